What follows belongs to an exercise in optimizing a design on an open flow for small area; a production flow would make more cautious choices.
At most, simulation tests tie the RTL to the original design; equivalence was not proved.
Order is by start time. A run may have started before the one above it ended, and the first run may already hold edits.
Not every run is shown, and edits may drop behaviour that the tests do not exercise.
Function not checked in run 1: the RTL went through the layout flow alone.
In runs 5 to 11 the design's own scripts or RTL, not TritonCTS, make the clock network.
No driver is modelled on the clock port, so clock power and skew are understated where the tree is cut down; a real chip needs a root buffer or a tree.
No activity file was given, so power comes from the tool's default toggle rates.

<file path="flow/config.mk">
export PLATFORM = sky130hd
export DESIGN_NAME = main
export DESIGN_NICKNAME = main
export VERILOG_FILES = /design/flow/design.v
export SDC_FILE = /design/flow/constraint.sdc
export NUM_CORES = 4
export LEC_CHECK = 0
export CAP_MARGIN = 20
export CORE_MARGIN = 2
export CORE_UTILIZATION = 40
export PLACE_DENSITY = 0.6
export SLEW_MARGIN = 20
</file>
<file path="flow/constraint.sdc">
create_clock -name core_clock -period 10.0 [get_ports {CLOCK}]
set_input_delay 2.0000 -clock core_clock [delete_from_list [all_inputs] [get_ports {CLOCK}]]
set_output_delay 2.0000 -clock core_clock [all_outputs]
set_load 0.01 [all_outputs]
</file>
<file path="flow/design.v">
`timescale 1ns / 1ps
module btn_clk_divider(
    input clock,
    input rst,
    output reg slowclk,
    output tick
    );
    reg [3:0] count;
    assign tick = (count == 0) && !slowclk;
    always @ (posedge clock) begin
        if (rst) begin
            count <= 0;
            slowclk <= 0;
        end else begin
            count <= count + 1;
            slowclk <= (count == 0) ? ~slowclk : slowclk;
        end
    end
endmodule
`timescale 1ns / 1ps
module fastclock(
    input CLOCK,
    input rst,
    output reg FASTCLK,
    output tick
    );
    reg [1:0] COUNT;
    assign tick = (COUNT == 0) && !FASTCLK;
    always @ (posedge CLOCK) begin
        if (rst) begin
            COUNT <= 0;
            FASTCLK <= 0;
        end else begin
            COUNT <= COUNT + 1;
            FASTCLK <= (COUNT == 0) ? ~FASTCLK : FASTCLK;
        end
    end
endmodule
`timescale 1ns / 1ps
module medclock(
    input CLOCK,
    input rst,
    output reg MEDCLK,
    output tick
    );
    reg [7:0] COUNT;
    assign tick = (COUNT == 0) && !MEDCLK;
    always @ (posedge CLOCK) begin
        if (rst) begin
            COUNT <= 0;
            MEDCLK <= 0;
        end else begin
            COUNT <= COUNT + 1;
            MEDCLK <= (COUNT == 0) ? ~MEDCLK : MEDCLK;
        end
    end
endmodule
`timescale 1ns / 1ps
module slowclock(
    input CLOCK,
    input rst,
    output reg SLOWCLK,
    output tick
    );
    reg [10:0] COUNT;
    assign tick = (COUNT == 0) && !SLOWCLK;
    always @ (posedge CLOCK) begin
        if (rst) begin
            COUNT <= 0;
            SLOWCLK <= 0;
        end else begin
            COUNT <= COUNT + 1;
            SLOWCLK <= (COUNT == 0) ? ~SLOWCLK : SLOWCLK;
        end
    end
endmodule
`timescale 1ns / 1ps
module slowerclock(
    input CLOCK,
    input rst,
    output reg SLOWCLK,
    output tick
    );
    reg [11:0] COUNT;
    assign tick = (COUNT == 0) && !SLOWCLK;
    always @ (posedge CLOCK) begin
        if (rst) begin
            COUNT <= 0;
            SLOWCLK <= 0;
        end else begin
            COUNT <= COUNT + 1;
            SLOWCLK <= (COUNT == 0) ? ~SLOWCLK : SLOWCLK;
        end
    end
endmodule
`timescale 1ns / 1ps
module dff(
    input dff_clock,
    input rst,
    input en,
    input D,
    output reg Q
    );
    always @ (posedge dff_clock) begin
        if (rst) Q <= 0;
        else if (en) Q <= D;
    end
endmodule
`timescale 1ns / 1ps
module single_pulse(
    input clock,
    input rst,
    input en,
    input btn,
    output pulse
    );
    wire Q0, Q1;
    dff d0(clock, rst, en, btn, Q0);
    dff d1(clock, rst, en, Q0, Q1);
    assign pulse = Q0 & ~Q1;
endmodule
`timescale 1ns / 1ps
module single_pulse_debounce(
    input clock,
    input rst,
    input btn,
    output slowtick, pulse
    );
    wire slowclk;
    btn_clk_divider c0(clock, rst, slowclk, slowtick);
    single_pulse s0(clock, rst, slowtick, btn, pulse);
endmodule
`timescale 1ns / 1ps
module a_activation(
    input CLOCK,
    input rst,
    input E,
    output [3:0] an,
    output [6:0] seg,
    output [15:0] led,
    output done
    );
    reg seen;
    wire on = E | seen;
    always @ (posedge CLOCK) begin
        if (rst) seen <= 0;
        else if (E) seen <= 1;
    end
    assign an = on ? 4'b0 : ~4'b0;
    assign seg = on ? 7'b1110110 : ~7'b0;
    assign led = on ? 16'h7fff : 16'h0;
    assign done = on;
endmodule
`timescale 1ns / 1ps
module c_countdown(
    input a_done, CLOCK, rst,
    output reg [15:0] led,
    output reg LOA
    );
    reg [3:0] count;
    wire SLOWCLK, SLOWTICK;
    slowclock c0(CLOCK, rst, SLOWCLK, SLOWTICK);  
    always @ (posedge CLOCK) begin
        if (rst) begin
            count <= 0;
            led <= 0;
            LOA <= 0;
        end else if (SLOWTICK && a_done) begin
            count <= (count == 4'd15) ? count : count + 1;
            case (count)
            4'd0: led <= 16'h7fff;  
            4'd1: led[14] <= 0;
            4'd2: led[13] <= 0;
            4'd3: led[12] <= 0;
            4'd4: led[11] <= 0;
            4'd5: led[10] <= 0;
            4'd6: led[9] <= 0;
            4'd7: led[8] <= 0;
            4'd8: led[7] <= 0;
            4'd9: led[6] <= 0;
            4'd10: led[5] <= 0;
            4'd11: led[4] <= 0;
            4'd12: led[3] <= 0;
            4'd13: led[2] <= 0;
            4'd14: led[1] <= 0;
            4'd15:
                begin
                    led[0] <= 0;
                    LOA <= 1;
                end
            default: led <= 0;
            endcase
        end
    end
endmodule
`timescale 1ns / 1ps
module c_countdown_ant(
    input QUAR, CLOCK, rst, resetFLAG,
    output reg [15:0] led,
    output reg LOA, resetQUAR
    );
    reg [3:0] count;
    wire SLOWCLK, SLOWTICK;
    slowclock c0(CLOCK, rst, SLOWCLK, SLOWTICK);  
    always @ (posedge CLOCK) begin
        if (rst) begin
            count <= 0;
            led <= 0;
            LOA <= 0;
            resetQUAR <= 0;
        end else if (SLOWTICK) begin
            resetQUAR <= resetFLAG ? 0 : resetQUAR;
            if (QUAR) begin
                LOA <= 1;
                count <= (count == 4'd15) ? 0 : count + 1;
                case (count)
                4'd0: led <= 16'h7fff;  
                4'd1: led[14] <= 0;
                4'd2: led[13] <= 0;
                4'd3: led[12] <= 0;
                4'd4: led[11] <= 0;
                4'd5: led[10] <= 0;
                4'd6: led[9] <= 0;
                4'd7: led[8] <= 0;
                4'd8: led[7] <= 0;
                4'd9: led[6] <= 0;
                4'd10: led[5] <= 0;
                4'd11: led[4] <= 0;
                4'd12: led[3] <= 0;
                4'd13: led[2] <= 0;
                4'd14: led[1] <= 0;
                4'd15:
                    begin
                        led[0] <= 0;
                        LOA <= 0;
                        resetQUAR <= 1;
                    end
                default: led <= 0;
                endcase
            end
        end
    end
endmodule
`timescale 1ns / 1ps
module d_loa(
    input CLOCK, rst, LOA,
    output reg [3:0] an,
    output reg [6:0] seg
    );
    wire slowclk, fastclk, slowtick, fasttick, CURRTICK;
    reg [1:0] count;
    reg [2:0] start;
    slowerclock s0(CLOCK, rst, slowclk, slowtick);  
    fastclock s1(CLOCK, rst, fastclk, fasttick);  
    assign CURRTICK = start ? slowtick : fasttick;
    always @ (posedge CLOCK) begin
        if (rst) begin
            an <= 4'b0;
            seg <= 7'b1110110;
            count <= 0;
            start <= 1;
        end else if (CURRTICK && LOA) begin
            count <= (count == 2'd2) ? 0 : count + 1;
            if (start) begin
                start <= (start == 3'd4) ? 0 : start + 1;
            end
            case (count)
            2'd0:  
                begin
                    an <= 4'b1011; seg <= 7'b1000111;
                end
            2'd1:  
                begin
                    an <= 4'b1101; seg <= 7'b1000000;
                end
            2'd2:  
                begin
                    an <= 4'b1110; seg <= 7'b0001000;
                end
            default:
                begin
                    an <= 4'b1111; seg <= ~7'b0;
                end
            endcase
        end
    end
endmodule
`timescale 1ns / 1ps
module set_quartz(
    input CLOCK, rst, en, PULC, pass, resetQUAR,
    output reg QUARTZ, resetFLAG
    );
    always @ (posedge CLOCK) begin
        if (rst) begin
            QUARTZ <= 0;
            resetFLAG <= 0;
        end else if (en) begin
            if (resetQUAR) begin
                QUARTZ <= 0;
                resetFLAG <= 1;
            end else begin
                QUARTZ <= QUARTZ ? QUARTZ : (pass && PULC);
                resetFLAG <= 0;
            end
        end
    end
endmodule
`timescale 1ns / 1ps
module show_char(
    input CLOCK, rst, SLOWTICK, MEDTICK, PULU, PULD, ptr, resetQUAR,
    output reg [6:0] seg
    );
    reg [6:0] segtog;  
    reg [3:0] char;  
    always @ (posedge CLOCK) begin
        if (rst) segtog <= 7'b0;
        else if (MEDTICK) segtog <= ptr ? ~segtog : 7'b0;
    end
    always @ (posedge CLOCK) begin
        if (rst) begin
            char <= 4'd10;
            seg <= 7'b0110110;
        end else if (SLOWTICK) begin
            if (resetQUAR) begin
                char <= 4'd10;
            end else if (ptr) begin
                char <= PULU ? char + 1 : (PULD ? ((char == 0) ? 4'd10 : char - 1)  : char);
                case (char)
                4'd10: seg <= segtog | 7'b0110110;
                4'd0: seg <= segtog | 7'b1000000;
                4'd1: seg <= segtog | 7'b1111001;
                4'd2: seg <= segtog | 7'b0100100;
                4'd3: seg <= segtog | 7'b0110000;
                4'd4: seg <= segtog | 7'b0011001;
                4'd5: seg <= segtog | 7'b0010010;
                4'd6: seg <= segtog | 7'b0000010;
                4'd7: seg <= segtog | 7'b1111000;
                4'd8: seg <= segtog | 7'b0;
                4'd9: seg <= segtog | 7'b0010000;
                4'd11: char <= 4'd0;
                default: seg <= segtog | 7'b0110110;
                endcase
            end else begin
                case (char)
                4'd10: seg <= 7'b0110110;
                4'd0: seg <= 7'b1000000;
                4'd1: seg <= 7'b1111001;
                4'd2: seg <= 7'b0100100;
                4'd3: seg <= 7'b0110000;
                4'd4: seg <= 7'b0011001;
                4'd5: seg <= 7'b0010010;
                4'd6: seg <= 7'b0000010;
                4'd7: seg <= 7'b1111000;
                4'd8: seg <= 7'b0;
                4'd9: seg <= 7'b0010000;
                4'd11: char <= 4'd0;
                default: seg <= 7'b0110110;
                endcase
            end
        end
    end
endmodule
`timescale 1ns / 1ps
module name(
    input CLOCK, rst, SLOWTICK, PULC,
    input [6:0] segq0, segq1, segq2, segq3,
    output reg [6:0] seg0, seg1, seg2, seg3,
    output reg ALLDONE
    );
    wire pass, QUARTZ, garb;
    assign pass = (segq3 == 7'b0010000) && (segq2 == 7'b0100100) && (segq1 == 7'b0) && (segq0 == 7'b0000010);
    set_quartz q0(CLOCK, rst, SLOWTICK, PULC, pass, 1'b0, QUARTZ, garb);
    always @ (posedge CLOCK) begin
        if (rst) begin
            seg0 <= 7'b0110110;
            seg1 <= 7'b0110110;
            seg2 <= 7'b0110110;
            seg3 <= 7'b0110110;
            ALLDONE <= 0;
        end else if (SLOWTICK) begin
            if (QUARTZ) begin
                seg3 <= 7'b1010101;  
                seg2 <= 7'b1001111;  
                seg1 <= 7'b0101111;  
                seg0 <= 7'b0001000;  
                ALLDONE <= 1;
            end else begin
                seg3 <= segq3;
                seg2 <= segq2;
                seg1 <= segq1;
                seg0 <= segq0;
            end
        end
    end
endmodule
`timescale 1ns / 1ps
module e_quar(
    input CLOCK, rst, LOA,
    input btnC, btnU,btnD,btnR,btnL,
    output reg [3:0] an,
    output reg [6:0] seg,
    output [15:0] led,
    output ANTINE, ALLDONE
    );
    reg [3:0] ptr;  
    reg [1:0] count;  
    wire PULC, PULU, PULD, PULR, PULL;  
    wire clkC,clkU,clkD,clkR,clkL;  
    wire FASTCLK, MEDCLK, FASTTICK, MEDTICK;  
    wire QUAR, resetQUAR, resetFLAG;  
    wire [6:0] seg0, seg1, seg2, seg3;  
    wire [6:0] segq0, segq1, segq2, segq3;  
    single_pulse_debounce s0(CLOCK, rst, btnC, clkC, PULC);
    single_pulse_debounce s1(CLOCK, rst, btnU, clkU, PULU);
    single_pulse_debounce s2(CLOCK, rst, btnD, clkD, PULD);
    single_pulse_debounce s3(CLOCK, rst, btnR, clkR, PULR);
    single_pulse_debounce s4(CLOCK, rst, btnL, clkL, PULL);
    fastclock c0(CLOCK, rst, FASTCLK, FASTTICK);  
    medclock c1(CLOCK, rst, MEDCLK, MEDTICK);  
    set_quartz q0(CLOCK, rst, clkC, PULC, LOA, resetQUAR, QUAR, resetFLAG);
    c_countdown_ant cd0(QUAR, CLOCK, rst, resetFLAG, led, ANTINE, resetQUAR);
    show_char p0(CLOCK, rst, clkU, MEDTICK, PULU, PULD, ptr[0], resetQUAR, segq0);
    show_char p1(CLOCK, rst, clkU, MEDTICK, PULU, PULD, ptr[1], resetQUAR, segq1);
    show_char p2(CLOCK, rst, clkU, MEDTICK, PULU, PULD, ptr[2], resetQUAR, segq2);
    show_char p3(CLOCK, rst, clkU, MEDTICK, PULU, PULD, ptr[3], resetQUAR, segq3);
    name n0(CLOCK, rst, clkC, PULC, segq0, segq1, segq2, segq3,
            seg0, seg1, seg2, seg3, ALLDONE);
    always @ (posedge CLOCK) begin
        if (rst) begin
            ptr <= 4'b0001;  
        end else if (clkR) begin
            if (resetQUAR) begin
                ptr <= 4'b0001;  
            end else begin
                ptr <= (PULR && !ptr[0]) ? ptr >> 1 :
                       (PULL && !ptr[3]) ? ptr << 1 : ptr;
            end
        end
    end
    always @ (posedge CLOCK) begin
        if (rst) begin
            count <= 0;
            an <= 0;
            seg <= 7'b0110110;
        end else if (FASTTICK) begin
            count <= count+1;
            case (count)
            2'd0:
                begin
                    an <= 4'b1110;
                    seg <= seg0;
                end
            2'd1:
                begin
                    an <= 4'b1101;
                    seg <= seg1;
                end
            2'd2:
                begin
                    an <= 4'b1011;
                    seg <= seg2;
                end
            2'd3:
                begin
                    an <= 4'b0111;
                    seg <= seg3;
                end
            endcase
        end
    end
endmodule
`timescale 1ns / 1ps
module multiplexer(
    input [2:0] flag,
    input [3:0] an_a, an_d, an_e,
    input [6:0] seg_a, seg_d, seg_e,
    input [15:0] led_b, led_c, led_e,
    output  reg [3:0] an,
    output  reg [6:0] seg,
    output reg [15:0] led
    );
    always @ (*) begin
        case (flag)
        3'd0:  
            begin
                an = an_a;
                seg = seg_a;
                led = led_b;
            end
        3'd1:  
            begin
                an = an_a;
                seg = seg_a;
                led = led_c;
            end
        3'd2:  
            begin
                an = an_d;
                seg = seg_d;
                led = 0;
            end
        3'd3:  
            begin
                an = an_e;
                seg = seg_e;
                led = led_e;
            end
        3'd4:  
            begin
                an = an_e;
                seg = seg_e;
                led = 0;
            end
        default:
            begin
                an = 0;
                seg = 0;
                led = 0;
            end
        endcase
    end
endmodule
`timescale 1ns / 1ps
module main(
    input CLOCK,
    input rst,
    input [15:0] sw,
    input btnC, btnU, btnD, btnR, btnL,
    output [3:0] an,
    output [6:0] seg,
    output dp,
    output [15:0] led
    );
    wire a_done, LOA, E, ANTINE, ALLDONE;
    wire [2:0] flag;  
    wire [3:0] an_a, an_d, an_e;
    wire [6:0] seg_a, seg_d, seg_e;
    wire [15:0] led_b, led_c, led_e;
    assign dp = 1;  
    assign E = (sw == 16'h001f);  
    a_activation a0(CLOCK, rst, E, an_a, seg_a, led_b, a_done);
    c_countdown c0(a_done, CLOCK, rst, led_c, LOA);
    d_loa d0 (CLOCK, rst, LOA, an_d, seg_d);
    e_quar e0 (CLOCK, rst, LOA, btnC, btnU, btnD, btnR, btnL, an_e, seg_e, led_e, ANTINE,ALLDONE);
    assign flag = ALLDONE ? 3'd4 : (a_done ? (LOA ? (ANTINE ? 3'd3 : 3'd2) : 3'd1) : 0);
    multiplexer mul0 (flag, an_a, an_d, an_e, seg_a, seg_d, seg_e,
                      led_b, led_c, led_e, an, seg,led);
endmodule
</file>
<file path="flow/run.sh">
#!/bin/bash
# synth_recipe.tcl (not shown) runs the flow's synth.tcl, then flattens the netlist and writes it again
# the make line also repeats each setting of config.mk as NAME=value (left out here)
make -C /OpenROAD-flow-scripts/flow DESIGN_CONFIG=/design/flow/config.mk WORK_HOME=/design/flow/orfs CLKGATE_MAP_FILE= SYNTH_SCRIPT=/design/flow/synth_recipe.tcl finish
</file>
==> flow_summary.json, run 1 <==
{
  "crit_slowest_cell": "clkdlybuf4s50_1",
  "report.power.total_mw": 2.60,
  "syn-cell-area_um2": 12500,
  "yosysTopAreaCellShare_pct": 42.4,
  "rsz0062_at_grt": "no",
  "drtIter0Drc": 713,
  "fin_crit_ps": 6240,
  "syn_inst": 1485,
  "hold_viol": 0,
  "wirelength_mm": 29.1,
  "grt_pass1_wl_mm": 48.8,
  "setup_violations": 0,
  "grt_usage_pct": 17.5,
  "hold_path_class": "reg -> reg",
  "fmaxAchievable_ghz": 0.160,
  "grt_max_degree": 92,
  "firstDrtPassIters": 5,
  "syn_avg_cell_area_um2": 8.39,
  "cp_data_arrival_time_ps": 4240,
  "post_cts_buffers": 0,
  "cts_root_buffer": "clkbuf_16",
  "r2r-start": "e0.cd0.c0.COUNT[0]$_SDFF_PP0_",
  "setup.worst_path.start": "sw[7]",
  "ys_warn_count": 15,
  "antenna_found_initial": 0,
  "dieArea_um2": 32600,
  "synth_fp_nets": 1565,
  "clk_pin_slew_ps": 60,
  "cp-start-kind": "input port",
  "drc_errors": 0,
  "p_leak_nw": 5.40,
  "clkSinkCount": 264,
  "required_ps": 8000,
  "fin_crit_sh_pct": 62.4,
  "cts_made_buffers": 29,
  "worstPathMaxFanout": 17,
  "hold_start": "d0.s1.COUNT[0]$_SDFF_PP0_",
  "final_max_slew_viol_count": 0,
  "gr-total-overflow": 0,
  "power.net_switching_mw": 0.668,
  "antenna_cells": 0,
  "synth_edf_count": 0,
  "cts_htree_levels": 1,
  "grt_pass1_vias": 9535,
  "pin_count": 51,
  "switching_share_pct": 25.6,
  "hpwl_mm": 19.5,
  "place.gp.congestion": 0.843,
  "worst_pin_slew_ps": 1030,
  "filler_cell_count": 3048,
  "yosysTopAreaCell": "dfxtp_1",
  "peakVddDrop_uv": 145,
  "synthTopCellsByArea": "dfxtp_1, nor2_1, ha_1, a21oi_1, nand2_1",
  "final_util_pct": 46.4,
  "drt.antenna.violating_nets": 0,
  "vias": 10300,
  "hold_buffers": 0,
  "tns_ps": 0,
  "fp.coreArea_um2": 30600,
  "worstSkewPairLatency_ps": 550,
  "die_h_um": 180,
  "syn_to_final_growth_pct": 13.9,
  "initial_core_util_pct": 40.7,
  "cp-end-kind": "output port",
  "power_density_nw_per_um2": 184,
  "nets": 1567,
  "clockBufferDepth": 3,
  "wl_per_cell_um": 15.3,
  "via_per_inst": 5.41,
  "maxCapViolCount": 0,
  "port_buffers": 48,
  "cts_tree": "yes",
  "cts.repair.resized": 0,
  "power_frac_seq_pct": 45.2,
  "synth_most_common_cell": "dfxtp_1",
  "yosys-top-cells-count": "dfxtp_1, nor2_1, a21oi_1",
  "async_flop_share_pct": 0,
  "ys.flop_type": "dfxtp_1",
  "fin_skew_ps": 18.8,
  "criticalPathCategory": "in -> out",
  "clockPowerShare_pct": 43.5,
  "path_cells": "clkdlybuf4s50_1 > nor4b_1 > a41oi_1 > buf_4 > nor3_1 > buf_4 > a22o_1 > clkdlybuf4s50_1",
  "fp-row-count": 64,
  "max_stage_delay_ps": 540,
  "layout-drive-gt1-share_pct": 5.43,
  "die_w_um": 180,
  "status": "timing/DRC/antenna clean",
  "slew_headroom_pct": 30.4,
  "synth_seq_cells": 264,
  "p_int_mw": 1.94,
  "p_comb_share_pct": 11.3,
  "seq_area_frac_synth_pct": 42.4,
  "ys_types": 71
}
[state kept, by name, summed over array words and instances (netlist names), 7 cells and up]
signal,count
c0.c0.COUNT,11
c0.led,15
d0.s0.COUNT,12
e0.c1.COUNT,8
e0.cd0.c0.COUNT,11
e0.cd0.led,15
e0.n0.seg0,7
e0.n0.seg1,7
e0.n0.seg2,7
e0.n0.seg3,7
e0.p0.seg,7
e0.p0.segtog,7
e0.p1.seg,7
e0.p1.segtog,7
e0.p2.seg,7
e0.p2.segtog,7
e0.p3.seg,7
e0.p3.segtog,7
e0.seg,7
[cell usage in the layout (no fill, tap or decap), drive strengths merged, types with 7 or more instances in the layout]
cell type        n
clkbuf          43
and2             9
o21a            21
clkdlybuf4s50   47
o21ai           54
and3            19
a222oi           7
a31oi           28
nand2b          12
nand3           53
ha              57
nor4b           13
a221oi           9
xnor2           26
nor3            54
nand4b           7
nor3b            9
o311ai           9
inv             68
nand2          100
buf             13
a22o            15
nor2           226
a211oi          31
nor2b           19
dfxtp          264
mux2i           17
o211ai          20
xor2            33
nor4            18
a21oi          110
[per-stage QoR]
| step | area [µm²] | hold slack (ps) | std cells | worst slack [ps] |
|---|---|---|---|---|
| finish | 14200 | 410 | 1905 | 3760 |
| global route | 14200 | 436 | 1905 | 3550 |
| CTS | 14200 | 415 | 1905 | 3740 |
| detailed placement | 13100 | 406 | 1852 | 3740 |
| global placement | 13100 | 403 | 1852 | 3790 |
| floorplan | 12500 | 393 | 1485 | 4470 |
[kinds of logic (layout without fill, tap and decap cells)]
group / Yosys count / after routing / synth area share, %
other cells: 2 / 2 / 0.0603
flops: 264 / 264 / 42.4
compound gates: 357 / 357 / 18.7
xor+xnor: 59 / 59 / 4.15
mux: 22 / 22 / 1.82
buf+inv: 158 / 182 / 5.12
fa+ha+maj: 57 / 57 / 5.73
simple gates: 566 / 566 / 22.0
[power groups by stage]
stage | sequential, mW | clock [mW] | combinational, mW
2_1_floorplan | 1.18 | 0 | 0.232
3_3_place_gp | 1.20 | 0 | 0.291
3_5_place_dp | 1.20 | 0 | 0.294
4_1_cts | 1.18 | 1.17 | 0.296
5_1_grt | 1.18 | 1.20 | 0.335
6_report | 1.18 | 1.13 | 0.295
[worst max-delay path, delay by kind of cell]
kind                   cells  cell delay, ps
and+or+nand+nor            2             450
buffers and inverters      4            1410
AOI/OAI and AO/OA          2             360
[layout make-up]
| cell class | instances | area [µm²] | area share [%] |
|---|---|---|---|
| Timing Repair Buffer | 60 | 572 | 4.03 |
| Multi-Input combinational cell | 1063 | 6540 | 46.1 |
| Clock buffer | 43 | 868 | 6.12 |
| Sequential cell | 264 | 5290 | 37.3 |
| Tap cell | 396 | 495 | 3.49 |
| Inverter | 69 | 259 | 1.83 |
| Clock inverter | 10 | 164 | 1.16 |
[routing by layer]
metal	GRT usage [%]	part of all wire [%]	wire length [µm]
met1	25.1	50	14500
met3	2.57	4.2	1210
met5	0	0	0
met2	27.7	44	12900
met4	4.23	1.8	515
[worst paths after layout]
check | slack (ps) | endpoint | cells past startpoint
worst max-delay path | 3760 | led[3] | 8
worst min-delay path | 410 | d0.s1.COUNT[0]$_SDFF_PP0_ | 1
worst max register to register | 7370 | e0.cd0.count[0]$_SDFFE_PP0P_ | 7
worst min register to register | 410 | d0.s1.COUNT[0]$_SDFF_PP0_ | 1
==> run 2: changes to the inputs <==
==> flow/design.v (replaced) <==
`timescale 1ns / 1ps
module main(
    input CLOCK,
    input rst,
    input [15:0] sw,
    input btnC, btnU, btnD, btnR, btnL,
    output [3:0] an,
    output [6:0] seg,
    output dp,
    output [15:0] led
    );
    assign dp = 1;
    reg [12:0] v;
    wire [12:0] vn = v + 1'b1;
    wire ft = &v[2:0];    
    wire bt = &v[4:0];    
    wire mt = &v[8:0];    
    wire st = &v[11:0];   
    wire xt = &v[12:0];   
    always @(posedge CLOCK)
        v <= rst ? 13'h1fff : vn;
    reg [4:0] q0, q1;
    always @(posedge CLOCK) begin
        if (rst) q0 <= 5'b0;
        else if (bt) q0 <= {btnL, btnR, btnD, btnU, btnC};
        if (bt) q1 <= q0;
    end
    wire [4:0] pul = q0 & ~q1;
    wire pC = pul[0], pU = pul[1], pD = pul[2], pR = pul[3], pL = pul[4];
    wire E = (sw == 16'h001f);
    reg seen;
    always @(posedge CLOCK)
        seen <= rst ? 1'b0 : (seen | E);
    wire a_done = E | seen;
    reg p;
    reg [1:0] l;
    wire LOA = ~(p & (l == 2'd0));
    reg [3:0] cnt;
    reg quar, rq;
    wire inc = st & (LOA ? quar : a_done);
    wire c15 = (cnt == 4'd15);
    wire dtick = LOA & (p ? ft : xt);
    always @(posedge CLOCK) begin
        if (rst) begin
            p <= 1'b1;
            l <= 2'd0;
        end else if (inc & c15 & ~LOA) begin
            p <= 1'b0;
        end else if (dtick) begin
            p <= p | (l == 2'd3);
            l <= (l == 2'd3) ? 2'd1 : l + 1'b1;
        end
    end
    always @(posedge CLOCK) begin
        if (rst) cnt <= 4'd0;
        else if (inc) cnt <= cnt + 1'b1;
        if (rst) quar <= 1'b0;
        else if (bt) quar <= ~rq & (quar | (LOA & pC));
        if (rst) rq <= 1'b0;
        else if (st) rq <= quar & (c15 | rq);
    end
    reg [1:0] ptr, j;
    reg t;
    always @(posedge CLOCK) begin
        if (rst) ptr <= 2'd0;
        else if (bt) begin
            if (rq) ptr <= 2'd0;
            else if (pR && ptr != 2'd0) ptr <= ptr - 1'b1;
            else if (pL && ptr != 2'd3) ptr <= ptr + 1'b1;
        end
        if (rst) t <= 1'b0;
        else if (mt) t <= ~(t & (ptr == j));
        if (mt) j <= ptr;
    end
    wire m = t & (ptr == j);
    reg [15:0] ch, sq, sn;
    genvar i;
    generate for (i = 0; i < 4; i = i + 1) begin : dg
        wire [3:0] c = ch[4*i +: 4];
        wire sel = (ptr == i);
        always @(posedge CLOCK) begin
            if (rst) ch[4*i +: 4] <= 4'd10;
            else if (bt) begin
                if (rq) ch[4*i +: 4] <= 4'd10;
                else if (c == 4'd11) ch[4*i +: 4] <= 4'd0;
                else if (sel & pU) ch[4*i +: 4] <= c + 1'b1;
                else if (sel & pD) ch[4*i +: 4] <= (c == 4'd0) ? 4'd10 : c - 1'b1;
            end
            if (bt & ~rq & (c != 4'd11))
                sq[4*i +: 4] <= (sel & m) ? 4'd11 : c;
            if (bt) sn[4*i +: 4] <= sq[4*i +: 4];
        end
    end endgenerate
    wire pass = (sq[15:12] == 4'd9) & (sq[11:8] == 4'd2) &
                (sq[7:4] == 4'd8) & (sq[3:0] == 4'd6);
    reg quartz, alldone;
    always @(posedge CLOCK) begin
        if (rst) begin
            quartz <= 1'b0;
            alldone <= 1'b0;
        end else if (bt) begin
            quartz <= quartz | (pass & pC);
            alldone <= alldone | quartz;
        end
    end
    reg [3:0] disp;
    wire [1:0] k = vn[4:3];
    always @(posedge CLOCK)
        if (ft) disp <= alldone ? {2'b11, k} : sn[4*k +: 4];
    reg [6:0] seg_e;
    always @(*) begin
        case (disp)
        4'd0:  seg_e = 7'b1000000;
        4'd1:  seg_e = 7'b1111001;
        4'd2:  seg_e = 7'b0100100;
        4'd3:  seg_e = 7'b0110000;
        4'd4:  seg_e = 7'b0011001;
        4'd5:  seg_e = 7'b0010010;
        4'd6:  seg_e = 7'b0000010;
        4'd7:  seg_e = 7'b1111000;
        4'd8:  seg_e = 7'b0000000;
        4'd9:  seg_e = 7'b0010000;
        4'd10: seg_e = 7'b0110110;
        4'd11: seg_e = 7'b1111111;
        4'd12: seg_e = 7'b0001000;
        4'd13: seg_e = 7'b0101111;
        4'd14: seg_e = 7'b1001111;
        default: seg_e = 7'b1010101;
        endcase
    end
    wire [3:0] an_e = ~(4'b0001 << v[4:3]);
    reg [3:0] an_d;
    reg [6:0] seg_d;
    always @(*) begin
        case (l)
        2'd0: begin an_d = 4'b0000; seg_d = 7'b1110110; end
        2'd1: begin an_d = 4'b1011; seg_d = 7'b1000111; end
        2'd2: begin an_d = 4'b1101; seg_d = 7'b1000000; end
        default: begin an_d = 4'b1110; seg_d = 7'b0001000; end
        endcase
    end
    wire showE = alldone | (LOA & (cnt != 4'd0));
    assign an = showE ? an_e : (a_done ? an_d : 4'hf);
    assign seg = showE ? seg_e : (a_done ? seg_d : 7'h7f);
    genvar b;
    generate for (b = 0; b < 16; b = b + 1) begin : lg
        assign led[b] = ~alldone & (cnt != 4'd0) & ({1'b0, cnt} <= 5'd15 - b);
    end endgenerate
endmodule
==> run 2 against run 1 <==
Highest routed layer unchanged. Non-clock buffer count shrank 10. Wire length down 65%. Cell count shrank 61%. Register-to-register slack better by 440 ps. Global-route usage shrank 1.9 points. Clock skew decreased by 9.6 ps. Via count down 63%. Largest power group unchanged. First-iteration DRC count down 73%. Still clean. Largest cell class unchanged.
==> flow_summary.json, run 2 <==
{
  "status": "timing/DRC/antenna clean",
  "peakVddDrop_uv": 78.0,
  "grt_max_degree": 56,
  "synth_most_common_cell": "dfxtp_1",
  "clkSinkCount": 92,
  "die_w_um": 116,
  "hold_buffers": 0,
  "p_comb_share_pct": 19.3,
  "yosysTopAreaCell": "edfxtp_1",
  "post_cts_buffers": 0,
  "cts_htree_levels": 3,
  "maxCapViolCount": 0,
  "wl_per_cell_um": 14.0,
  "criticalPathCategory": "in -> out",
  "p_leak_nw": 2.10,
  "clockPowerShare_pct": 31.8,
  "syn_to_final_growth_pct": 17.4,
  "firstDrtPassIters": 4,
  "reg2reg_depth": 4,
  "max_stage_delay_ps": 570,
  "whs_endpoint": "v[0]$_SDFF_PP1_",
  "reg_top3": "ch x16, sn x16, sq x16",
  "nets": 615,
  "port_buffers": 48,
  "required_ps": 8000,
  "fmaxAchievable_ghz": 0.165,
  "fin_crit_sh_pct": 60.7,
  "r2r-start": "v[2]$_SDFF_PP1_",
  "async_flop_share_pct": 0,
  "cp-start-kind": "input port",
  "synth_edf_count": 43,
  "worstPathMaxFanout": 11,
  "fp-row-count": 41,
  "path_cells": "clkdlybuf4s50_1 > and4b_1 > a41oi_2 > nor2_1 > a21oi_1 > clkdlybuf4s50_1",
  "synthTopCellsByArea": "edfxtp_1, dfxtp_1, ha_1, nor2_1, nand2_1",
  "drtIter0Drc": 195,
  "ys.flop_type": "dfxtp_1",
  "p_int_mw": 0.705,
  "vias": 3859,
  "cp-end-kind": "output port",
  "yosys-top-cells-count": "dfxtp_1, edfxtp_1, nor2_1",
  "grt_pass1_wl_mm": 17.0,
  "hold_path_class": "reg -> reg",
  "hpwl_mm": 7.48,
  "grt_pass1_vias": 3581,
  "power_density_nw_per_um2": 166,
  "cts_tree": "yes",
  "clockBufferDepth": 2,
  "synth_seq_cells": 92,
  "pin_count": 51,
  "worstSkewPairLatency_ps": 340,
  "regToRegEndpoint": "disp[2]$_SDFFCE_PP1P_",
  "filler_cell_count": 1185,
  "drc_errors": 0,
  "rsz0062_at_grt": "no",
  "hold_start": "v[0]$_SDFF_PP1_",
  "design_area_um2": 5940,
  "wirelength_mm": 10.3,
  "via_per_inst": 5.24,
  "setup_violations": 0,
  "slew_headroom_pct": 55.3,
  "fin_crit_ps": 6070,
  "fin_skew_ps": 9.21,
  "syn-cell-area_um2": 5060,
  "power.net_switching_mw": 0.282,
  "ys_warn_count": 1,
  "synth_fp_nets": 581,
  "worst_pin_slew_ps": 668,
  "die_h_um": 116,
  "syn_inst": 526,
  "cts_root_buffer": "clkbuf_16",
  "mostFrequentLayoutCells": "dfxtp_1, clkdlybuf4s50_1, nor2_1, edfxtp_1, nand2_1",
  "r2r_setup_slack_ps": 7810,
  "whs_path_depth": 1,
  "tns_ps": 0,
  "cp_data_arrival_time_ps": 4070,
  "hold_viol": 0,
  "cts_made_buffers": 9,
  "clk_pin_slew_ps": 70,
  "place.gp.congestion": 0.751,
  "post_layout_nonfiller_instances": 737,
  "power_frac_seq_pct": 48.9,
  "antenna_found_initial": 0,
  "layout-drive-gt1-share_pct": 8.67,
  "gr-total-overflow": 0,
  "cts.repair.resized": 0,
  "antenna_cells": 0,
  "fp.coreArea_um2": 12500,
  "grt_usage_pct": 15.6,
  "dieArea_um2": 13600,
  "drt.antenna.violating_nets": 0,
  "layout_commonest_cell": "dfxtp_1",
  "report.power.total_mw": 0.987,
  "initial_core_util_pct": 40.6,
  "crit_slowest_cell": "clkdlybuf4s50_1",
  "final_max_slew_viol_count": 0,
  "place_area_um2": 5650,
  "cp_common_cell": "clkdlybuf4s50_1",
  "syn_avg_cell_area_um2": 9.62,
  "yosysTopAreaCellShare_pct": 25.5,
  "dp_cells": 721,
  "seq_area_frac_synth_pct": 44.9,
  "switching_share_pct": 28.6,
  "ys_types": 60
}
## run 2: worst max-delay path, delay by kind of cell
family / cells / cell delay, ps
buffers and inverters: 2 / 1010
AOI/OAI and AO/OA: 2 / 710
and+or+nand+nor: 2 / 350
## run 2: how the worst max path moves through the flow
stage / slack, ps / start / to
CTS: 3530 / sw[7] / an[2]
global route: 3770 / sw[8] / seg[4]
global placement: 3660 / sw[7] / seg[3]
finish: 3930 / sw[7] / an[2]
detailed placement: 3550 / sw[7] / an[2]
floorplan: 4870 / sw[1] / seg[3]
## run 2: through the flow
stage	hold slack, ps	util (%)	setup WS, ps
6_report	427	47.6	3930
5_1_grt	456	47.6	3770
4_1_cts	433	47.6	3530
3_5_place_dp	408	45.3	3550
3_3_place_gp	401	45.3	3660
2_1_floorplan	388	-	4870
## run 2: power groups by stage
| stage | logic (mW) | registers (mW) | clock network, mW |
|---|---|---|---|
| detailed placement | 0.192 | 0.490 | 0 |
| floorplan | 0.155 | 0.477 | 0 |
| global route | 0.216 | 0.488 | 0.338 |
| global placement | 0.188 | 0.488 | 0 |
| CTS | 0.193 | 0.482 | 0.324 |
| finish | 0.191 | 0.482 | 0.314 |
## run 2: kinds of logic (layout without fill, tap and decap cells)
family                   after synthesis  in the layout  share of synthesized area, %
buffers and inverters                 51             90                          3.98
XOR/XNOR                              16             16                          2.77
AND/OR/NAND/NOR                      205            205                          21.8
flip-flops                            92             92                          44.9
other                                  2              2                         0.148
adder cells (fa/ha/maj)               32             32                          7.91
multiplexers                          15             15                          3.56
AO/OA/AOI/OAI                        113            113                          14.9
## run 2: layout make-up
class | instances | area [µm²] | area share [%]
tap | 172 | 215 | 3.62
inverter | 24 | 90.1 | 1.52
clock buffer | 10 | 229 | 3.86
multi-input combinational | 383 | 2590 | 43.7
clock inverter | 6 | 47.5 | 0.801
sequential | 92 | 2270 | 38.3
timing repair buffer | 50 | 490 | 8.26
## run 2: layer usage
layer  track usage (%)  share of wire [%]
met5                 0                  0
met4              4.92                1.2
met3              2.91                4.0
met2              25.7                 48
met1              21.0                 47
==> run 3: changes to the inputs <==
--- a/flow/config.mk
+++ b/flow/config.mk
@@ -8,5 +8,8 @@
 export CAP_MARGIN = 20
 export CORE_MARGIN = 2
 export CORE_UTILIZATION = 40
+export CTS_BUF_LIST = sky130_fd_sc_hd__clkbuf_8
+export CTS_CLUSTER_DIAMETER = 200
+export CTS_CLUSTER_SIZE = 50
 export PLACE_DENSITY = 0.6
 export SLEW_MARGIN = 20
==> run 3 against run 2 <==
Still clean on timing, DRC and antenna. Via count grew 0.34%. Utilization shrank 0.81 points. Register-to-register slack is essentially flat. Worst setup slack gained 1.3 ps. Cell count is the same. Die area is the same. Critical path type unchanged. Largest power group unchanged.
==> flow_summary.json, run 3 <==
{
  "place_area_um2": 5650,
  "die_h_um": 116,
  "yosys-mux-area-fraction_pct": 3.56,
  "hold_viol": 0,
  "report.power.total_mw": 0.898,
  "drc_errors": 0,
  "regToRegEndpoint": "disp[2]$_SDFFCE_PP1P_",
  "gr-total-overflow": 0,
  "layout-drive-gt1-share_pct": 8.67,
  "die_w_um": 116,
  "syn_to_final_growth_pct": 15.4,
  "wl_met3_um": 439,
  "wl_per_cell_um": 14.1,
  "criticalPathCategory": "in -> out",
  "path_cells": "clkdlybuf4s50_1 > and4b_1 > a41oi_2 > nor2_1 > a21oi_1 > clkdlybuf4s50_1",
  "place.gp.congestion": 0.751,
  "syn_inst": 526,
  "synth_top_family_by_area": "simple AND/OR/NAND/NOR gates",
  "filler_cell_count": 1198,
  "synth_seq_cells": 92,
  "whs_endpoint": "v[0]$_SDFF_PP1_",
  "cts.repair.resized": 0,
  "worstPathMaxFanout": 11,
  "ys.flop_type": "dfxtp_1",
  "crit_buf_inv": 2,
  "cp-start-kind": "input port",
  "synth_most_common_cell": "dfxtp_1",
  "syn_avg_cell_area_um2": 9.62,
  "clockPowerShare_pct": 25.1,
  "yosys-top-cells-count": "dfxtp_1, edfxtp_1, nor2_1",
  "synthAdderAreaFrac_pct": 7.91,
  "final_max_slew_viol_count": 0,
  "multi_input_area_um2": 2590,
  "grt_usage_pct": 15.7,
  "reg_top3": "ch x16, sn x16, sq x16",
  "mostFrequentLayoutCells": "dfxtp_1, clkdlybuf4s50_1, nor2_1, edfxtp_1, nand2_1",
  "cts_made_buffers": 9,
  "ff_latch_area_um2": 2270,
  "r2r_setup_slack_ps": 7810,
  "yosysTopAreaCellShare_pct": 25.5,
  "clkSinkCount": 92,
  "post_layout_nonfiller_instances": 737,
  "setup.worst_path.start": "sw[7]",
  "switching_share_pct": 30.4,
  "clockBufferDepth": 2,
  "drt.antenna.violating_nets": 0,
  "p_leak_nw": 2.06,
  "syn-cell-area_um2": 5060,
  "required_ps": 8000,
  "hpwl_mm": 7.48,
  "max_stage_delay_ps": 570,
  "design_area_um2": 5840,
  "dp_cells": 721,
  "cp-end-kind": "output port",
  "fin_crit_ps": 6070,
  "wl_met2_mm": 4.90,
  "clk_pin_slew_ps": 100,
  "cts_root_buffer": "clkbuf_8",
  "wirelength_mm": 10.4,
  "nets": 615,
  "hold_path_class": "reg -> reg",
  "cts_htree_levels": 3,
  "pin_count": 51,
  "fmaxAchievable_ghz": 0.165,
  "peakVddDrop_uv": 64.0,
  "reg2reg_depth": 4,
  "via_per_inst": 5.25,
  "dr.max_layer_used": "met4",
  "whs_path_depth": 1,
  "post_cts_buffers": 0,
  "synthXorXnorAreaFrac_pct": 2.77,
  "power_density_nw_per_um2": 154,
  "synthSimpleGateAreaFrac_pct": 21.8,
  "yosysTopAreaCell": "edfxtp_1",
  "initial_core_util_pct": 40.6,
  "drtIter0Drc": 236,
  "tns_ps": 0,
  "synth_edf_count": 43,
  "port_buffers": 48,
  "dieArea_um2": 13600,
  "firstDrtPassIters": 5,
  "cp_common_cell": "clkdlybuf4s50_1",
  "layout_commonest_cell": "dfxtp_1",
  "crit_slowest_cell": "clkdlybuf4s50_1",
  "cp_top_family": "buffers and inverters",
  "fin_skew_ps": 16.4,
  "grt_pass1_wl_mm": 16.9,
  "rsz0062_at_grt": "no",
  "worst_pin_slew_ps": 669,
  "power_frac_seq_pct": 53.6,
  "synthTopCellsByArea": "edfxtp_1, dfxtp_1, ha_1, nor2_1, nand2_1",
  "antenna_found_initial": 0,
  "synth_fp_nets": 581,
  "power.net_switching_mw": 0.273,
  "hold_start": "v[0]$_SDFF_PP1_",
  "ys_types": 60,
  "r2r-start": "v[2]$_SDFF_PP1_",
  "seq_area_frac_synth_pct": 44.9,
  "ys_warn_count": 1,
  "wl_met1_mm": 4.88,
  "grt_max_degree": 56,
  "synth-compound-area-share_pct": 14.9,
  "vias": 3872,
  "p_int_mw": 0.625,
  "status": "timing/DRC/antenna clean",
  "slew_headroom_pct": 55.2,
  "antenna_cells": 0,
  "fp-row-count": 41,
  "fin_crit_sh_pct": 60.7,
  "grt_pass1_vias": 3582,
  "fp.coreArea_um2": 12500,
  "cp_data_arrival_time_ps": 4070,
  "cts_tree": "yes",
  "setup_violations": 0,
  "hold_buffers": 0,
  "p_comb_share_pct": 21.3,
  "worstSkewPairLatency_ps": 370,
  "maxCapViolCount": 0,
  "async_flop_share_pct": 0
}
-- run 3: cells by family after synthesis --
family,Yosys count
buffers and inverters,51
AOI/OAI and AO/OA,113
muxes,15
and+or+nand+nor,205
xor gates and xnor gates,16
other,2
adders and majority gates,32
DFF,92
-- run 3: area by class of cell --
type	count	share of cell area [%]
Sequential cell	92	38.9
Timing Repair Buffer	50	8.40
Clock inverter	7	0.879
Tap cell	172	3.69
Clock buffer	9	2.12
Multi-Input combinational cell	383	44.4
Inverter	24	1.54
-- run 3: through the flow --
stage	hold WS, ps	setup WS [ps]	util (%)
floorplan	388	4870	-
global placement	401	3660	45.3
detailed placement	408	3550	45.3
CTS	439	3530	46.8
global route	456	3770	46.8
finish	436	3930	46.8
-- run 3: power by group through the flow --
stage	clock [mW]	sequential (mW)	combinational [mW]
floorplan	0	0.477	0.155
detailed placement	0	0.490	0.192
finish	0.226	0.482	0.191
global placement	0	0.488	0.188
CTS	0.234	0.482	0.193
global route	0.248	0.488	0.216
-- run 3: how the worst max path moves through the flow --
stage	end	slack, ps	cells after the start
detailed placement	an[2]	3550	6
finish	an[2]	3930	6
global route	seg[4]	3770	6
global placement	seg[3]	3660	6
floorplan	seg[3]	4870	5
CTS	an[2]	3530	6
-- run 3: worst register-to-register path, delay by kind of cell (launching register included) --
family,cells,cell delay [ps]
and+or+nand+nor,2,420
muxes,1,580
xor gates and xnor gates,1,570
DFF,1,390
-- run 3: layer usage --
metal | vias up | GRT usage [%]
li1 | 1962 | -
met1 | 1816 | 21.0
met2 | 80 | 25.5
met3 | 14 | 2.59
met4 | 0 | 5.87
met5 | - | 0
==> run 4: changes to the inputs <==
==> flow/flow/run.sh (new file) <==
#!/bin/bash
# Own layout flow: the standard synthesis, then the combinational logic
# between the (unchanged) registers is re-mapped by ABC for area, then the
# standard ORFS layout with port buffers of the smallest buffer and a small
# clock tree. Each tool's output goes to a log_*.txt file in the work folder.
set -euo pipefail
W=$(pwd)
F=$W/flow
R=$W/orfs/results/$FLOW_PLATFORM/main/base
LIB=$FLOW_HOME/platforms/$FLOW_PLATFORM/lib/sky130_fd_sc_hd__tt_025C_1v80.lib

# 1. standard synthesis
bash standard.sh synth > $W/log_synth.txt 2>&1
cp $R/1_2_yosys.v $W/std_synth.v

# 2. re-map the combinational logic
DU=$(make -s -C $FLOW_HOME DESIGN_CONFIG=$W/config.mk print-DONT_USE_CELLS 2>/dev/null | sed 's/^DONT_USE_CELLS: //')
DARGS=""
for c in $DU; do DARGS="$DARGS -dont_use $c"; done
FFS=$(grep -oE "sky130_fd_sc_hd__[a-z]*df[a-z]*_[0-9]+" $W/std_synth.v | sort -u | tr '\n' ' ')
cat > $W/resynth.ys <<EOS
read_liberty -ignore_miss_func $LIB
read_verilog $W/std_synth.v
hierarchy -top $FLOW_TOP
setattr -mod -set keep_hierarchy 1 $FFS
flatten
opt -purge
abc -liberty $LIB $DARGS -script $F/area.abc
opt -purge
splitnets
opt_clean -purge
hilomap -singleton -hicell sky130_fd_sc_hd__conb_1 HI -locell sky130_fd_sc_hd__conb_1 LO
insbuf -buf sky130_fd_sc_hd__buf_1 A X
opt_clean -purge
select $FLOW_TOP
write_verilog -noattr -noexpr -nohex -nodec -selected $W/resynth.v
select -clear
tee -o $W/resynth_stat.txt stat -liberty $LIB
EOS
yosys -l $W/log_resynth.txt -s $W/resynth.ys > /dev/null 2>&1
cp $W/resynth.v $R/1_2_yosys.v
rm -f $R/1_synth.odb $R/1_synth.sdc

# 3. layout
export BUFFER_PORTS_ARGS="-buffer_cell sky130_fd_sc_hd__buf_1"
export CTS_ARGS="-sink_clustering_enable -repair_clock_nets -buf_list sky130_fd_sc_hd__clkbuf_8 -sink_clustering_size 50 -sink_clustering_max_diameter 200 -dont_use_dummy_load"
bash standard.sh finish > $W/log_layout.txt 2>&1
==> flow/flow/area.abc (new file) <==
strash
ifraig
scorr
dc2
strash
&get -n
&st
&dch -f
&nf
&put
==> flow/standard.sh (new file) <==
#!/bin/bash
# synth_recipe.tcl (not shown) runs the flow's synth.tcl, then flattens the netlist and writes it again
# the make line also repeats each setting of config.mk as NAME=value (left out here)
make -C /OpenROAD-flow-scripts/flow DESIGN_CONFIG=/design/flow/config.mk WORK_HOME=/design/flow/orfs CLKGATE_MAP_FILE= SYNTH_SCRIPT=/design/flow/synth_recipe.tcl "${@:-finish}"
--- a/flow/config.mk
+++ b/flow/config.mk
@@ -8,8 +8,5 @@
 export CAP_MARGIN = 20
 export CORE_MARGIN = 2
 export CORE_UTILIZATION = 40
-export CTS_BUF_LIST = sky130_fd_sc_hd__clkbuf_8
-export CTS_CLUSTER_DIAMETER = 200
-export CTS_CLUSTER_SIZE = 50
 export PLACE_DENSITY = 0.6
 export SLEW_MARGIN = 20
removed: flow/run.sh
==> run 4 against run 3 <==
Still clean on timing, DRC and antenna. Global-route usage is 0.55 points higher. Count of clock-buffer cells in the layout is the same. Cell area fell by 16%. Non-clock buffer count unchanged. Combinational power shrank 33%. Die area shrank 13%. Area after synthesis fell by 13%. Highest routed layer unchanged.
==> flow_summary.json, run 4 <==
{
  "antenna_cells": 0,
  "clk_pin_slew_ps": 80,
  "worstPathMaxFanout": 5,
  "cts_made_buffers": 9,
  "whs_path_depth": 0,
  "worst_pin_slew_ps": 800,
  "ys_warn_count": 1,
  "cp_data_arrival_time_ps": 3710,
  "grt_usage_pct": 16.2,
  "drtIter0Drc": 246,
  "pin_count": 51,
  "drc_errors": 0,
  "hold_viol": 0,
  "grt_pass1_vias": 3237,
  "reg_top3": "ch x16, sn x16, sq x16",
  "path_cells": "buf_1 > or4_1 > nor4_1 > nor2_1 > nor3_1 > a31oi_1 > buf_1",
  "fin_ws_ps": 4290,
  "met2_usage_pct": 25.7,
  "status": "timing/DRC/antenna clean",
  "cts_root_buffer": "clkbuf_8",
  "rsz0062_at_grt": "no",
  "crit_slowest_cell": "or4_1",
  "fin_hold_ws_ps": 426,
  "layout_commonest_cell": "nor2_1",
  "grt_max_degree": 49,
  "switching_share_pct": 27.6,
  "clockPowerShare_pct": 24.4,
  "mostFrequentLayoutCells": "nor2_1, dfxtp_1, a21oi_1, buf_1, nand2_1",
  "cp-end-kind": "output port",
  "power.net_switching_mw": 0.215,
  "clockBufferDepth": 2,
  "hpwl_mm": 6.46,
  "vias": 3648,
  "filler_cell_count": 1036,
  "hold_path_class": "reg -> reg",
  "nets": 560,
  "cts.repair.resized": 0,
  "power_frac_seq_pct": 59.2,
  "die_w_um": 109,
  "r2r_setup_slack_ps": 6980,
  "multi_input_area_um2": 2070,
  "grtUsageMet1_pct": 21.8,
  "reg2reg_depth": 7,
  "cp-start-kind": "input port",
  "max_stage_delay_ps": 500,
  "synth_fp_nets": 501,
  "post_cts_buffers": 0,
  "busiest_layer": "met2",
  "regToRegEndpoint": "cnt[3]$_SDFFE_PP0P_",
  "hold_buffers": 0,
  "fin_skew_ps": 14.7,
  "maxCapViolCount": 0,
  "required_ps": 8000,
  "clkSinkCount": 92,
  "slew_headroom_pct": 46.5,
  "die_h_um": 109,
  "initial_core_util_pct": 40.7,
  "cp_common_cell": "buf_1",
  "crit_end": "an[0]",
  "worstSkewPairLatency_ps": 350,
  "fp-row-count": 38,
  "fin_crit_sh_pct": 57.1,
  "ff_latch_area_um2": 2270,
  "setup_violations": 0,
  "antenna_found_initial": 0,
  "dieArea_um2": 11800,
  "syn-cell-area_um2": 4390,
  "syn_inst": 478,
  "dp_slack_ps": 4250,
  "gr-total-overflow": 0,
  "criticalPathCategory": "in -> out",
  "fin_crit_ps": 5710,
  "p_comb_share_pct": 16.4,
  "wirelength_mm": 9.06,
  "r2r-start": "v[0]$_SDFF_PP1_",
  "final_max_slew_viol_count": 0,
  "p_int_mw": 0.565,
  "place.gp.congestion": 0.795,
  "drt.antenna.violating_nets": 0,
  "peakVddDrop_uv": 81.3,
  "wl_per_cell_um": 13.4,
  "cts_htree_levels": 3,
  "port_buffers": 48,
  "firstDrtPassIters": 5,
  "fmaxAchievable_ghz": 0.175,
  "syn_avg_cell_area_um2": 9.19,
  "syn_to_final_growth_pct": 11.1,
  "p_leak_nw": 1.58,
  "tns_ps": 0,
  "grt_pass1_wl_mm": 15.1,
  "setup.worst_path.start": "sw[11]",
  "fp.coreArea_um2": 10800,
  "via_per_inst": 5.40,
  "cts_tree": "yes",
  "layout-drive-gt1-share_pct": 2.24,
  "power_density_nw_per_um2": 160,
  "grt_util_met3_pct": 3.23
}
[run 4: metal layers]
metal  share of wire, %  wire length [µm]  up-vias
met5                  0                 0        -
met4                1.5               139        0
met3                4.3               388       15
met2                 47              4280       81
met1                 47              4250     1682
li1                   -                 -     1870
[run 4: how the worst min path moves through the flow]
stage                         startpoint               end  slack [ps]
floorplan                v[0]$_SDFF_PP1_   v[0]$_SDFF_PP1_         400
global placement         v[0]$_SDFF_PP1_   v[0]$_SDFF_PP1_         410
detailed placement       v[0]$_SDFF_PP1_   v[0]$_SDFF_PP1_         430
CTS                 sq[13]$_SDFFCE_PP1P_  sn[13]$_DFFE_PP_         430
global route        sq[13]$_SDFFCE_PP1P_  sn[13]$_DFFE_PP_         450
finish              sq[13]$_SDFFCE_PP1P_  sn[13]$_DFFE_PP_         430
[run 4: worst max-delay path, delay by kind of cell]
family / cells / cell delay, ps
AO/OA/AOI/OAI: 1 / 140
buffers and inverters: 2 / 210
AND/OR/NAND/NOR: 4 / 1360
[run 4: area by class of cell]
cell class,count,area share (%)
sequential,92,46.6
timing repair buffer,50,4.02
tap,140,3.59
inverter,12,0.923
clock buffer,9,2.54
multi-input combinational,372,42.4
[run 4: power by group through the flow]
| stage | sequential, mW | combinational [mW] | clock [mW] |
|---|---|---|---|
| after floorplan | 0.464 | 0.0970 | 0 |
| after global placement | 0.470 | 0.125 | 0 |
| after detailed placement | 0.471 | 0.128 | 0 |
| after global routing | 0.468 | 0.147 | 0.213 |
| final | 0.463 | 0.128 | 0.190 |
| after CTS | 0.462 | 0.129 | 0.201 |
[run 4: metrics by stage]
step / utilization [%] / total power, mW / instances / area, µm²
2_1_floorplan: - / 0.561 / 478 / 4390
3_3_place_gp: 44.1 / 0.595 / 666 / 4760
3_5_place_dp: 44.1 / 0.599 / 666 / 4760
4_1_cts: 45.2 / 0.792 / 675 / 4880
5_1_grt: 45.2 / 0.828 / 675 / 4880
6_report: 45.2 / 0.781 / 675 / 4880
==> run 5: changes to the inputs <==
--- a/flow/design.v
+++ b/flow/design.v
@@ -73,26 +73,66 @@
         if (mt) j <= ptr;
     end
     wire m = t & (ptr == j);
+    localparam [3:0] C0 = 4'd0;
+    localparam [3:0] C1 = 4'd1;
+    localparam [3:0] C2 = 4'd2;
+    localparam [3:0] C3 = 4'd3;
+    localparam [3:0] C4 = 4'd4;
+    localparam [3:0] C5 = 4'd5;
+    localparam [3:0] C6 = 4'd6;
+    localparam [3:0] C7 = 4'd7;
+    localparam [3:0] C8 = 4'd8;
+    localparam [3:0] C9 = 4'd9;
+    localparam [3:0] CB = 4'd10;
+    localparam [3:0] CE = 4'd11;
+    function [3:0] up(input [3:0] c);
+        reg [15:0] oh;
+        begin
+            oh = 16'd1 << c;
+            up[0] = |(oh & 16'h0555);
+            up[1] = |(oh & 16'h0666);
+            up[2] = |(oh & 16'h0078);
+            up[3] = |(oh & 16'h0780);
+        end
+    endfunction
+    function [3:0] dn(input [3:0] c);
+        reg [15:0] oh;
+        begin
+            oh = 16'd1 << c;
+            dn[0] = |(oh & 16'h0554);
+            dn[1] = |(oh & 16'h0199);
+            dn[2] = |(oh & 16'h01e0);
+            dn[3] = |(oh & 16'h0601);
+        end
+    endfunction
+    function [3:0] letter(input [1:0] k);
+        case (k)
+        2'd0: letter = 4'd12;
+        2'd1: letter = 4'd13;
+        2'd2: letter = 4'd14;
+        2'd3: letter = 4'd15;
+        endcase
+    endfunction
     reg [15:0] ch, sq, sn;
+    wire [3:0] csel = ch[4*ptr +: 4];
+    wire [3:0] cup = up(csel), cdn = dn(csel);
+    wire pud = pU | pD;
+    wire [3:0] nsel = pU ? cup : cdn;
     genvar i;
     generate for (i = 0; i < 4; i = i + 1) begin : dg
         wire [3:0] c = ch[4*i +: 4];
         wire sel = (ptr == i);
+        wire ce = (c == CE);
         always @(posedge CLOCK) begin
-            if (rst) ch[4*i +: 4] <= 4'd10;
-            else if (bt) begin
-                if (rq) ch[4*i +: 4] <= 4'd10;
-                else if (c == 4'd11) ch[4*i +: 4] <= 4'd0;
-                else if (sel & pU) ch[4*i +: 4] <= c + 1'b1;
-                else if (sel & pD) ch[4*i +: 4] <= (c == 4'd0) ? 4'd10 : c - 1'b1;
-            end
-            if (bt & ~rq & (c != 4'd11))
-                sq[4*i +: 4] <= (sel & m) ? 4'd11 : c;
+            if (rst | (bt & rq)) ch[4*i +: 4] <= CB;
+            else if (bt & (ce | (sel & pud))) ch[4*i +: 4] <= (sel & pud) ? nsel : C0;
+            if (bt & ~rq & ~ce)
+                sq[4*i +: 4] <= (sel & m) ? CE : c;
             if (bt) sn[4*i +: 4] <= sq[4*i +: 4];
         end
     end endgenerate
-    wire pass = (sq[15:12] == 4'd9) & (sq[11:8] == 4'd2) &
-                (sq[7:4] == 4'd8) & (sq[3:0] == 4'd6);
+    wire pass = (sq[15:12] == C9) & (sq[11:8] == C2) &
+                (sq[7:4] == C8) & (sq[3:0] == C6);
     reg quartz, alldone;
     always @(posedge CLOCK) begin
         if (rst) begin
@@ -105,29 +145,18 @@
     end
     reg [3:0] disp;
     wire [1:0] k = vn[4:3];
+    wire [3:0] lk = letter(k);
     always @(posedge CLOCK)
-        if (ft) disp <= alldone ? {2'b11, k} : sn[4*k +: 4];
-    reg [6:0] seg_e;
-    always @(*) begin
-        case (disp)
-        4'd0:  seg_e = 7'b1000000;
-        4'd1:  seg_e = 7'b1111001;
-        4'd2:  seg_e = 7'b0100100;
-        4'd3:  seg_e = 7'b0110000;
-        4'd4:  seg_e = 7'b0011001;
-        4'd5:  seg_e = 7'b0010010;
-        4'd6:  seg_e = 7'b0000010;
-        4'd7:  seg_e = 7'b1111000;
-        4'd8:  seg_e = 7'b0000000;
-        4'd9:  seg_e = 7'b0010000;
-        4'd10: seg_e = 7'b0110110;
-        4'd11: seg_e = 7'b1111111;
-        4'd12: seg_e = 7'b0001000;
-        4'd13: seg_e = 7'b0101111;
-        4'd14: seg_e = 7'b1001111;
-        default: seg_e = 7'b1010101;
-        endcase
-    end
+        if (ft) disp <= alldone ? lk : sn[4*k +: 4];
+    wire [15:0] dsel = 16'd1 << disp;
+    wire [6:0] seg_e;
+    assign seg_e[0] = |(dsel & 16'he812);
+    assign seg_e[1] = |(dsel & 16'h6c60);
+    assign seg_e[2] = |(dsel & 16'hec04);
+    assign seg_e[3] = |(dsel & 16'h7892);
+    assign seg_e[4] = |(dsel & 16'h8eba);
+    assign seg_e[5] = |(dsel & 16'h2c8e);
+    assign seg_e[6] = |(dsel & 16'hc883);
     wire [3:0] an_e = ~(4'b0001 << v[4:3]);
     reg [3:0] an_d;
     reg [6:0] seg_d;
--- a/flow/flow/run.sh
+++ b/flow/flow/run.sh
@@ -43,5 +43,9 @@
 
 # 3. layout
 export BUFFER_PORTS_ARGS="-buffer_cell sky130_fd_sc_hd__buf_1"
-export CTS_ARGS="-sink_clustering_enable -repair_clock_nets -buf_list sky130_fd_sc_hd__clkbuf_8 -sink_clustering_size 50 -sink_clustering_max_diameter 200 -dont_use_dummy_load"
+bash standard.sh place > $W/log_place.txt 2>&1
+# own clock tree in place of ORFS's CTS step
+R=$R OUTDIR=$R LIB=$LIB CLKPORT=CLOCK CLK_K=4 CLK_SLEW_TARGET=0.105 \
+  CLKBUFS="sky130_fd_sc_hd__buf_8 sky130_fd_sc_hd__buf_12 sky130_fd_sc_hd__buf_16" \
+  openroad -no_init -exit $F/cts.tcl > $W/log_cts.txt 2>&1
 bash standard.sh finish > $W/log_layout.txt 2>&1
==> flow/flow/area.abc (replaced) <==
strash
&get -n
&st
&deepsyn -T 20 -S 7
&dch -f
&nf -R 1000 -p
&put
==> flow/flow/cts.tcl (new file) <==
set R $::env(R)
read_liberty $::env(LIB)
read_db $R/3_place.odb
read_sdc $R/3_place.sdc
source $::env(FLOW_HOME)/platforms/sky130hd/setRC.tcl
set K $::env(CLK_K)
set block [ord::get_db_block]
set clk [$block findNet $::env(CLKPORT)]
set master [[ord::get_db] findMaster [lindex $::env(CLKBUFS) 0]]
set sinks {}
foreach it [$clk getITerms] {
  set bb [[$it getInst] getBBox]
  lappend sinks [list $it [expr {([$bb xMin] + [$bb xMax]) / 2.0}] [expr {([$bb yMin] + [$bb yMax]) / 2.0}]]
}
set n [llength $sinks]
# initial centres: sinks spread along x order
set sorted [lsort -real -index 1 $sinks]
set cx {}; set cy {}
for {set k 0} {$k < $K} {incr k} {
  set s [lindex $sorted [expr {int(($k + 0.5) * $n / $K)}]]
  lappend cx [lindex $s 1]; lappend cy [lindex $s 2]
}
set cap [expr {int(ceil(double($n) / $K)) + 2}]
for {set iter 0} {$iter < 50} {incr iter} {
  # balanced assignment: each sink to its nearest centre with room left
  set cnt [lrepeat $K 0]
  set asg {}
  set order {}
  foreach s $sinks {
    set best 1e30
    for {set k 0} {$k < $K} {incr k} {
      set d [expr {abs([lindex $s 1] - [lindex $cx $k]) + abs([lindex $s 2] - [lindex $cy $k])}]
      if {$d < $best} {set best $d}
    }
    lappend order [list $s $best]
  }
  foreach e [lsort -real -index 1 $order] {
    set s [lindex $e 0]
    set bk -1; set best 1e30
    for {set k 0} {$k < $K} {incr k} {
      if {[lindex $cnt $k] >= $cap} continue
      set d [expr {abs([lindex $s 1] - [lindex $cx $k]) + abs([lindex $s 2] - [lindex $cy $k])}]
      if {$d < $best} {set best $d; set bk $k}
    }
    lset cnt $bk [expr {[lindex $cnt $bk] + 1}]
    lappend asg [list $s $bk]
  }
  set nx [lrepeat $K 0.0]; set ny [lrepeat $K 0.0]
  foreach a $asg {
    set k [lindex $a 1]; set s [lindex $a 0]
    lset nx $k [expr {[lindex $nx $k] + [lindex $s 1]}]
    lset ny $k [expr {[lindex $ny $k] + [lindex $s 2]}]
  }
  for {set k 0} {$k < $K} {incr k} {
    if {[lindex $cnt $k] > 0} {
      lset cx $k [expr {[lindex $nx $k] / [lindex $cnt $k]}]
      lset cy $k [expr {[lindex $ny $k] / [lindex $cnt $k]}]
    }
  }
}
for {set k 0} {$k < $K} {incr k} {
  set b [odb::dbInst_create $block $master clkbuf_$k]
  set nn [odb::dbNet_create $block clknet_$k]
  $nn setSigType CLOCK
  [$b findITerm A] connect $clk
  [$b findITerm X] connect $nn
  $b setLocation [expr {int([lindex $cx $k])}] [expr {int([lindex $cy $k])}]
  $b setPlacementStatus PLACED
  set bufs($k) $b; set nets($k) $nn
}
foreach a $asg {
  set it [lindex [lindex $a 0] 0]
  $it disconnect
  $it connect $nets([lindex $a 1])
}
puts "clock sinks: $n in $K clusters of at most $cap"
detailed_placement
set_propagated_clock [all_clocks]
# upsize each cluster's buffer until its flip-flops' clock slew is under target
set sizes $::env(CLKBUFS)
set target $::env(CLK_SLEW_TARGET)
for {set k 0} {$k < $K} {incr k} { set lvl($k) 0 }
for {set pass 0} {$pass < [llength $sizes]} {incr pass} {
  estimate_parasitics -placement
  set changed 0
  for {set k 0} {$k < $K} {incr k} {
    set w 0
    foreach it [$nets($k) getITerms] {
      if {[$it isOutputSignal]} continue
      set p [get_pins -of_objects [get_cells [[$it getInst] getName]] -filter "direction == input"]
      set pin [get_pins "[[$it getInst] getName]/[[$it getMTerm] getName]"]
      set s [get_property $pin slew_max]
      if {$s > $w} {set w $s}
    }
    puts "cluster $k buffer [[$bufs($k) getMaster] getName] worst slew $w"
    if {$w > $target && $lvl($k) + 1 < [llength $sizes]} {
      incr lvl($k)
      replace_cell [$bufs($k) getName] [lindex $sizes $lvl($k)]
      set changed 1
    }
  }
  if {!$changed} break
}
detailed_placement
check_placement -verbose
estimate_parasitics -placement
report_clock_skew
set worst 0
foreach p [get_pins -hierarchical */CLK] { set s [get_property $p slew_max]; if {$s > $worst} {set worst $s} }
puts "WORST CLK SLEW $worst"
report_worst_slack -max
report_worst_slack -min
if {[info exists ::env(OUTDIR)]} {
  write_db $::env(OUTDIR)/4_1_cts.odb
  write_sdc $::env(OUTDIR)/4_cts.sdc
}
==> run 5 against run 4 <==
Still clean on timing, DRC and antenna. Wire length is 10% lower. Synthesized cell count decreased by 14%. Fmax down 4.1%. Power increased by 2.1%. Clock skew decreased by 6.3 ps. Critical path depth increased by 2. Register-to-register slack lost 710 ps. Worst setup slack worse by 250 ps. Flip-flop and latch count is the same. Sequential share of layout area rose by 4.1 points. Cell count down 12%.
==> flow_summary.json, run 5 <==
{
  "die_h_um": 105,
  "slew_headroom_pct": 36.0,
  "fin_hold_ws_ps": 444,
  "p_comb_share_pct": 20.6,
  "fp-row-count": 36,
  "clockPowerShare_pct": 19.6,
  "hold_viol": 0,
  "cp_data_arrival_time_ps": 3960,
  "vias": 3229,
  "worstPathMaxFanout": 6,
  "grt_pass1_vias": 2954,
  "drc_errors": 0,
  "ys_warn_count": 1,
  "status": "timing/DRC/antenna clean",
  "wl_per_cell_um": 13.7,
  "synth_fp_nets": 433,
  "criticalPathCategory": "in -> out",
  "port_buffers": 48,
  "tns_ps": 0,
  "power.net_switching_mw": 0.227,
  "grt_max_degree": 33,
  "setup_violations": 0,
  "clk_pin_slew_ps": 90,
  "drt.antenna.violating_nets": 0,
  "fin_skew_ps": 8.42,
  "worst_pin_slew_ps": 956,
  "syn_to_final_growth_pct": 10.7,
  "gr-total-overflow": 0,
  "grt_usage_pct": 14.4,
  "syn-cell-area_um2": 4050,
  "hold_path_class": "reg -> reg",
  "firstDrtPassIters": 4,
  "reg_top3": "ch x16, sn x16, sq x16",
  "fp.coreArea_um2": 9820,
  "maxCapViolCount": 0,
  "worstSkewPairLatency_ps": 130,
  "fin_crit_ps": 5960,
  "cp-start-kind": "input port",
  "wirelength_mm": 8.14,
  "power_density_nw_per_um2": 178,
  "switching_share_pct": 28.5,
  "drtIter0Drc": 126,
  "mostFrequentLayoutCells": "nor2_1, dfxtp_1, buf_1",
  "die_w_um": 105,
  "initial_core_util_pct": 41.2,
  "peakVddDrop_uv": 97.4,
  "p_leak_nw": 1.47,
  "hpwl_mm": 6.13,
  "layout-drive-gt1-share_pct": 1.30,
  "p_int_mw": 0.570,
  "fin_crit_sh_pct": 59.6,
  "pin_count": 51,
  "final_max_slew_viol_count": 0,
  "dieArea_um2": 10900,
  "syn_inst": 410,
  "layout_commonest_cell": "nor2_1",
  "cp-end-kind": "output port",
  "nets": 487,
  "antenna_cells": 0,
  "antenna_found_initial": 0,
  "fmaxAchievable_ghz": 0.168,
  "syn_avg_cell_area_um2": 9.88,
  "grt_pass1_wl_mm": 13.5,
  "via_per_inst": 5.43,
  "required_ps": 8000,
  "rsz0062_at_grt": "no",
  "filler_cell_count": 985,
  "place.gp.congestion": 0.843,
  "power_frac_seq_pct": 59.8
}
==> run 5: metrics by stage <==
| step | util (%) | std cells | power, mW | area [µm²] | worst slack [ps] |
|---|---|---|---|---|---|
| 2_1_floorplan | - | 410 | 0.601 | 4050 | 4430 |
| 3_3_place_gp | 44.9 | 591 | 0.645 | 4400 | 4150 |
| 3_5_place_dp | 44.9 | 591 | 0.650 | 4400 | 4060 |
| 5_1_grt | 45.7 | 595 | 0.842 | 4480 | 3950 |
| 6_report | 45.7 | 595 | 0.797 | 4480 | 4040 |
==> run 5: critical path, stage by stage <==
cell,delay [ps]
buf_1,60
or4_1,510
nor2_1,120
a31oi_1,140
or3_1,430
nor2b_1,270
and2_0,220
a211oi_1,70
buf_1,140
==> run 5: path summary, 6_finish.rpt <==
check / start / endpoint / slack [ps] / cells after the start
max: sw[12] / an[0] / 4040 / 9
min: v[0]$_SDFF_PP1_ / v[0]$_SDFF_PP1_ / 440 / 1
max reg2reg: v[0]$_SDFF_PP1_ / cnt[3]$_SDFFE_PP0P_ / 6270 / 12
min reg2reg: v[0]$_SDFF_PP1_ / v[0]$_SDFF_PP1_ / 440 / 1
==> run 5: power by group through the flow <==
stage                     Clock, mW  Sequential, mW  Combinational, mW
after floorplan                   0           0.476              0.125
after global placement            0           0.484              0.161
after detailed placement          0           0.485              0.165
after global routing          0.173           0.484              0.185
final                         0.156           0.477              0.164
==> run 5: final cells by class <==
type	instances	area [µm²]	area share (%)
flip-flops and latches	92	2270	50.7
multi-input cells	307	1740	38.7
repair buffers	50	195	4.35
well taps	133	166	3.71
plain buffers	4	80.1	1.79
inverters	9	33.8	0.753
==> run 5: per-layer routing <==
metal | vias up | part of all wire (%) | global-route usage [%]
met1 | 1512 | 47 | 18.6
met2 | 65 | 48 | 26.5
met3 | 16 | 2.8 | 0.811
li1 | 1636 | - | -
met4 | 0 | 2.8 | 3.33
met5 | - | 0 | 0
==> run 6: changes to the inputs <==
--- a/flow/design.v
+++ b/flow/design.v
@@ -73,18 +73,18 @@
         if (mt) j <= ptr;
     end
     wire m = t & (ptr == j);
-    localparam [3:0] C0 = 4'd0;
-    localparam [3:0] C1 = 4'd1;
-    localparam [3:0] C2 = 4'd2;
-    localparam [3:0] C3 = 4'd3;
-    localparam [3:0] C4 = 4'd4;
-    localparam [3:0] C5 = 4'd5;
-    localparam [3:0] C6 = 4'd6;
-    localparam [3:0] C7 = 4'd7;
-    localparam [3:0] C8 = 4'd8;
-    localparam [3:0] C9 = 4'd9;
-    localparam [3:0] CB = 4'd10;
-    localparam [3:0] CE = 4'd11;
+    localparam [3:0] C0 = 4'd2;
+    localparam [3:0] C1 = 4'd3;
+    localparam [3:0] C2 = 4'd4;
+    localparam [3:0] C3 = 4'd5;
+    localparam [3:0] C4 = 4'd6;
+    localparam [3:0] C5 = 4'd7;
+    localparam [3:0] C6 = 4'd8;
+    localparam [3:0] C7 = 4'd9;
+    localparam [3:0] C8 = 4'd10;
+    localparam [3:0] C9 = 4'd11;
+    localparam [3:0] CB = 4'd0;
+    localparam [3:0] CE = 4'd1;
     function [3:0] up(input [3:0] c);
         reg [15:0] oh;
         begin
@@ -99,10 +99,10 @@
         reg [15:0] oh;
         begin
             oh = 16'd1 << c;
-            dn[0] = |(oh & 16'h0554);
-            dn[1] = |(oh & 16'h0199);
+            dn[0] = |(oh & 16'h0551);
+            dn[1] = |(oh & 16'h099b);
             dn[2] = |(oh & 16'h01e0);
-            dn[3] = |(oh & 16'h0601);
+            dn[3] = |(oh & 16'h0e01);
         end
     endfunction
     function [3:0] letter(input [1:0] k);
@@ -150,13 +150,13 @@
         if (ft) disp <= alldone ? lk : sn[4*k +: 4];
     wire [15:0] dsel = 16'd1 << disp;
     wire [6:0] seg_e;
-    assign seg_e[0] = |(dsel & 16'he812);
-    assign seg_e[1] = |(dsel & 16'h6c60);
-    assign seg_e[2] = |(dsel & 16'hec04);
-    assign seg_e[3] = |(dsel & 16'h7892);
-    assign seg_e[4] = |(dsel & 16'h8eba);
-    assign seg_e[5] = |(dsel & 16'h2c8e);
-    assign seg_e[6] = |(dsel & 16'hc883);
+    assign seg_e[0] = |(dsel & 16'he04a);
+    assign seg_e[1] = |(dsel & 16'h6183);
+    assign seg_e[2] = |(dsel & 16'he013);
+    assign seg_e[3] = |(dsel & 16'h724a);
+    assign seg_e[4] = |(dsel & 16'h8aeb);
+    assign seg_e[5] = |(dsel & 16'h223b);
+    assign seg_e[6] = |(dsel & 16'hc20e);
     wire [3:0] an_e = ~(4'b0001 << v[4:3]);
     reg [3:0] an_d;
     reg [6:0] seg_d;
--- a/flow/flow/run.sh
+++ b/flow/flow/run.sh
@@ -37,7 +37,21 @@
 select -clear
 tee -o $W/resynth_stat.txt stat -liberty $LIB
 EOS
-yosys -l $W/log_resynth.txt -s $W/resynth.ys > /dev/null 2>&1
+# deepsyn is a randomised search: run it with four seeds, keep the smallest
+for S in 1 2 3 7; do
+  sed -e "s/@SEED@/$S/" $F/area.abc > $W/area_$S.abc
+  sed -e "s#$F/area.abc#$W/area_$S.abc#; s#$W/resynth.v#$W/resynth_$S.v#; s#$W/resynth_stat.txt#$W/resynth_stat_$S.txt#" $W/resynth.ys > $W/resynth_$S.ys
+  yosys -l $W/log_resynth_$S.txt -s $W/resynth_$S.ys > /dev/null 2>&1 &
+done
+wait
+best=""; besta=""
+for S in 1 2 3 7; do
+  a=$(grep "Chip area for top module" $W/resynth_stat_$S.txt | grep -oE "[0-9.]+$" || true)
+  echo "seed $S area $a" >> $W/log_resynth_pick.txt
+  if [[ -n "$a" ]] && { [[ -z "$besta" ]] || awk "BEGIN{exit !($a < $besta)}"; }; then best=$S; besta=$a; fi
+done
+echo "picked seed $best area $besta" >> $W/log_resynth_pick.txt
+cp $W/resynth_$best.v $W/resynth.v
 cp $W/resynth.v $R/1_2_yosys.v
 rm -f $R/1_synth.odb $R/1_synth.sdc
 
==> flow/flow/area.abc (replaced) <==
strash
&get -n
&st
&deepsyn -T 30 -S @SEED@
&dch -f
&nf -R 1000 -p
&put
==> run 6 against run 5 <==
First-iteration DRC count fell by 1.6%. Clock skew decreased by 4.7 ps. Worst setup slack improved by 160 ps. Power fell by 0.38%. Synthesized cell count down 0.98%. Via count shrank 1.9%. Clock power decreased by 3%. Sequential share of layout area increased by 0.54 points. Critical path depth fell by 1. Largest cell class unchanged.
==> flow_summary.json, run 6 <==
{
  "cp-end-kind": "output port",
  "grt_pass1_vias": 2921,
  "fp.coreArea_um2": 9730,
  "grt_usage_pct": 14.7,
  "whs_path_depth": 1,
  "drtIter0Drc": 124,
  "antenna_found_initial": 0,
  "firstDrtPassIters": 4,
  "worstSkewPairLatency_ps": 130,
  "grt_max_degree": 37,
  "rsz0062_at_grt": "no",
  "syn_inst": 406,
  "die_h_um": 104,
  "fin_hold_ws_ps": 444,
  "r2r-start": "v[0]$_SDFF_PP1_",
  "status": "timing/DRC/antenna clean",
  "grtUsageMet1_pct": 19.4,
  "mostFrequentLayoutCells": "nor2_1, dfxtp_1, buf_1",
  "vias": 3168,
  "drt.antenna.violating_nets": 0,
  "cp-start-kind": "input port",
  "power_density_nw_per_um2": 179,
  "fin_ws_ps": 4200,
  "setup_violations": 0,
  "grt_util_met3_pct": 0.877,
  "crit_end": "seg[0]",
  "dieArea_um2": 10800,
  "dp_cells": 587,
  "syn_to_final_growth_pct": 10.7,
  "dp_slack_ps": 4190,
  "reg2reg_depth": 11,
  "layout_commonest_cell": "nor2_1",
  "layout-drive-gt1-share_pct": 1.31,
  "hold_viol": 0,
  "antenna_cells": 0,
  "reg_top3": "ch x16, sn x16, sq x16",
  "synth_fp_nets": 429,
  "setup.worst_path.start": "sw[8]",
  "via_per_inst": 5.36,
  "wl_per_cell_um": 13.9,
  "port_buffers": 48,
  "clk_pin_slew_ps": 100,
  "fin_skew_ps": 3.68,
  "die_w_um": 104,
  "initial_core_util_pct": 41.2,
  "fin_crit_sh_pct": 58.0,
  "report.power.total_mw": 0.794,
  "met2_usage_pct": 27.1,
  "drc_errors": 0,
  "ys_warn_count": 1,
  "final_max_slew_viol_count": 0,
  "hold_path_class": "reg -> reg",
  "grt_pass1_wl_mm": 13.7,
  "fin_crit_ps": 5800,
  "syn_avg_cell_area_um2": 9.87,
  "post_layout_nonfiller_instances": 591,
  "hold_start": "v[0]$_SDFF_PP1_",
  "busiest_layer": "met2",
  "regToRegEndpoint": "cnt[3]$_SDFFE_PP0P_",
  "r2r_setup_slack_ps": 6540,
  "slew_headroom_pct": 40.7,
  "maxCapViolCount": 0,
  "worstPathMaxFanout": 4,
  "gr-total-overflow": 0,
  "fmaxAchievable_ghz": 0.172,
  "place_area_um2": 4360,
  "nets": 483,
  "wirelength_mm": 8.24,
  "syn-cell-area_um2": 4010,
  "peakVddDrop_uv": 92.0,
  "design_area_um2": 4440,
  "filler_cell_count": 979,
  "fp-row-count": 36,
  "p_leak_nw": 1.55,
  "hpwl_mm": 6.12,
  "place.gp.congestion": 0.839,
  "final_util_pct": 45.6,
  "tns_ps": 0,
  "required_ps": 8000,
  "cp_data_arrival_time_ps": 3800,
  "pin_count": 51,
  "worst_pin_slew_ps": 877,
  "criticalPathCategory": "in -> out"
}
## run 6: layer usage
metal | vias up | routed length [µm]
li1 | 1605 | -
met3 | 11 | 286
met2 | 63 | 4060
met5 | - | 0
met4 | 0 | 119
met1 | 1489 | 3770
## run 6: layout make-up
class,count,area (µm²),share of cell area (%)
Timing Repair Buffer,50,195,4.40
Buffer,4,75.1,1.69
Sequential cell,92,2270,51.2
Inverter,15,56.3,1.27
Tap cell,133,166,3.75
Multi-Input combinational cell,297,1670,37.7
## run 6: how the worst min path moves through the flow
stage / slack (ps) / end
after global routing: 460 / v[0]$_SDFF_PP1_
after global placement: 410 / v[0]$_SDFF_PP1_
final: 440 / v[0]$_SDFF_PP1_
after floorplan: 400 / v[0]$_SDFF_PP1_
after detailed placement: 430 / v[0]$_SDFF_PP1_
## run 6: where the power goes
| group | internal (mW) | switching, mW | total [mW] |
|---|---|---|---|
| combinational | 0.0566 | 0.102 | 0.158 |
| sequential | 0.453 | 0.0324 | 0.485 |
| clock | 0.0603 | 0.0908 | 0.151 |
| total | 0.570 | 0.225 | 0.794 |
## run 6: critical path, cell delays in order
cell,delay (ps)
buf_1,70
or4_1,500
nor4_1,190
a31oi_1,210
or3_1,410
nor2_1,200
nor3_1,90
buf_1,130
==> run 7: changes to the inputs <==
--- a/flow/design.v
+++ b/flow/design.v
@@ -113,21 +113,37 @@
         2'd3: letter = 4'd15;
         endcase
     endfunction
-    reg [15:0] ch, sq, sn;
-    wire [3:0] csel = ch[4*ptr +: 4];
+    reg [15:0] chd, sn;
+    reg pdU, pdD, pdRq, pdM;
+    reg [1:0] pdPtr;
+    always @(posedge CLOCK) begin
+        if (rst) begin
+            pdU <= 1'b0;
+            pdD <= 1'b0;
+            pdRq <= 1'b0;
+            pdM <= 1'b0;
+        end else if (bt) begin
+            pdU <= pU;
+            pdD <= pD;
+            pdRq <= rq;
+            pdM <= m;
+        end
+        if (bt) pdPtr <= ptr;
+    end
+    wire [3:0] csel = chd[4*pdPtr +: 4];
     wire [3:0] cup = up(csel), cdn = dn(csel);
-    wire pud = pU | pD;
-    wire [3:0] nsel = pU ? cup : cdn;
+    wire pud = pdU | pdD;
+    wire [3:0] nsel = pdU ? cup : cdn;
+    wire [15:0] sq;
     genvar i;
     generate for (i = 0; i < 4; i = i + 1) begin : dg
-        wire [3:0] c = ch[4*i +: 4];
-        wire sel = (ptr == i);
+        wire [3:0] c = chd[4*i +: 4];
+        wire sel = (pdPtr == i);
         wire ce = (c == CE);
+        assign sq[4*i +: 4] = (pdRq | ce) ? sn[4*i +: 4] : ((sel & pdM) ? CE : c);
         always @(posedge CLOCK) begin
-            if (rst | (bt & rq)) ch[4*i +: 4] <= CB;
-            else if (bt & (ce | (sel & pud))) ch[4*i +: 4] <= (sel & pud) ? nsel : C0;
-            if (bt & ~rq & ~ce)
-                sq[4*i +: 4] <= (sel & m) ? CE : c;
+            if (rst | (bt & pdRq)) chd[4*i +: 4] <= CB;
+            else if (bt & (ce | (sel & pud))) chd[4*i +: 4] <= (sel & pud) ? nsel : C0;
             if (bt) sn[4*i +: 4] <= sq[4*i +: 4];
         end
     end endgenerate
==> run 7 against run 6 <==
Clock power shrank 7%. Via count is 1.9% higher. Fmax up 4.6%. Critical path depth unchanged. Largest power group unchanged. Flip-flop and latch count decreased by 10. Sequential power is 8.0% lower. Critical endpoint is now an[3].
==> flow_summary.json, run 7 <==
{
  "status": "timing/DRC/antenna clean",
  "fin_crit_sh_pct": 55.5,
  "worst_pin_slew_ps": 774,
  "switching_share_pct": 30.2,
  "clockPowerShare_pct": 18.3,
  "crit_slowest_cell": "or3_1",
  "reg_top3": "chd x16, sn x16, v x13",
  "ys_warn_count": 1,
  "power_frac_seq_pct": 57.9,
  "final_util_pct": 45.7,
  "fmaxAchievable_ghz": 0.180,
  "antenna_cells": 0,
  "syn_inst": 399,
  "drt.antenna.violating_nets": 0,
  "place_area_um2": 4140,
  "cp_data_arrival_time_ps": 3550,
  "r2r_setup_slack_ps": 6790,
  "fin_skew_ps": 10.2,
  "p_int_mw": 0.538,
  "fin_hold_ws_ps": 448,
  "grt_pass1_vias": 2857,
  "r2r-start": "v[0]$_SDFF_PP1_",
  "max_stage_delay_ps": 440,
  "clk_pin_slew_ps": 90,
  "wirelength_mm": 8.45,
  "design_area_um2": 4220,
  "worstSkewPairLatency_ps": 130,
  "grt_usage_pct": 16.1,
  "synth_fp_nets": 422,
  "place.gp.congestion": 0.837,
  "syn-cell-area_um2": 3790,
  "nets": 476,
  "path_cells": "buf_1 > nand4b_1 > nor4_1 > a31oi_1 > or3_1 > nor3_1 > a31oi_1 > buf_1",
  "final_max_slew_viol_count": 0,
  "syn_to_final_growth_pct": 11.2,
  "slew_headroom_pct": 48.1,
  "dieArea_um2": 10300,
  "report.power.total_mw": 0.771,
  "fp.coreArea_um2": 9240,
  "grt_util_met3_pct": 0.621,
  "fin_crit_ps": 5550,
  "grtUsageMet1_pct": 22.8,
  "reg2reg_depth": 11,
  "wl_per_cell_um": 14.6,
  "setup.worst_path.start": "sw[7]",
  "regToRegEndpoint": "cnt[3]$_SDFFE_PP0P_",
  "layout_commonest_cell": "dfxtp_1",
  "hold_viol": 0,
  "grt_max_degree": 39,
  "power_density_nw_per_um2": 183,
  "criticalPathCategory": "in -> out",
  "drc_errors": 0,
  "firstDrtPassIters": 5,
  "die_h_um": 101,
  "via_per_inst": 5.57,
  "rsz0062_at_grt": "no",
  "grt_pass1_wl_mm": 13.8,
  "gr-total-overflow": 0,
  "setup_violations": 0,
  "syn_avg_cell_area_um2": 9.51,
  "busiest_layer": "met2",
  "cp-start-kind": "input port",
  "die_w_um": 101,
  "vias": 3228,
  "layout-drive-gt1-share_pct": 1.33,
  "tns_ps": 0,
  "required_ps": 8000,
  "hold_path_class": "reg -> reg",
  "drtIter0Drc": 176,
  "fp-row-count": 35,
  "crit_end": "an[3]",
  "initial_core_util_pct": 41.1,
  "power.net_switching_mw": 0.233,
  "port_buffers": 48,
  "mostFrequentLayoutCells": "dfxtp_1, buf_1, nor2_1",
  "met2_usage_pct": 28.4,
  "antenna_found_initial": 0,
  "hpwl_mm": 6.20,
  "cp-end-kind": "output port",
  "p_comb_share_pct": 23.8,
  "maxCapViolCount": 0,
  "worstPathMaxFanout": 6,
  "p_leak_nw": 1.47,
  "pin_count": 51,
  "peakVddDrop_uv": 99.0
}
-- run 7: metrics by stage --
step / setup WS, ps / std cells
final: 4450 / 580
after global routing: 4260 / 580
after detailed placement: 4460 / 576
after global placement: 4540 / 576
after floorplan: 4800 / 399
-- run 7: area by class of cell --
class / instances / area, µm²
multi-input combinational: 299 / 1800
sequential: 82 / 1930
fill: 920 / 5020
inverter: 16 / 60.1
timing repair buffer: 50 / 195
buffer: 4 / 75.1
tap: 129 / 161
-- run 7: worst min-delay path by stage --
| stage | startpoint | slack (ps) | cells after the start | end |
|---|---|---|---|---|
| 6_report | v[0]$_SDFF_PP1_ | 450 | 1 | v[0]$_SDFF_PP1_ |
| 5_1_grt | q0[1]$_SDFFE_PP0P_ | 490 | 0 | q1[1]$_DFFE_PP_ |
| 3_5_place_dp | v[0]$_SDFF_PP1_ | 430 | 1 | v[0]$_SDFF_PP1_ |
| 3_3_place_gp | v[0]$_SDFF_PP1_ | 420 | 1 | v[0]$_SDFF_PP1_ |
| 2_1_floorplan | v[0]$_SDFF_PP1_ | 400 | 1 | v[0]$_SDFF_PP1_ |
-- run 7: power by group through the flow --
stage	clock network [mW]	logic (mW)	registers, mW
finish	0.141	0.183	0.446
global placement	0	0.180	0.452
detailed placement	0	0.183	0.453
global route	0.159	0.205	0.452
floorplan	0	0.142	0.440
-- run 7: worst max-delay path: cells and delay by family --
| kind | cells | cell delay [ps] |
|---|---|---|
| compound gates | 2 | 290 |
| simple gates | 4 | 1030 |
| buf+inv | 2 | 230 |
-- run 7: routing by layer --
| metal | up-vias | wire (µm) |
|---|---|---|
| li1 | 1605 | - |
| met3 | 5 | 323 |
| met1 | 1544 | 3910 |
| met4 | 0 | 89 |
| met2 | 74 | 4130 |
| met5 | - | 0 |
==> run 8: changes to the inputs <==
--- a/flow/design.v
+++ b/flow/design.v
@@ -135,20 +135,23 @@
     wire pud = pdU | pdD;
     wire [3:0] nsel = pdU ? cup : cdn;
     wire [15:0] sq;
+    wire [3:0] pd;    
     genvar i;
     generate for (i = 0; i < 4; i = i + 1) begin : dg
         wire [3:0] c = chd[4*i +: 4];
         wire sel = (pdPtr == i);
         wire ce = (c == CE);
-        assign sq[4*i +: 4] = (pdRq | ce) ? sn[4*i +: 4] : ((sel & pdM) ? CE : c);
+        wire hold = pdRq | ce;
+        wire [3:0] pc = (i == 0) ? C6 : (i == 1) ? C8 : (i == 2) ? C2 : C9;
+        assign sq[4*i +: 4] = hold ? sn[4*i +: 4] : ((sel & pdM) ? CE : c);
+        assign pd[i] = hold ? (sn[4*i +: 4] == pc) : (~(sel & pdM) & (c == pc));
         always @(posedge CLOCK) begin
             if (rst | (bt & pdRq)) chd[4*i +: 4] <= CB;
             else if (bt & (ce | (sel & pud))) chd[4*i +: 4] <= (sel & pud) ? nsel : C0;
             if (bt) sn[4*i +: 4] <= sq[4*i +: 4];
         end
     end endgenerate
-    wire pass = (sq[15:12] == C9) & (sq[11:8] == C2) &
-                (sq[7:4] == C8) & (sq[3:0] == C6);
+    wire pass = &pd;
     reg quartz, alldone;
     always @(posedge CLOCK) begin
         if (rst) begin
--- a/flow/config.mk
+++ b/flow/config.mk
@@ -7,6 +7,6 @@
 export LEC_CHECK = 0
 export CAP_MARGIN = 20
 export CORE_MARGIN = 2
-export CORE_UTILIZATION = 40
-export PLACE_DENSITY = 0.6
+export CORE_UTILIZATION = 70
+export PLACE_DENSITY = 0.9
 export SLEW_MARGIN = 20
==> run 8 against run 7 <==
Clock skew increased by 0.77 ps. Utilization increased by 34 points. Critical path depth increased by 2. Still clean on timing, DRC and antenna. Sequential power increased by 11%. Global-route usage increased by 11 points.
==> flow_summary.json, run 8 <==
{
  "power_density_nw_per_um2": 208,
  "gr-total-overflow": 0,
  "drc_errors": 0,
  "fin_crit_sh_pct": 57.9,
  "reg2reg_depth": 12,
  "worstSkewPairLatency_ps": 130,
  "p_comb_share_pct": 27.1,
  "drtIter0Drc": 188,
  "final_max_slew_viol_count": 0,
  "grt_usage_pct": 27.3,
  "syn_to_final_growth_pct": 8.88,
  "p_int_mw": 0.574,
  "initial_core_util_pct": 73.5,
  "grt_max_degree": 32,
  "clockPowerShare_pct": 15.6,
  "slew_headroom_pct": 51.8,
  "nets": 489,
  "hold_start": "v[0]$_SDFF_PP1_",
  "ys_warn_count": 1,
  "whs_endpoint": "v[0]$_SDFF_PP1_",
  "dp_cells": 530,
  "fp-row-count": 26,
  "port_buffers": 48,
  "worst_pin_slew_ps": 716,
  "post_layout_nonfiller_instances": 534,
  "cp-end-kind": "output port",
  "drt.antenna.violating_nets": 0,
  "pin_count": 51,
  "fin_crit_ps": 5790,
  "crit_slowest_cell": "nor4b_1",
  "switching_share_pct": 33.4,
  "reg_top3": "chd x16, sn x16, v x13",
  "max_stage_delay_ps": 320,
  "hold_path_class": "reg -> reg",
  "die_w_um": 77.7,
  "syn_avg_cell_area_um2": 9.21,
  "syn-cell-area_um2": 3800,
  "mostFrequentLayoutCells": "dfxtp_1, nor2_1, buf_1",
  "whs_path_depth": 1,
  "grt_pass1_vias": 3128,
  "wl_per_cell_um": 15.3,
  "via_per_inst": 6.21,
  "cp_common_cell": "buf_1",
  "maxCapViolCount": 0,
  "cp-start-kind": "input port",
  "regToRegEndpoint": "cnt[3]$_SDFFE_PP0P_",
  "filler_cell_count": 353,
  "power_frac_seq_pct": 57.2,
  "fmaxAchievable_ghz": 0.173,
  "syn_inst": 413,
  "fp.coreArea_um2": 5170,
  "antenna_cells": 0,
  "path_cells": "buf_1 > nor4b_1 > nand2_1 > nor4_1 > a41oi_1 > nand2b_1 > nor2b_1 > and2_0 > a211oi_1 > buf_1",
  "peakVddDrop_uv": 173,
  "setup_violations": 0,
  "vias": 3316,
  "fin_skew_ps": 10.9,
  "die_h_um": 77.7,
  "power.net_switching_mw": 0.287,
  "firstDrtPassIters": 5,
  "grt_pass1_wl_mm": 13.8,
  "wirelength_mm": 8.19,
  "antenna_found_initial": 0,
  "hpwl_mm": 6.04,
  "criticalPathCategory": "in -> out",
  "rsz0062_at_grt": "no",
  "hold_viol": 0,
  "place.gp.congestion": 0.884,
  "final_util_pct": 80.0,
  "worstPathMaxFanout": 5,
  "cp_top_family": "simple AND/OR/NAND/NOR gates",
  "p_leak_nw": 1.44,
  "required_ps": 8000,
  "r2r-start": "v[0]$_SDFF_PP1_",
  "tns_ps": 0,
  "crit_buf_inv": 2,
  "synth_fp_nets": 436,
  "status": "timing/DRC/antenna clean",
  "r2r_setup_slack_ps": 5980,
  "cp_data_arrival_time_ps": 3790,
  "dieArea_um2": 6040,
  "layout-drive-gt1-share_pct": 1.08,
  "clk_pin_slew_ps": 100,
  "layout_commonest_cell": "dfxtp_1"
}
-- run 8: metrics by stage --
| stage | cell area (µm²) | total power [mW] | hold WS, ps | setup slack (ps) |
|---|---|---|---|---|
| 6_report | 4140 | 0.861 | 469 | 4210 |
| 3_5_place_dp | 4070 | 0.726 | 443 | 4220 |
| 2_1_floorplan | 3800 | 0.654 | 403 | 4640 |
| 5_1_grt | 4140 | 0.911 | 501 | 3880 |
| 3_3_place_gp | 4070 | 0.710 | 415 | 4320 |
-- run 8: worst reg2reg max path, cell delays in order (launching register included) --
cell and delay [ps]:
dfxtp_1 400, and3_1 410, nand3_1 460, clkinv_1 580
and3_1 250, and2_0 190, and2_0 410, and4_1 390
o211ai_1 140, nor2b_1 290, and3_1 250, o21bai_1 70
a21oi_1 110
-- run 8: worst max path at each step --
stage           start    end  slack (ps)  cells past startpoint
2_1_floorplan  sw[15]  an[0]        4640                      8
5_1_grt        sw[15]  an[0]        3880                     10
3_3_place_gp   sw[15]  an[0]        4320                     10
6_report       sw[15]  an[0]        4210                     10
3_5_place_dp   sw[15]  an[0]        4220                     10
-- run 8: final cells by class --
cell class	count	area (µm²)	area share, %
sequential	82	1930	46.7
multi-input combinational	313	1800	43.5
timing repair buffer	49	188	4.53
tap	70	87.6	2.12
buffer	4	70.1	1.69
inverter	16	60.1	1.45
-- run 8: layer usage --
| metal | vias up | routed length [µm] | GRT usage, % |
|---|---|---|---|
| li1 | 1627 | - | - |
| met1 | 1557 | 3350 | 34.6 |
| met2 | 122 | 4280 | 50.7 |
| met3 | 10 | 472 | 1.98 |
| met4 | 0 | 96 | 6.25 |
| met5 | - | 0 | 0 |
-- run 8: power by group through the flow --
| stage | clock network [mW] | registers, mW | logic [mW] |
|---|---|---|---|
| floorplan | 0 | 0.476 | 0.178 |
| global placement | 0 | 0.490 | 0.220 |
| detailed placement | 0 | 0.497 | 0.229 |
| global route | 0.146 | 0.501 | 0.264 |
| finish | 0.135 | 0.493 | 0.234 |
==> run 9: changes to the inputs <==
--- a/flow/design.v
+++ b/flow/design.v
@@ -73,18 +73,18 @@
         if (mt) j <= ptr;
     end
     wire m = t & (ptr == j);
-    localparam [3:0] C0 = 4'd2;
-    localparam [3:0] C1 = 4'd3;
-    localparam [3:0] C2 = 4'd4;
-    localparam [3:0] C3 = 4'd5;
-    localparam [3:0] C4 = 4'd6;
-    localparam [3:0] C5 = 4'd7;
-    localparam [3:0] C6 = 4'd8;
-    localparam [3:0] C7 = 4'd9;
-    localparam [3:0] C8 = 4'd10;
-    localparam [3:0] C9 = 4'd11;
-    localparam [3:0] CB = 4'd0;
-    localparam [3:0] CE = 4'd1;
+    localparam [3:0] C0 = 4'd1;
+    localparam [3:0] C1 = 4'd2;
+    localparam [3:0] C2 = 4'd3;
+    localparam [3:0] C3 = 4'd4;
+    localparam [3:0] C4 = 4'd5;
+    localparam [3:0] C5 = 4'd6;
+    localparam [3:0] C6 = 4'd7;
+    localparam [3:0] C7 = 4'd8;
+    localparam [3:0] C8 = 4'd9;
+    localparam [3:0] C9 = 4'd10;
+    localparam [3:0] CB = 4'd11;
+    localparam [3:0] CE = 4'd0;
     function [3:0] up(input [3:0] c);
         reg [15:0] oh;
         begin
@@ -99,10 +99,10 @@
         reg [15:0] oh;
         begin
             oh = 16'd1 << c;
-            dn[0] = |(oh & 16'h0551);
-            dn[1] = |(oh & 16'h099b);
+            dn[0] = |(oh & 16'h0557);
+            dn[1] = |(oh & 16'h099a);
             dn[2] = |(oh & 16'h01e0);
-            dn[3] = |(oh & 16'h0e01);
+            dn[3] = |(oh & 16'h0e02);
         end
     endfunction
     function [3:0] letter(input [1:0] k);
@@ -169,13 +169,13 @@
         if (ft) disp <= alldone ? lk : sn[4*k +: 4];
     wire [15:0] dsel = 16'd1 << disp;
     wire [6:0] seg_e;
-    assign seg_e[0] = |(dsel & 16'he04a);
-    assign seg_e[1] = |(dsel & 16'h6183);
-    assign seg_e[2] = |(dsel & 16'he013);
-    assign seg_e[3] = |(dsel & 16'h724a);
-    assign seg_e[4] = |(dsel & 16'h8aeb);
-    assign seg_e[5] = |(dsel & 16'h223b);
-    assign seg_e[6] = |(dsel & 16'hc20e);
+    assign seg_e[0] = |(dsel & 16'he025);
+    assign seg_e[1] = |(dsel & 16'h68c1);
+    assign seg_e[2] = |(dsel & 16'he809);
+    assign seg_e[3] = |(dsel & 16'h7125);
+    assign seg_e[4] = |(dsel & 16'h8d75);
+    assign seg_e[5] = |(dsel & 16'h291d);
+    assign seg_e[6] = |(dsel & 16'hc107);
     wire [3:0] an_e = ~(4'b0001 << v[4:3]);
     reg [3:0] an_d;
     reg [6:0] seg_d;
--- a/flow/flow/run.sh
+++ b/flow/flow/run.sh
@@ -37,15 +37,20 @@
 select -clear
 tee -o $W/resynth_stat.txt stat -liberty $LIB
 EOS
-# deepsyn is a randomised search: run it with four seeds, keep the smallest
-for S in 1 2 3 7; do
+# deepsyn is a randomised search: run it with eight seeds (four at a time),
+# keep the smallest
+SEEDS="1 2 3 7 4 5 6 8"
+n=0
+for S in $SEEDS; do
   sed -e "s/@SEED@/$S/" $F/area.abc > $W/area_$S.abc
   sed -e "s#$F/area.abc#$W/area_$S.abc#; s#$W/resynth.v#$W/resynth_$S.v#; s#$W/resynth_stat.txt#$W/resynth_stat_$S.txt#" $W/resynth.ys > $W/resynth_$S.ys
   yosys -l $W/log_resynth_$S.txt -s $W/resynth_$S.ys > /dev/null 2>&1 &
+  n=$((n + 1))
+  if (( n % 4 == 0 )); then wait; fi
 done
 wait
 best=""; besta=""
-for S in 1 2 3 7; do
+for S in $SEEDS; do
   a=$(grep "Chip area for top module" $W/resynth_stat_$S.txt | grep -oE "[0-9.]+$" || true)
   echo "seed $S area $a" >> $W/log_resynth_pick.txt
   if [[ -n "$a" ]] && { [[ -z "$besta" ]] || awk "BEGIN{exit !($a < $besta)}"; }; then best=$S; besta=$a; fi
==> run 9 against run 8 <==
Hold slack worse by 19 ps. Wire length is 2.5% lower. Combinational power is 38% lower. Sequential power is 17% lower. Utilization is 0.13 points lower. Via count is 0.30% lower. Register-to-register slack better by 170 ps. Critical path depth is 2 lower. Clock power is 4% higher. Area after synthesis is 0.99% lower. Clock skew is 2.3 ps higher. Critical path type unchanged. Largest cell class unchanged.
==> flow_summary.json, run 9 <==
{
  "path_cells": "buf_1 > or4_1 > nor4_1 > a31oi_1 > or2_0 > nor2b_1 > a211oi_1 > buf_1",
  "gr-total-overflow": 0,
  "antenna_cells": 0,
  "syn_avg_cell_area_um2": 9.30,
  "synth_fp_nets": 428,
  "required_ps": 8000,
  "antenna_found_initial": 0,
  "grt_pass1_vias": 3010,
  "grt_usage_pct": 26.3,
  "via_per_inst": 6.29,
  "worstPathMaxFanout": 5,
  "status": "timing/DRC/antenna clean",
  "tns_ps": 0,
  "layout-drive-gt1-share_pct": 1.10,
  "power_density_nw_per_um2": 168,
  "clk_pin_slew_ps": 80,
  "p_comb_share_pct": 20.8,
  "drtIter0Drc": 261,
  "wirelength_mm": 7.99,
  "worstSkewPairLatency_ps": 130,
  "fmaxAchievable_ghz": 0.170,
  "reg_top3": "chd x16, sn x16, v x13",
  "fin_crit_sh_pct": 59.0,
  "mostFrequentLayoutCells": "dfxtp_1, buf_1, nor2_1",
  "rsz0062_at_grt": "no",
  "crit_buf_inv": 2,
  "fin_skew_ps": 13.3,
  "hpwl_mm": 5.85,
  "cp-end-kind": "output port",
  "cp_common_cell": "buf_1",
  "switching_share_pct": 28.9,
  "fp.coreArea_um2": 5140,
  "p_leak_nw": 1.36,
  "place.gp.congestion": 0.908,
  "maxCapViolCount": 0,
  "grt_pass1_wl_mm": 13.4,
  "vias": 3306,
  "cp_data_arrival_time_ps": 3900,
  "criticalPathCategory": "in -> out",
  "fp-row-count": 26,
  "setup_violations": 0,
  "syn-cell-area_um2": 3760,
  "layout_commonest_cell": "dfxtp_1",
  "hold_path_class": "reg -> reg",
  "worst_pin_slew_ps": 796,
  "fin_crit_ps": 5900,
  "final_max_slew_viol_count": 0,
  "max_stage_delay_ps": 520,
  "cp_top_family": "simple AND/OR/NAND/NOR gates",
  "drc_errors": 0,
  "dp_cells": 522,
  "firstDrtPassIters": 5,
  "initial_core_util_pct": 73.2,
  "clockPowerShare_pct": 20.2,
  "post_layout_nonfiller_instances": 526,
  "pin_count": 51,
  "syn_inst": 405,
  "wl_per_cell_um": 15.2,
  "power_frac_seq_pct": 59.0,
  "hold_viol": 0,
  "crit_slowest_cell": "or4_1",
  "syn_to_final_growth_pct": 9.11,
  "dieArea_um2": 5980,
  "slew_headroom_pct": 46.6,
  "grt_max_degree": 30,
  "peakVddDrop_uv": 160,
  "port_buffers": 48,
  "ys_warn_count": 1,
  "cp-start-kind": "input port",
  "power.net_switching_mw": 0.200,
  "nets": 481,
  "p_int_mw": 0.491,
  "die_w_um": 77.3,
  "die_h_um": 77.3,
  "drt.antenna.violating_nets": 0
}
run 9: cell types whose count changed in the layout (fill, tap and decap cells not counted), moves of 6 or more:
cell / delta
a21oi_1: -12
o22a_1: +8
o22ai_1: -6
mux2_1: -8
o21ai_0: -7
nand2_1: +16
run 9: path summary, 6_finish.rpt:
path / startpoint / end / slack [ps] / depth (start not counted)
worst min register to register: v[0]$_SDFF_PP1_ / v[0]$_SDFF_PP1_ / 450 / 1
worst max register to register: v[0]$_SDFF_PP1_ / cnt[3]$_SDFFE_PP0P_ / 6150 / 9
worst max-delay path: sw[9] / an[0] / 4100 / 8
worst min-delay path: v[0]$_SDFF_PP1_ / v[0]$_SDFF_PP1_ / 450 / 1
run 9: stage by stage:
| step | cell area [µm²] | util (%) | hold slack [ps] | power, mW | worst slack (ps) |
|---|---|---|---|---|---|
| finish | 4110 | 79.9 | 450 | 0.691 | 4100 |
| global route | 4110 | 79.9 | 485 | 0.725 | 3890 |
| floorplan | 3760 | - | 404 | 0.515 | 4440 |
| detailed placement | 4030 | 78.5 | 426 | 0.556 | 4140 |
| global placement | 4030 | 78.5 | 419 | 0.547 | 4170 |
run 9: layout make-up:
class                      instances  area [µm²]
buffer                             4        75.1
fill                             375        1030
timing repair buffer              49         188
inverter                          17        63.8
sequential                        82        1930
multi-input combinational        304        1760
tap                               70        87.6
run 9: per-layer routing:
metal / part of all wire (%) / routed length, µm / global-route usage, %
met4: 1.0 / 81 / 5.00
met5: 0 / 0 / 0
met1: 42 / 3330 / 34.2
met3: 6.5 / 519 / 1.74
met2: 51 / 4060 / 48.9
run 9: power by group through the flow:
stage	sequential (mW)	clock, mW	combinational (mW)
2_1_floorplan	0.407	0	0.107
3_3_place_gp	0.412	0	0.135
3_5_place_dp	0.414	0	0.142
5_1_grt	0.412	0.152	0.160
6_report	0.408	0.140	0.144
run 9: worst reg2reg max path, cell delays in order, from the launching register on:
cell and delay, ps:
dfxtp_1 390, and3_1 410, nand3_1 470, clkinv_1 520
and3_1 300, and3_1 390, nand4_1 220, a211oi_1 600
a41oi_1 220, a211oi_1 260
==> run 10: changes to the inputs <==
--- a/flow/config.mk
+++ b/flow/config.mk
@@ -8,5 +8,6 @@
 export CAP_MARGIN = 20
 export CORE_MARGIN = 2
 export CORE_UTILIZATION = 70
+export GPL_TIMING_DRIVEN = 0
 export PLACE_DENSITY = 0.9
 export SLEW_MARGIN = 20
==> run 10 against run 9 <==
Area after synthesis unchanged. Cell count up 0.19%. Cell area about the same. Sequential power about the same. Wire length down 2.5%. Register-to-register slack better by 190 ps. First-iteration DRC count up 26%. Critical path type unchanged. Critical endpoint unchanged.
==> flow_summary.json, run 10 <==
{
  "status": "timing/DRC/antenna clean",
  "fin_crit_sh_pct": 59.9,
  "grt_max_degree": 30,
  "peakVddDrop_uv": 140,
  "cp_data_arrival_time_ps": 3990,
  "fp-row-count": 26,
  "via_per_inst": 6.22,
  "pin_count": 51,
  "vias": 3278,
  "reg2reg_depth": 9,
  "initial_core_util_pct": 73.2,
  "switching_share_pct": 28.6,
  "syn_to_final_growth_pct": 9.01,
  "rsz0062_at_grt": "no",
  "antenna_found_initial": 0,
  "p_int_mw": 0.486,
  "dieArea_um2": 5980,
  "cp-end-kind": "output port",
  "required_ps": 8000,
  "power.net_switching_mw": 0.195,
  "hold_start": "v[0]$_SDFF_PP1_",
  "hold_viol": 0,
  "ys_warn_count": 1,
  "final_max_slew_viol_count": 0,
  "worstPathMaxFanout": 5,
  "fp.coreArea_um2": 5140,
  "fin_crit_ps": 5990,
  "r2r_setup_slack_ps": 6340,
  "grt_pass1_vias": 2943,
  "synth_fp_nets": 428,
  "wirelength_mm": 7.79,
  "reg_top3": "chd x16, sn x16, v x13",
  "die_h_um": 77.3,
  "filler_cell_count": 362,
  "wl_per_cell_um": 14.8,
  "tns_ps": 0,
  "maxCapViolCount": 0,
  "firstDrtPassIters": 5,
  "ff_latch_area_um2": 1930,
  "criticalPathCategory": "in -> out",
  "final_util_pct": 79.8,
  "r2r-start": "v[0]$_SDFF_PP1_",
  "layout_commonest_cell": "dfxtp_1",
  "nets": 482,
  "worstSkewPairLatency_ps": 130,
  "clockPowerShare_pct": 19.4,
  "grt_pass1_wl_mm": 13.2,
  "layout-drive-gt1-share_pct": 1.09,
  "place.gp.congestion": 0.854,
  "port_buffers": 48,
  "p_leak_nw": 1.36,
  "slew_headroom_pct": 47.4,
  "drtIter0Drc": 328,
  "die_w_um": 77.3,
  "hpwl_mm": 5.73,
  "whs_path_depth": 1,
  "syn-cell-area_um2": 3760,
  "grt_usage_pct": 25.8,
  "multi_input_area_um2": 1760,
  "hold_path_class": "reg -> reg",
  "fin_skew_ps": 14.9,
  "fmaxAchievable_ghz": 0.167,
  "antenna_cells": 0,
  "syn_inst": 405,
  "power_frac_seq_pct": 59.8,
  "setup_violations": 0,
  "power_density_nw_per_um2": 166,
  "cp-start-kind": "input port",
  "syn_avg_cell_area_um2": 9.30,
  "drc_errors": 0,
  "worst_pin_slew_ps": 783,
  "clk_pin_slew_ps": 100,
  "regToRegEndpoint": "cnt[3]$_SDFFE_PP0P_",
  "whs_endpoint": "v[0]$_SDFF_PP1_",
  "drt.antenna.violating_nets": 0,
  "p_comb_share_pct": 20.8,
  "gr-total-overflow": 0,
  "mostFrequentLayoutCells": "dfxtp_1, buf_1, nor2_1"
}
run 10: cell types whose count changed in the layout (fill, tap and decap cells not counted):
| cell | previous run | this run |
|---|---|---|
| buf_1 | 48 | 49 |
| buf_12 | 3 | 2 |
| buf_4 | 1 | 0 |
| buf_8 | 1 | 2 |
| clkbuf_2 | 0 | 1 |
run 10: worst max path at each step:
| stage | slack (ps) | depth (start not counted) | endpoint | startpoint |
|---|---|---|---|---|
| 5_1_grt | 3850 | 8 | an[0] | sw[9] |
| 6_report | 4010 | 8 | an[0] | sw[9] |
| 3_5_place_dp | 4000 | 8 | an[0] | sw[9] |
| 3_3_place_gp | 4050 | 8 | an[0] | sw[9] |
| 2_1_floorplan | 4440 | 6 | an[0] | sw[9] |
run 10: metrics by stage:
stage / instances / cell area [µm²] / total power [mW] / hold WS, ps / worst slack (ps)
after floorplan: 405 / 3760 / 0.515 / 404 / 4440
after global placement: 523 / 4030 / 0.545 / 420 / 4050
after detailed placement: 523 / 4030 / 0.554 / 446 / 4000
after global routing: 527 / 4100 / 0.717 / 496 / 3850
final: 527 / 4100 / 0.681 / 467 / 4010
run 10: final cells by class:
cell class | instances | area share [%]
repair buffers | 48 | 4.42
plain buffers | 6 | 1.89
well taps | 70 | 2.13
inverters | 17 | 1.55
flip-flops and latches | 82 | 47.1
multi-input cells | 304 | 42.9
run 10: metal layers:
layer  part of all wire (%)  global-route usage (%)  vias to the layer above
li1                       -                       -                     1640
met1                     42                    33.3                     1478
met2                     50                    47.6                      151
met3                    6.9                    2.09                        9
met4                    1.1                    5.54                        0
met5                      0                       0                        -
run 10: power groups by stage:
stage                     Sequential [mW]  Combinational [mW]  Clock (mW)
after floorplan                     0.407               0.107           0
after global placement              0.412               0.133           0
after detailed placement            0.414               0.140           0
after global routing                0.412               0.160       0.145
final                               0.408               0.142       0.132
run 10: worst max-delay path, stage by stage:
cell      delay (ps)
buf_1             70
or4_1            520
nor4_1           250
a31oi_1          210
or2_0            330
nor2b_1          350
a211oi_1         140
buf_1            140
==> run 11: changes to the inputs <==
--- a/flow/flow/run.sh
+++ b/flow/flow/run.sh
@@ -37,9 +37,9 @@
 select -clear
 tee -o $W/resynth_stat.txt stat -liberty $LIB
 EOS
-# deepsyn is a randomised search: run it with eight seeds (four at a time),
+# deepsyn is a randomised search: run it with sixteen seeds (four at a time),
 # keep the smallest
-SEEDS="1 2 3 7 4 5 6 8"
+SEEDS="1 2 3 7 4 5 6 8 9 10 11 12 13 14 15 16"
 n=0
 for S in $SEEDS; do
   sed -e "s/@SEED@/$S/" $F/area.abc > $W/area_$S.abc
==> run 11 against run 10 <==
Critical path depth unchanged. Combinational power about the same. Fmax unchanged. Register-to-register slack about the same. Largest cell class unchanged.
==> flow_summary.json, run 11 <==
{
  "status": "timing/DRC/antenna clean",
  "antenna_cells": 0,
  "p_leak_nw": 1.36,
  "criticalPathCategory": "in -> out",
  "crit_buf_inv": 2,
  "port_buffers": 48,
  "place_area_um2": 4030,
  "cp_common_cell": "buf_1",
  "vias": 3278,
  "setup.worst_path.start": "sw[9]",
  "via_per_inst": 6.22,
  "final_max_slew_viol_count": 0,
  "firstDrtPassIters": 5,
  "place.gp.congestion": 0.854,
  "syn_to_final_growth_pct": 9.01,
  "power_density_nw_per_um2": 166,
  "cp_top_family": "simple AND/OR/NAND/NOR gates",
  "grt_pass1_vias": 2943,
  "hold_path_class": "reg -> reg",
  "die_w_um": 77.3,
  "clk_pin_slew_ps": 100,
  "required_ps": 8000,
  "worstPathMaxFanout": 5,
  "reg_top3": "chd x16, sn x16, v x13",
  "hold_viol": 0,
  "worstSkewPairLatency_ps": 130,
  "report.power.total_mw": 0.681,
  "hold_start": "v[0]$_SDFF_PP1_",
  "fp-row-count": 26,
  "mostFrequentLayoutCells": "dfxtp_1, buf_1, nor2_1",
  "design_area_um2": 4100,
  "drtIter0Drc": 328,
  "reg2reg_depth": 9,
  "regToRegEndpoint": "cnt[3]$_SDFFE_PP0P_",
  "crit_slowest_cell": "or4_1",
  "worst_pin_slew_ps": 783,
  "grt_pass1_wl_mm": 13.2,
  "gr-total-overflow": 0,
  "drt.antenna.violating_nets": 0,
  "path_cells": "buf_1 > or4_1 > nor4_1 > a31oi_1 > or2_0 > nor2b_1 > a211oi_1 > buf_1",
  "synth_fp_nets": 428,
  "fin_crit_ps": 5990,
  "whs_path_depth": 1,
  "fin_skew_ps": 14.9,
  "pin_count": 51,
  "ys_warn_count": 1,
  "hpwl_mm": 5.73,
  "initial_core_util_pct": 73.2,
  "r2r_setup_slack_ps": 6340,
  "dieArea_um2": 5980,
  "wl_per_cell_um": 14.8,
  "die_h_um": 77.3,
  "nets": 482,
  "grt_max_degree": 30,
  "filler_cell_count": 362,
  "syn_avg_cell_area_um2": 9.30,
  "layout-drive-gt1-share_pct": 1.09,
  "antenna_found_initial": 0,
  "whs_endpoint": "v[0]$_SDFF_PP1_",
  "peakVddDrop_uv": 140,
  "max_stage_delay_ps": 520,
  "syn-cell-area_um2": 3760,
  "cp_data_arrival_time_ps": 3990,
  "maxCapViolCount": 0,
  "slew_headroom_pct": 47.4,
  "drc_errors": 0,
  "cp-end-kind": "output port",
  "r2r-start": "v[0]$_SDFF_PP1_",
  "tns_ps": 0,
  "layout_commonest_cell": "dfxtp_1",
  "wirelength_mm": 7.79,
  "fin_crit_sh_pct": 59.9,
  "grt_usage_pct": 25.8,
  "syn_inst": 405,
  "cp-start-kind": "input port",
  "cp_num_cells": 8,
  "setup_violations": 0,
  "rsz0062_at_grt": "no",
  "fp.coreArea_um2": 5140,
  "fmaxAchievable_ghz": 0.167
}
-- run 11: routing by layer --
metal	GRT usage [%]	up-vias	share of wire (%)
met5	0	-	0
li1	-	1640	-
met3	2.09	9	6.9
met2	47.6	151	50
met4	5.54	0	1.1
met1	33.3	1478	42
-- run 11: worst register-to-register path, stage by stage (launching register included) --
cell      delay (ps)
dfxtp_1          400
and3_1           420
nand3_1          450
clkinv_1         510
and3_1           310
and3_1           390
nand4_1          160
a211oi_1         540
a41oi_1          180
a211oi_1         220
-- run 11: worst max path at each step --
| stage | endpoint | slack (ps) |
|---|---|---|
| after floorplan | an[0] | 4440 |
| final | an[0] | 4010 |
| after global routing | an[0] | 3850 |
| after detailed placement | an[0] | 4000 |
| after global placement | an[0] | 4050 |
-- run 11: cell type report --
type                            instances  area (µm²)  area share (%)
Timing Repair Buffer                   48         181            4.42
Sequential cell                        82        1930            47.1
Multi-Input combinational cell        304        1760            42.9
Inverter                               17        63.8            1.55
Tap cell                               70        87.6            2.13
Buffer                                  6        77.6            1.89
-- run 11: through the flow --
stage | hold slack (ps) | instances | util, % | setup WS (ps)
floorplan | 404 | 405 | - | 4440
global placement | 420 | 523 | 78.5 | 4050
detailed placement | 446 | 523 | 78.5 | 4000
global route | 496 | 527 | 79.8 | 3850
finish | 467 | 527 | 79.8 | 4010
-- run 11: power breakdown --
part	switching [mW]	total, mW	internal [mW]
Sequential	0.0270	0.408	0.381
Combinational	0.0915	0.142	0.0503
Clock	0.0768	0.132	0.0554

static timing again, ports no longer ideal:
No port has a modelled driver above. Below, the same layouts with a new extraction and two added sets of constraints. Step 1: set_driving_cell puts a clkbuf_16 on CLOCK and a buf_2 on each other input, an assumption about the parent block. Step 2 also shifts input and output timing later by t, the mid clock arrival at the registers, as if the neighbouring blocks saw the same clock. Slacks: no drivers / after step 1 / after step 2; pairs: no drivers / after step 1.
run | t, ns | slack for setup (ns) | latest minus earliest clock arrival (ns)
run 1 | 0.595 | 3.759 / 3.727 / 3.727 | 0.020 / 0.021
run 2 | 0.367 | 3.930 / 3.897 / 3.897 | 0.009 / 0.010
run 3 | 0.393 | 3.932 / 3.898 / 3.898 | 0.017 / 0.016
run 4 | 0.375 | 4.286 / 4.266 / 4.266 | 0.016 / 0.016
run 5 | 0.211 | 4.038 / 4.018 / 4.018 | 0.008 / 0.008
run 6 | 0.207 | 4.197 / 4.176 / 4.176 | 0.004 / 0.004
run 7 | 0.204 | 4.453 / 4.429 / 4.429 | 0.011 / 0.011
run 8 | 0.199 | 4.211 / 4.191 / 4.191 | 0.011 / 0.011
run 9 | 0.199 | 4.102 / 4.080 / 4.080 | 0.014 / 0.014
run 10 | 0.200 | 4.006 / 3.984 / 3.984 | 0.015 / 0.015
run 11 | 0.200 | 4.006 / 3.984 / 3.984 | 0.015 / 0.015
After both steps every run listed still meets setup and hold. The setup slack of run 3, which loses most, moves by -0.034 ns with the drivers and by -0.034 ns with both steps.
